Source: an optimization exercise on an open RTL-to-GDS flow (aim: a short achievable clock period and few clock cycles). Production flows keep margins and buffers that such runs may drop.
Function was checked by simulation only, so behaviour that the tests miss may differ from the original.
The runs stand in the order in which they began. Some may have run side by side, so a run need not build on the results above it, and the first need not be the original design.
The series may have gaps, and a smaller design here may also do less where the tests do not look.

**design/flow/design.v**
```verilog
module engine_multiply
# (
            parameter            WIDTH = 32
)
(
   input    logic                clock,
   input    logic                clock_sreset,
   input    logic [WIDTH-1:0]    dataa,
   input    logic [WIDTH-1:0]    datab,
   input    logic                go,
   output   logic                busy,
   output   logic                result_valid,
   output   logic [WIDTH*2-1:0]  result
);
            localparam           WIDTHD = (WIDTH * 2);
            localparam           WIDTHC = $clog2(WIDTH);
   enum     logic [1:0]          {S1, S2} fsm;
            logic [WIDTH-1:0]    dataa_reg;
            logic [WIDTHD-1:0]   datab_reg;
            logic [WIDTHC-1:0]   count;
   always_ff @ (posedge clock) begin
      if (clock_sreset) begin
         fsm <= S1;
      end
      else begin
         case (fsm)
            S1 : begin
               result_valid <= 1'b0;
               dataa_reg <= dataa;
               datab_reg <= datab;
               result <= {WIDTHD{1'b0}};
               count <= WIDTH[WIDTHC-1:0] - {{WIDTHC-1{1'b0}}, 1'b1};
               busy <= go;
               if (go)
                  fsm <= S2;
            end
            S2 : begin
               if ((~|count) | (~|dataa_reg)) begin
                  busy <= 1'b0;
                  result_valid <= 1'b1;
                  fsm <= S1;
               end
               count <= count - {{WIDTHC-1{1'b0}}, 1'b1};
               if (dataa_reg[0])
                  result <= result + datab_reg;
               dataa_reg <= dataa_reg >> 1;
               datab_reg <= datab_reg << 1;
            end
         endcase
      end
   end
endmodule
module engine_divide # (
            parameter            WIDTH = 32
)
(
   input    logic                clock,
   input    logic                clock_sreset,
   input    logic [WIDTH-1:0]    numerator,
   input    logic [WIDTH-1:0]    denominator,
   input    logic                go,
   output   logic                busy,
   output   logic                result_valid,
   output   logic [WIDTH-1:0]    quotient,
   output   logic [WIDTH-1:0]    remainder
);
            localparam           WIDTHD = (WIDTH * 2);
            localparam           WIDTHC = $clog2(WIDTH + 1);
   enum     logic [2:0]          {S1, S2, S3} fsm;
            logic [WIDTH-1:0]    denominator_reg, numerator_reg;
            logic [WIDTHC-1:0]   count;
            wire  [WIDTH+1:0]    remainder_calc = {1'b0, remainder, numerator_reg[WIDTH-1]} - {2'b00, denominator_reg};
   always_ff @ (posedge clock) begin
      if (clock_sreset) begin
         busy <= 1'b0;
         result_valid <= 1'b0;
         fsm <= S1;
      end
      else begin
         case (fsm)
            S1 : begin
               numerator_reg <= numerator;
               denominator_reg <= denominator;
               remainder <= {WIDTH{1'b0}};
               count <= WIDTH[WIDTHC-1:0] - {{WIDTHC-1{1'b0}}, 1'b1};
               busy <= go;
               result_valid <= 1'b0;
               if (go)
                  fsm <= S2;
            end
            S2 : begin
               result_valid <= ~|count;
               if (~|count) begin
                  busy <= 1'b0;
                  fsm <= S1;
               end
               count <= count - {{WIDTHC-1{1'b0}}, 1'b1};
               numerator_reg <= {numerator_reg[WIDTH-2:0], 1'b0};
               quotient <= {quotient[WIDTH-2:0], ~remainder_calc[WIDTH+1]};
               if (~remainder_calc[WIDTH+1])
                  remainder <= remainder_calc[WIDTH-1:0];
               else
                  remainder <= {remainder[WIDTH-2:0], numerator_reg[WIDTH-1]};
            end            
         endcase
      end
   end
endmodule
module engine # (
            parameter            WIDTHA = 12,
            parameter            WIDTHD = 32,
            parameter            ISA = 6,
            parameter            RESET_ADDR = 'h24,
            parameter            IRQ_ADDR = 'h20,
            parameter            STACK_ADDR = 'h1e0,
            parameter            MULT_SIZE = 32,
            parameter            BARREL_SHIFT = 0
)
(
   input    logic                clock,
   input    logic                clock_sreset,
   output   logic [WIDTHA-1:0]   address,
   output   logic [WIDTHD-1:0]   writedata,
   input    logic [WIDTHD-1:0]   readdata,
   output   logic                read,
   output   logic                write,
   input    logic                waitrequest,
   input    logic [WIDTHD-1:0]   irq
);
            localparam           OP = (WIDTHD / ISA);
            localparam           WIDTHI = (OP * ISA);
            localparam           WIDTHS = $clog2(OP);
            localparam           WIDTHP = (WIDTHA + WIDTHS);
            localparam           WIDTHB = $clog2(WIDTHD);
            localparam           WIDTHM = (MULT_SIZE * 2);
            localparam           ZERO = 128'h0;
            localparam           ONE = 128'h1;
   enum     logic [1:0]          {FETCH, EXECUTE, WRITE} state;
   typedef  logic [ISA-1:0]      itype;
            itype [OP-1:0]       ir;
            itype                instr;
            logic [WIDTHD-1:0]   ra, rb, rc, rx, ry, rk, ri, rt;
            logic [WIDTHD-1:0]   ra_offset, rx_offset, ry_offset;
            logic [WIDTHD-1:0]   prev_ra, next_rc, prev_rc, reg_mux[12:0];
            logic [WIDTHA-1:0]   pc, next_pc;
            logic [WIDTHS-1:0]   slot, next_slot;
            logic [WIDTHD-1:0]   alu[9:0], alu_result, div_rem, div_quot;
            logic [WIDTHD+1:0]   adder;
            logic [WIDTHD*2-1:0] mult_result;
            logic [63:0]         opcode;
            logic [2:0]          opbits;
            logic [3:0]          alu_select, ra_sel, rb_sel, rc_sel;
            logic                pf, ef, ff, irqf, irq_event;
            logic                alu_cout, alu_imm, alu_mem;
            logic                ra_zero, last_slot, mem_op, imm_op, alu_op;
            logic                read_complete, write_complete, mem_complete;
            logic                NOP, JSR, JPZ, JMP, DUP, SWP, POP, PSH;
            logic                EXT, ZEQ, IRQ;
            logic                PUY, STY, LDY, AKX, POX, PUX, STX, LDX;
            logic                MBD, MFD, AKA, STA, LDA, AKY, POY;
            logic                DIV, MLT, XOR, IOR, AND, AGB, SUB, ADD;
            logic                F2I, I2F, FPD, FPM, FPA, SHL, SHR;
            logic                PFX, NUL;
            logic                div_go, div_busy, div_valid;
   engine_divide                 # (
                                    .WIDTH(WIDTHD)
                                 )
                                 divide (
                                    .clock(clock),
                                    .clock_sreset(clock_sreset),
                                    .numerator(ra),
                                    .denominator(rb),
                                    .go(div_go),
                                    .busy(div_busy),
                                    .result_valid(div_valid),
                                    .quotient(div_quot),
                                    .remainder(div_rem)
                                 );
            logic                mult_go, mult_busy, mult_valid;
   engine_multiply               # (
                                    .WIDTH(WIDTHD)
                                 )
                                 multiply (
                                    .clock(clock),
                                    .clock_sreset(clock_sreset),
                                    .dataa(ra),
                                    .datab(rb),
                                    .go(mult_go),
                                    .busy(mult_busy),
                                    .result_valid(mult_valid),
                                    .result(mult_result)
                                 );
   always_comb begin
      ra_offset = ra + rk;
      rx_offset = rx + rk;
      ry_offset = ry + rk;
      writedata = STA ? rb : (MFD | MBD) ? rt : ra;
      read_complete = read & ~waitrequest;
      write_complete = write & ~waitrequest;
      mem_complete = (read_complete | write_complete);
      irq_event = |irq & ~pf & ~ef & ~ff & ~irqf;
      instr = (slot < OP) ? ir[slot] : 6'h17;
      opbits = (ISA == 6) ? instr[5:3] : ef ? {1'b1, instr[4:3]} : {2'b01, instr[3]};
      opcode = 64'h1 << {opbits, instr[2:0]};
      PFX = |opcode[15:0];
      {NOP, JSR, JPZ, JMP, DUP, SWP, POP, PSH} = opcode[23:16];
      {EXT, ZEQ, IRQ} = {opcode[31], opcode[25:24]};
      {PUY, STY, LDY, AKX, POX, PUX, STX, LDX} = opcode[39:32];
      {MBD, MFD, AKA, STA, LDA, AKY, POY} = opcode[46:40];
      {DIV, MLT, XOR, IOR, AND, AGB, SUB, ADD} = opcode[55:48];
      {F2I, I2F, FPD, FPM, FPA, SHL, SHR} = opcode[62:56];
      NUL = |{opcode[63], opcode[47], opcode[30:26]};
      alu_op = ADD | SUB | AGB | AND | IOR | XOR | ZEQ | SHL | SHR | MLT | DIV;
      mem_op = (LDA | STA | LDX | STX | LDY | STY | MFD | MBD);
      imm_op = (~mem_op & ~DIV & ~MLT) | (DIV & div_valid) | (MLT & mult_valid);
      ra_zero = ~|ra;
      adder = {1'b0, rb, 1'b1} + {1'b0, ra ^ {WIDTHD{SUB | AGB}}, (SUB | AGB)};
      alu[0] = adder[WIDTHD:1];
      alu[1] = {WIDTHD{adder[WIDTHD+1]}};
      alu[2] = rb & ra;
      alu[3] = rb | ra;
      alu[4] = rb ^ ra;
      alu[5] = {WIDTHD{ra_zero}};
      alu[6] = ra << ((BARREL_SHIFT != 0) ? rb[WIDTHB-1:0] : 1'b1);
      alu[7] = ra >> ((BARREL_SHIFT != 0) ? rb[WIDTHB-1:0] : 1'b1);
      alu[8] = mult_result[WIDTHD*2-1:WIDTHD];
      alu[9] = div_rem;
      alu_select = AGB ? 4'h1 : AND ? 4'h2 : IOR ? 4'h3 : XOR ? 4'h4 : ZEQ ? 4'h5 :
         SHL ? 4'h6 : SHR ? 4'h7 : MLT ? 4'h8 : DIV ? 4'h9 : 4'h0;
      alu_result = alu[alu_select];
      last_slot = (slot >= (OP - 1));
      next_pc = pc + last_slot;
      next_slot = last_slot ? ZERO[WIDTHS-1:0] : (slot + ONE[WIDTHS-1:0]);
      next_rc = rc + ONE[WIDTHD-1:0];
      prev_rc = rc - ONE[WIDTHD-1:0];
      prev_ra = ra - ONE[WIDTHD-1:0];
   end
   always_comb begin
      reg_mux[0] = ra;
      reg_mux[1] = rb;
      reg_mux[2] = rc;
      reg_mux[3] = rk;
      reg_mux[4] = {next_pc, next_slot};
      reg_mux[5] = rx;
      reg_mux[6] = ry;
      reg_mux[7] = ri;
      reg_mux[8] = alu_result;
      reg_mux[9] = readdata;
      reg_mux[10] = ra_offset;
      reg_mux[11] = mult_result[WIDTHD-1:0];
      reg_mux[12] = div_quot;
      ra_sel = AKA ? 4'ha : PSH ? 4'h3 : POP|STY|SWP|STX ? 4'h1 : JSR ? 4'h4 : IRQ ? 4'h7 :
         alu_op ? 4'h8 : LDX|LDY|LDA ? 4'h9 : PUX ? 4'h5 : PUY ? 4'h6 : STA ? 4'h2 : 4'h0;
      rb_sel = POP|STY|STX|POX|POY ? 4'h2 : PSH|SWP|DUP|IRQ|LDX|LDY|PUX|PUY ? 4'h0 :
         MLT ? 4'hb : DIV ? 4'hc : 4'h1;
      rc_sel = PSH|DUP|IRQ|LDX|LDY|PUX|PUY ? 4'h1 : 4'h2;
      {div_go, mult_go} = 2'b00;
      if (state == EXECUTE)
         {div_go, mult_go} = {DIV & ~div_valid, MLT & ~mult_valid};
   end
   always_ff @ (posedge clock) begin
      if (clock_sreset) begin
         address <= ZERO[WIDTHA-1:0];
         read <= 1'b0;
         write <= 1'b0;
      end
      else
         case (state)
            FETCH : begin
               address <= pc;
               write <= 1'b0;
               if (~irq_event) begin
                  read <= ~read_complete;
               end
            end
            EXECUTE : begin
               address <= (LDX | STX) ? rx_offset[WIDTHA-1:0] :
                  (LDY | STY) ? ry_offset[WIDTHA-1:0] :
                  (LDA | STA) ? ra_offset[WIDTHA-1:0] : rb[WIDTHA-1:0];
               read <= read_complete ? 1'b0 : (LDX | LDY | LDA | MFD | MBD);
               write <= write_complete ? 1'b0 : (STX | STY | STA);
            end
            WRITE : begin
               address <= rc[WIDTHA-1:0];
               write <= ~write_complete;
            end
         endcase
   end
   always_ff @ (posedge clock) begin
      if (clock_sreset) begin
         pc <= RESET_ADDR[WIDTHA-1:0];
         ra <= ZERO[WIDTHD-1:0];
         rb <= ZERO[WIDTHD-1:0];
         rc <= ZERO[WIDTHD-1:0];
         rx <= ZERO[WIDTHD-1:0];
         ry <= ZERO[WIDTHD-1:0];
         rk <= ZERO[WIDTHD-1:0];
         ri <= ZERO[WIDTHD-1:0];
         rt <= ZERO[WIDTHD-1:0];
         ir <= ZERO[OP*ISA-1:0];
         pf <= 1'b0;
         ef <= 1'b0;
         ff <= 1'b0;
         irqf <= 1'b0;
         slot <= ZERO[WIDTHS-1:0];
         state <= FETCH;
      end
      else begin
         case (state)
            FETCH : begin
               ir <= readdata[WIDTHI-1:0];
               if (irq_event) begin
                  irqf <= 1'b1;
                  ri <= {pc, slot};
                  {pc, slot} <= {IRQ_ADDR[WIDTHA-1:0], ZERO[WIDTHS-1:0]};
               end
               else begin
                  ff <= 1'b1;
                  if (read_complete) begin
                     state <= EXECUTE;
                  end
               end
            end
            EXECUTE : begin
               ff <= 1'b0;
               if (NUL | NOP) ;
               if (IRQ) irqf <= 1'b0;
               if (POX) rx <= ra;
               if (AKX) rx <= rx_offset;
               if (AKY) ry <= ry_offset;
               if (MFD | MBD) rt <= readdata;
               if (imm_op | mem_complete) begin
                  pf <= PFX;
                  ef <= EXT;
                  rk <= PFX ? (pf ? {rk[WIDTHD-5:0], instr[3:0]} :
                     {{WIDTHD-4{instr[3]}}, instr[3:0]}) : ZERO[WIDTHD-1:0];
                  ra <= reg_mux[ra_sel];
                  rb <= reg_mux[rb_sel];
                  rc <= reg_mux[rc_sel];
                  if (JSR | JMP | (JPZ & ~ra_zero)) begin
                     {pc, slot} <= JSR ? ra[WIDTHP-1:0] : rk[WIDTHP-1:0];
                     state <= FETCH;
                  end
                  else begin
                     if (MFD | MBD) begin
                        state <= WRITE;
                     end
                     else begin
                        {pc, slot} <= {next_pc, next_slot};
                        if (last_slot)
                           state <= FETCH;
                     end
                  end
               end
            end
            WRITE : begin
               if (write_complete) begin
                  ra <= prev_ra;
                  rc <= MBD ? prev_rc : next_rc;
                  {pc, slot} <= {next_pc, next_slot};
                  if (last_slot)
                     state <= FETCH;
                  else
                     state <= EXECUTE;
               end
            end
         endcase
      end
   end
endmodule
```
**design/flow/run.sh**
```bash
#!/bin/bash
# synth_recipe.tcl (not shown) runs the flow's synth.tcl, then flattens the netlist and writes it again
# the make line also repeats each setting of config.mk as NAME=value (left out here)
make -C /OpenROAD-flow-scripts/flow DESIGN_CONFIG=/design/flow/config.mk WORK_HOME=/design/flow/orfs CLKGATE_MAP_FILE= SYNTH_SCRIPT=/design/flow/synth_recipe.tcl finish
```
**design/flow/config.mk**
```make
export PLATFORM = sky130hd
export DESIGN_NAME = engine
export DESIGN_NICKNAME = engine
export VERILOG_FILES = /design/flow/design.v
export SDC_FILE = /design/flow/constraint.sdc
export NUM_CORES = 4
export LEC_CHECK = 0
export CAP_MARGIN = 20
export CORE_MARGIN = 2
export CORE_UTILIZATION = 40
export SLEW_MARGIN = 20
```
**design/flow/constraint.sdc**
```tcl
create_clock -name core_clock -period 9.0 [get_ports {clock}]
set_input_delay 1.8000 -clock core_clock [delete_from_list [all_inputs] [get_ports {clock}]]
set_output_delay 1.8000 -clock core_clock [all_outputs]
set_load 0.01 [all_outputs]
```
==> results by group, run 1 <==
Cells and area
  – Most common cell after layout, fill and taps aside: nand2_1
  – Layout Utilization: 45.4%
  – Final net count: 5628
  – Most frequent cells in the layout: 644 x nand2_1, 465 x a21oi_1, 442 x o21ai_0
  – Area Overhead vs Synth: 12.4%
  – Layout cell share with drive strength beyond 1: 6.62%

Critical path
  – CP Class: flop to output pin
  – CP Launch Type: flop
  – Setup crit start: slot[0]$_SDFFE_PP0P_
  – Reg-to-Reg End: rc[30]$_SDFFE_PP0P_
  – Worst r2r src: slot[0]$_SDFFE_PP0P_
  – Critical path endpoint: writedata[29]
  – Critical path fanouts, max: 35
  – Reg2reg setup slack: 2.67 ns
  – CP arrival: 4.84 ns
  – Req. time, crit path: 7.20 ns
  – Critical Path Sink Type: output pin
  – Reg2Reg Depth: 19

Flow run
  – Max-cap violations: 0

Timing
  – Fmax: 151 MHz
  – Setup ws final: 2.36 ns
  – Final Critical Period: 6.64 ns
  – Number of setup violations in the final report: 0
  – Crit share post-route: 73.8%
  – RSZ-0062 raised after global routing: false
  – Clock skew: 0.0310 ns
  – Total Neg Setup Slack: 0 ns
  – Slew Viols, Final: 0
  – Worst slew margin: 20.6%
  – Worst-margin pin slew: 1.16 ns
  – Hold Vio Cnt, Final: 0

Routing
  – Vias/cell: 6.55
  – Via Count: 43900
  – Total Wirelength: 200000 um
  – Post-route DRC: 0
  – Drt first pass iters: 9
  – WL/cell: 29.9 um
  – Initial drt markers: 6870
  – Detail Route Antenna Nets: 0

Clock network
  – CTS clk-pin slew, worst paths: 0.06 ns
  – CTS Buffer Depth: 3
  – Post-CTS Setup Repair Bufs: 0
  – CTS Root Cell: clkbuf_16
  – # hold bufs at CTS: 0
  – Cts repair resizes: 0
  – Htree depth: 3
  – Total CTS buffers: 77
  – CTS tree: done
  – Clock Sinks: 607
  – Worst-skew pair later-pin latency: 0.68 ns

Synthesis
  – Synthesized area: 0.0439 mm^2
  – Main flop type after synthesis: dfxtp_1
  – EDFF count, synth: 300
  – Synth area leaders: edfxtp_1 21%, dfxtp_1 14%, ha_1 9.3%, nand2_1 5.5%, a21oi_1 5.3%
  – Post-Synthesis Cells: 5240
  – Most area-hungry cell type in the Yosys netlist: edfxtp_1
  – Mean post-synth cell area: 8.38 um^2
  – Synth warn: 5
  – Syn_nets: 5639
  – Number of synthesized register bits: 607
  – Asr flop ratio synth: 0%
  – Yosys top cell area share: 20.5%
  – Yosys cell types: 99
  – Post-synthesis sequential area ratio: 34.5%

Floorplanning
  – Starting Density: 40.3%
  – Die W: 335 um
  – Full die area: 0.112 mm^2
  – Die span in y: 335 um
  – Ports: 113
  – Row cnt: 121
  – Area of the core: 0.109 mm^2

Place
  – Routability cong.: 1.03
  – Place WS: 2.84 ns
  – DPL Wire Length: 143000 um
  – PortBufs: 112

GRT
  – Largest net degree at the start of global routing: 118
  – Vias in the first global route: 39500
  – First-pass GRT wire length: 285000 um
  – Met2 usage: 49.0%
  – Initial antenna violation count: 15
  – Met1 usage: 46.7%
  – GR Overflow Total: 0
  – Met3 Use GR: 9.53%
  – GRT Overall Usage: 34.5%
  – GR peak layer: met2

Status
  – Status: finished clean

Hold path
  – Hold Path Class: flop to flop
-- Yosys cell counts (all sizes together), types with 60 or more instances --
master	number
a21oi	469
a31oi	87
xnor2	181
xor2	70
nand2	645
dfxtp	307
a22oi	60
o21ai	450
mux2i	105
nor3	100
a222oi	93
inv	184
nand3	121
nor2	373
clkbuf	278
edfxtp	300
ha	326
and2	99
a21o	145
-- area by class of cell --
class                      instances  area, um^2
fill                           10800       59500
multi-input combinational       4111       27000
sequential                       607       15200
clock buffer                     108        2280
timing repair buffer             247        2140
tap                             1414        1770
inverter                         185         702
clock inverter                    33         334
antenna                            7        17.5
-- worst min path at each step --
| stage | from | endpoint | slack (ns) | cells after the start |
|---|---|---|---|---|
| after floorplan | divide.quotient[9]$_DFFE_PP_ | divide.quotient[10]$_DFFE_PP_ | 0.43 | 0 |
| after global placement | divide.quotient[26]$_DFFE_PP_ | divide.quotient[27]$_DFFE_PP_ | 0.43 | 0 |
| after detailed placement | divide.quotient[7]$_DFFE_PP_ | divide.quotient[8]$_DFFE_PP_ | 0.43 | 0 |
| after CTS | divide.quotient[14]$_DFFE_PP_ | divide.quotient[15]$_DFFE_PP_ | 0.45 | 0 |
| after global routing | divide.quotient[21]$_DFFE_PP_ | divide.quotient[22]$_DFFE_PP_ | 0.45 | 0 |
| final | divide.quotient[18]$_DFFE_PP_ | divide.quotient[19]$_DFFE_PP_ | 0.45 | 0 |
-- metrics by stage --
stage               instance area [um^2]  instances  hold WS [ns]
finish                             49400       6712         0.447
global route                       49400       6708         0.453
CTS                                49300       6705         0.449
detailed placement                 46700       6564         0.434
global placement                   46700       6564         0.428
floorplan                          43900       5240         0.427
-- routing by layer --
metal	wire length, um	vias up
li1	-	19500
met1	80200	21100
met2	82000	2825
met3	24700	561
met4	13500	10
met5	65	-
-- worst max-delay path: stages, from the launching register on --
cell	delay [ns]
dfxtp_1	0.91
mux4_2	0.43
a21o_1	0.54
nand3_1	0.40
nor3_4	0.21
buf_4	0.55
mux2i_1	0.17
o21ai_0	0.28
clkdlybuf4s50_1	0.60
-- cells by family after synthesis --
kind of cell | count (synthesis) | synth area share [%]
compound gates | 1803 | 26.8
simple gates | 1610 | 16.8
flops | 607 | 34.5
buf+inv | 522 | 4.59
fa+ha+maj | 332 | 9.56
xor+xnor | 251 | 5.02
mux | 115 | 2.68
Testbench counts, summed over its fixed seeds: cycles 218,161.
Power of run 1 is not shown: the default activity estimate is doubtful for this run.
==> inputs of run 2 (changes only) <==
==> design/flow/design.v (replaced) <==
module engine_multiply
# (
            parameter            WIDTH = 32
)
(
   input    logic                clock,
   input    logic                clock_sreset,
   input    logic                en,
   input    logic                go,
   input    logic                ack,
   input    logic [WIDTH-1:0]    dataa,
   input    logic [WIDTH-1:0]    datab,
   output   logic                busy,
   output   logic                result_valid,
   output   logic [WIDTH*2-1:0]  result
);
            logic [31:0]         mcand, mplier;
            logic [2:0]          count;
            logic [2:0]          na, nb, n;
            logic                swap;
            logic [39:0]         partial;
   function automatic logic [2:0] nbytes(input logic [31:0] x);
      nbytes = (|x[31:24]) ? 3'd4 : (|x[23:16]) ? 3'd3 : (|x[15:8]) ? 3'd2 : (|x[7:0]) ? 3'd1 : 3'd0;
   endfunction
   always_comb begin
      na = nbytes(dataa);
      nb = nbytes(datab);
      swap = (na < nb);
      n = swap ? na : nb;
      partial = mcand * mplier[31:24];
   end
   always_ff @ (posedge clock) begin
      if (clock_sreset) begin
         busy <= 1'b0;
         result_valid <= 1'b0;
         count <= 3'd0;
         mcand <= 32'h0;
         mplier <= 32'h0;
         result <= 64'h0;
      end
      else if (en) begin
         if (ack)
            result_valid <= 1'b0;
         if (go) begin
            mcand <= swap ? datab : dataa;
            case (n)
               3'd1: mplier <= (swap ? dataa : datab) << 24;
               3'd2: mplier <= (swap ? dataa : datab) << 16;
               3'd3: mplier <= (swap ? dataa : datab) << 8;
               default: mplier <= swap ? dataa : datab;
            endcase
            count <= n;
            result <= 64'h0;
            busy <= (n != 3'd0);
            result_valid <= (n == 3'd0);
         end
         else if (busy) begin
            result <= {result[55:0], 8'h00} + {24'h0, partial};
            mplier <= {mplier[23:0], 8'h00};
            count <= count - 3'd1;
            if (count == 3'd1) begin
               busy <= 1'b0;
               result_valid <= 1'b1;
            end
         end
      end
   end
endmodule
module engine_divide # (
            parameter            WIDTH = 32
)
(
   input    logic                clock,
   input    logic                clock_sreset,
   input    logic                en,
   input    logic                go,
   input    logic                ack,
   input    logic [WIDTH-1:0]    numerator,
   input    logic [WIDTH-1:0]    denominator,
   output   logic                busy,
   output   logic                result_valid,
   output   logic [WIDTH-1:0]    quotient,
   output   logic [WIDTH-1:0]    remainder
);
            logic [31:0]         num, den, dsh;
            logic [4:0]          zn, zd, sh, count;
            logic                prep, iter;
            logic [32:0]         diff;
   function automatic logic [4:0] clz(input logic [31:0] x);
      clz = 5'd31;
      for (int i = 0; i < 32; i++)
         if (x[i]) clz = 5'(31 - i);
   endfunction
   always_comb begin
      zn = clz(num);
      zd = clz(den);
      sh = zd - zn;
      diff = {1'b0, remainder} - {1'b0, dsh};
   end
   assign busy = prep | iter;
   always_ff @ (posedge clock) begin
      if (clock_sreset) begin
         prep <= 1'b0;
         iter <= 1'b0;
         result_valid <= 1'b0;
         num <= 32'h0;
         den <= 32'h0;
         dsh <= 32'h0;
         count <= 5'h0;
         quotient <= 32'h0;
         remainder <= 32'h0;
      end
      else if (en) begin
         if (ack)
            result_valid <= 1'b0;
         if (go) begin
            num <= numerator;
            den <= denominator;
            prep <= 1'b1;
         end
         else if (prep) begin
            prep <= 1'b0;
            remainder <= num;
            quotient <= (den == 32'h0) ? 32'hffffffff : 32'h0;
            dsh <= den << sh;
            count <= sh;
            if ((den == 32'h0) || (num < den))
               result_valid <= 1'b1;
            else
               iter <= 1'b1;
         end
         else if (iter) begin
            if (~diff[32])
               remainder <= diff[31:0];
            quotient <= {quotient[30:0], ~diff[32]};
            dsh <= {1'b0, dsh[31:1]};
            count <= count - 5'd1;
            if (count == 5'd0) begin
               iter <= 1'b0;
               result_valid <= 1'b1;
            end
         end
      end
   end
endmodule
module engine_decode (
   input    logic [29:0]         word,
   input    logic [2:0]          s,
   input    logic                pf_in,
   input    logic [31:0]         rk_in,
   output   logic [2:0]          o,
   output   logic [63:0]         dec,
   output   logic                pxo,
   output   logic                wend,
   output   logic [31:0]         keff,
   output   logic                tail_p,
   output   logic [31:0]         rk_trail
);
            logic [5:0]          sop[5];
            logic [3:0]          nib[5];
            logic [4:0]          isp, ge, np;
            logic [2:0]          k;
            logic                hi;
            logic [5:0]          op;
            logic [3:0]          nib_s;
            logic [31:0]         base;
            logic [15:0]         tn;
            logic [19:0]         n20;
   always_comb begin
      for (int i = 0; i < 5; i++) begin
         sop[i] = word[6*i +: 6];
         nib[i] = word[6*i +: 4];
         isp[i] = ~word[6*i + 5] & ~word[6*i + 4];
         ge[i] = (3'(i) >= s);
      end
      hi = (s > 3'd4);
      np = ~isp & ge;
      o = np[0] ? 3'd0 : np[1] ? 3'd1 : np[2] ? 3'd2 : np[3] ? 3'd3 : np[4] ? 3'd4 : 3'd5;
      k = o - s;
      pxo = ~hi & (o == 3'd5);
      case (o)
         3'd0: tail_p = &isp[4:1];
         3'd1: tail_p = &isp[4:2];
         3'd2: tail_p = &isp[4:3];
         3'd3: tail_p = isp[4];
         default: tail_p = 1'b0;
      endcase
      if (hi) tail_p = 1'b0;
      wend = hi | (o >= 3'd4);
      case (s)
         3'd0: nib_s = nib[0];
         3'd1: nib_s = nib[1];
         3'd2: nib_s = nib[2];
         3'd3: nib_s = nib[3];
         default: nib_s = nib[4];
      endcase
      base = pf_in ? rk_in : {32{nib_s[3]}};
      n20 = {nib[0], nib[1], nib[2], nib[3], nib[4]};
      case (o)
         3'd1: tn = {12'h0, nib[0]};
         3'd2: tn = {8'h0, nib[0], nib[1]};
         3'd3: tn = {4'h0, nib[0], nib[1], nib[2]};
         3'd4: tn = {nib[0], nib[1], nib[2], nib[3]};
         default: tn = {nib[1], nib[2], nib[3], nib[4]};
      endcase
      case (k)
         3'd0: keff = rk_in;
         3'd1: keff = {base[27:0], tn[3:0]};
         3'd2: keff = {base[23:0], tn[7:0]};
         3'd3: keff = {base[19:0], tn[11:0]};
         3'd4: keff = {base[15:0], tn[15:0]};
         default: keff = {base[11:0], n20};
      endcase
      if (hi) keff = rk_in;
      case (o)
         3'd0: rk_trail = {{16{nib[1][3]}}, nib[1], nib[2], nib[3], nib[4]};
         3'd1: rk_trail = {{20{nib[2][3]}}, nib[2], nib[3], nib[4]};
         3'd2: rk_trail = {{24{nib[3][3]}}, nib[3], nib[4]};
         default: rk_trail = {{28{nib[4][3]}}, nib[4]};
      endcase
      case (o)
         3'd0: op = sop[0];
         3'd1: op = sop[1];
         3'd2: op = sop[2];
         3'd3: op = sop[3];
         3'd4: op = sop[4];
         default: op = 6'h00;
      endcase
      if (hi) op = 6'h17;
      dec = pxo ? 64'h0 : (64'h1 << op);
   end
endmodule
module engine # (
            parameter            WIDTHA = 12,
            parameter            WIDTHD = 32,
            parameter            ISA = 6,
            parameter            RESET_ADDR = 'h24,
            parameter            IRQ_ADDR = 'h20,
            parameter            STACK_ADDR = 'h1e0,
            parameter            MULT_SIZE = 32,
            parameter            BARREL_SHIFT = 0
)
(
   input    logic                clock,
   input    logic                clock_sreset,
   output   logic [WIDTHA-1:0]   address,
   output   logic [WIDTHD-1:0]   writedata,
   input    logic [WIDTHD-1:0]   readdata,
   output   logic                read,
   output   logic                write,
   input    logic                waitrequest,
   input    logic [WIDTHD-1:0]   irq
);
            logic [11:0]         pc;
            logic [2:0]          slot;
            logic [31:0]         ra, rb, rc, rx, ry, rk, rt;
            logic [14:0]         ri;
            logic                pf, ef, irqf;
            logic [29:0]         ir, nb;
            logic                irv, nbv, boot, mv_ph;
            logic [2:0]          d_o;
            logic [63:0]         d_dec;
            logic                d_pure, d_wend, d_tail_p;
            logic [31:0]         d_keff, d_rk_trail;
            logic                en;
            logic [2:0]          o_inc;
            logic [11:0]         pc_inc;
            logic [14:0]         ret_addr, jtarget;
            logic                NOP, JSR, JPZ, JMP, DUP, SWP, POP, PSH;
            logic                EXT, ZEQ, IRQ;
            logic                PUY, STY, LDY, AKX, POX, PUX, STX, LDX;
            logic                MBD, MFD, AKA, STA, LDA, AKY, POY;
            logic                DIV, MLT, XOR, IOR, AND, AGB, SUB, ADD;
            logic                SHL, SHR, MV, alu_op;
            logic                ra_zero, taken, trail, word_end, ready, exec, gdone;
            logic                data_rd, data_wr, fetch_ir, jfetch, prefetch;
            logic                pf_new, ef_new, irqf_new, irq_take, wr_hit_next;
            logic [31:0]         rk_new;
            logic [11:0]         daddr;
            logic [32:0]         adder;
            logic [31:0]         alu_result;
            logic [2:0]          a_o, b_o, b_s;
            logic [63:0]         a_dec, b_dec;
            logic                a_pure, a_wend, a_tail_p, b_pure, b_wend, b_tail_p, b_pf;
            logic [31:0]         a_keff, a_rk_trail, b_keff, b_rk_trail, b_rk;
            logic [29:0]         b_word;
            logic                mul_go, mul_busy, mul_valid;
            logic [63:0]         mul_result;
            logic                div_go, div_busy, div_valid;
            logic [31:0]         div_quot, div_rem;
   engine_multiply               multiply (
                                    .clock(clock),
                                    .clock_sreset(clock_sreset),
                                    .en(en),
                                    .go(mul_go),
                                    .ack(mul_valid),
                                    .dataa(ra),
                                    .datab(rb),
                                    .busy(mul_busy),
                                    .result_valid(mul_valid),
                                    .result(mul_result)
                                 );
   engine_divide                 divide (
                                    .clock(clock),
                                    .clock_sreset(clock_sreset),
                                    .en(en),
                                    .go(div_go),
                                    .ack(div_valid),
                                    .numerator(ra),
                                    .denominator(rb),
                                    .busy(div_busy),
                                    .result_valid(div_valid),
                                    .quotient(div_quot),
                                    .remainder(div_rem)
                                 );
   engine_decode                 dec_a (
                                    .word(ir),
                                    .s(o_inc),
                                    .pf_in(1'b0),
                                    .rk_in(32'h0),
                                    .o(a_o),
                                    .dec(a_dec),
                                    .pxo(a_pure),
                                    .wend(a_wend),
                                    .keff(a_keff),
                                    .tail_p(a_tail_p),
                                    .rk_trail(a_rk_trail)
                                 );
   engine_decode                 dec_b (
                                    .word(b_word),
                                    .s(b_s),
                                    .pf_in(b_pf),
                                    .rk_in(b_rk),
                                    .o(b_o),
                                    .dec(b_dec),
                                    .pxo(b_pure),
                                    .wend(b_wend),
                                    .keff(b_keff),
                                    .tail_p(b_tail_p),
                                    .rk_trail(b_rk_trail)
                                 );
   always_comb begin
      {NOP, JSR, JPZ, JMP, DUP, SWP, POP, PSH} = d_dec[23:16];
      {EXT, ZEQ, IRQ} = {d_dec[31], d_dec[25:24]};
      {PUY, STY, LDY, AKX, POX, PUX, STX, LDX} = d_dec[39:32];
      {MBD, MFD, AKA, STA, LDA, AKY, POY} = d_dec[46:40];
      {DIV, MLT, XOR, IOR, AND, AGB, SUB, ADD} = d_dec[55:48];
      {SHL, SHR} = d_dec[57:56];
      MV = MFD | MBD;
      alu_op = ADD | SUB | AGB | AND | IOR | XOR | SHL | SHR;
      en = ~waitrequest;
      ra_zero = ~|ra;
      pc_inc = pc + 12'd1;
      o_inc = d_o + 3'd1;
      ret_addr = (d_o == 3'd4) ? {pc_inc, 3'd0} : {pc, o_inc};
      jtarget = JSR ? ra[14:0] : d_keff[14:0];
      taken = JMP | JSR | (JPZ & ~ra_zero);
      trail = d_tail_p & ~taken;
      word_end = d_wend | trail;
      exec = irv & ~boot;
      ready = MV ? mv_ph : MLT ? mul_valid : DIV ? div_valid : 1'b1;
      gdone = exec & ready;
      mul_go = exec & MLT & ~mul_busy & ~mul_valid;
      div_go = exec & DIV & ~div_busy & ~div_valid;
      pf_new = ~taken & (trail | d_pure);
      ef_new = ~taken & ~trail & EXT;
      irqf_new = irqf & ~IRQ;
      irq_take = (|irq) & ~pf_new & ~ef_new & ~irqf_new;
      rk_new = taken ? 32'h0 : trail ? d_rk_trail : d_pure ? d_keff : 32'h0;
      adder = {1'b0, rb} + {1'b0, ra ^ {32{SUB | AGB}}} + {32'h0, SUB | AGB};
      alu_result = AND ? (rb & ra) : IOR ? (rb | ra) : XOR ? (rb ^ ra) :
         AGB ? {32{adder[32]}} : SHL ? {ra[30:0], 1'b0} : SHR ? {1'b0, ra[31:1]} :
         adder[31:0];
      data_rd = exec & (LDX | LDY | LDA | (MV & ~mv_ph));
      data_wr = exec & (STX | STY | STA | (MV & mv_ph));
      fetch_ir = ~boot & ~irv;
      jfetch = exec & taken;
      prefetch = exec & ~nbv & ~data_rd & ~data_wr & ~taken;
      daddr = (LDX | STX) ? rx[11:0] + d_keff[11:0] :
              (LDY | STY) ? ry[11:0] + d_keff[11:0] :
              (LDA | STA) ? ra[11:0] + d_keff[11:0] :
              mv_ph ? rc[11:0] : rb[11:0];
      read = data_rd | fetch_ir | jfetch | prefetch;
      write = data_wr;
      address = (data_rd | data_wr) ? daddr : fetch_ir ? pc : jfetch ? jtarget[14:3] : pc_inc;
      writedata = STA ? rb : MV ? rt : ra;
      wr_hit_next = data_wr & (daddr == pc_inc);
      b_word = (irv & nbv & ~taken) ? nb : readdata[29:0];
      b_s = ~irv ? slot : taken ? jtarget[2:0] : 3'd0;
      b_pf = irv ? pf_new : pf;
      b_rk = irv ? rk_new : rk;
   end
   always_ff @ (posedge clock) begin
      if (clock_sreset) begin
         pc <= RESET_ADDR[11:0];
         slot <= 3'd0;
         ra <= 32'h0;
         rb <= 32'h0;
         rc <= 32'h0;
         rx <= 32'h0;
         ry <= 32'h0;
         rk <= 32'h0;
         rt <= 32'h0;
         ri <= 15'h0;
         pf <= 1'b0;
         ef <= 1'b0;
         irqf <= 1'b0;
         ir <= 30'h0;
         nb <= 30'h0;
         irv <= 1'b0;
         nbv <= 1'b0;
         boot <= 1'b1;
         mv_ph <= 1'b0;
         d_o <= 3'd0;
         d_dec <= 64'h0;
         d_pure <= 1'b0;
         d_wend <= 1'b0;
         d_tail_p <= 1'b0;
         d_keff <= 32'h0;
         d_rk_trail <= 32'h0;
      end
      else if (en) begin
         if (boot) begin
            boot <= 1'b0;
            if (|irq) begin
               irqf <= 1'b1;
               ri <= {pc, slot};
               pc <= IRQ_ADDR[11:0];
               slot <= 3'd0;
            end
         end
         else if (~irv) begin
            ir <= readdata[29:0];
            irv <= 1'b1;
            d_o <= b_o;
            d_dec <= b_dec;
            d_pure <= b_pure;
            d_wend <= b_wend;
            d_tail_p <= b_tail_p;
            d_keff <= b_keff;
            d_rk_trail <= b_rk_trail;
         end
         else begin
            if (exec & MV & ~mv_ph) begin
               rt <= readdata;
               mv_ph <= 1'b1;
            end
            if (prefetch) begin
               nb <= readdata[29:0];
               nbv <= 1'b1;
            end
            if (wr_hit_next)
               nbv <= 1'b0;
            if (gdone) begin
               mv_ph <= 1'b0;
               rk <= rk_new;
               pf <= pf_new;
               ef <= ef_new;
               irqf <= irqf_new;
               if (PSH | IRQ | LDX | LDY | PUX | PUY) begin
                  rc <= rb;
                  rb <= ra;
               end
               if (POP | STX | STY | POX | POY)
                  rb <= rc;
               if (SWP)
                  rb <= ra;
               if (DUP) begin
                  rc <= rb;
                  rb <= ra;
               end
               if (PSH) ra <= d_keff;
               if (IRQ) ra <= {17'h0, ri};
               if (LDX | LDY | LDA) ra <= readdata;
               if (PUX) ra <= rx;
               if (PUY) ra <= ry;
               if (POP | STX | STY | SWP) ra <= rb;
               if (JSR) ra <= {17'h0, ret_addr};
               if (ZEQ) ra <= {32{ra_zero}};
               if (alu_op) ra <= alu_result;
               if (AKA) ra <= ra + d_keff;
               if (STA) ra <= rc;
               if (POX) rx <= ra;
               if (AKX) rx <= rx + d_keff;
               if (AKY) ry <= ry + d_keff;
               if (MV) begin
                  ra <= ra - 32'h1;
                  rc <= MBD ? rc - 32'h1 : rc + 32'h1;
               end
               if (MLT) begin
                  ra <= mul_result[63:32];
                  rb <= mul_result[31:0];
               end
               if (DIV) begin
                  ra <= div_rem;
                  rb <= div_quot;
               end
               if (word_end | taken) begin
                  nbv <= 1'b0;
                  if (irq_take) begin
                     irqf <= 1'b1;
                     ri <= taken ? jtarget : {pc_inc, 3'd0};
                     pc <= IRQ_ADDR[11:0];
                     slot <= 3'd0;
                     irv <= 1'b0;
                  end
                  else begin
                     pc <= taken ? jtarget[14:3] : pc_inc;
                     slot <= taken ? jtarget[2:0] : 3'd0;
                     if (taken | (nbv & ~wr_hit_next) | prefetch) begin
                        ir <= b_word;
                        d_o <= b_o;
                        d_dec <= b_dec;
                        d_pure <= b_pure;
                        d_wend <= b_wend;
                        d_tail_p <= b_tail_p;
                        d_keff <= b_keff;
                        d_rk_trail <= b_rk_trail;
                     end
                     else
                        irv <= 1'b0;
                  end
               end
               else begin
                  slot <= o_inc;
                  d_o <= a_o;
                  d_dec <= a_dec;
                  d_pure <= a_pure;
                  d_wend <= a_wend;
                  d_tail_p <= a_tail_p;
                  d_keff <= a_keff;
                  d_rk_trail <= a_rk_trail;
               end
            end
         end
      end
   end
endmodule
--- a/design/flow/config.mk
+++ b/design/flow/config.mk
@@ -5,7 +5,9 @@
 export SDC_FILE = /design/flow/constraint.sdc
 export NUM_CORES = 4
 export LEC_CHECK = 0
+export ABC_CLOCK_PERIOD_IN_PS = 4000
 export CAP_MARGIN = 20
 export CORE_MARGIN = 2
 export CORE_UTILIZATION = 40
+export SETUP_SLACK_MARGIN = 4
 export SLEW_MARGIN = 20
==> run 2 against run 1 <==
Effect of this change:
- now fails the layout checks on max-capacitance violations, max-slew violations
- global-route usage grew 6.3 points
- cell area grew 58%
- setup slack gained 0.94 ns
- first-iteration DRC count grew 46%
- via count grew 69%
- critical path type is now flop to flop
- worst hold slack gained 0.0047 ns
- sequential share of layout area shrank 12 points
==> results by group, run 2 <==
Status
  – Status: failed layout checks
  – Fail Reasons: max-capacitance violations, max-slew violations

Hold path
  – Hold Path Class: flop to flop
  – WHS Endpoint: multiply.result[62]$_SDFFE_PP0P_
  – Hold Crit Depth: 2 (+2)
  – Hold Startpoint: multiply.result[62]$_SDFFE_PP0P_

Synthesis
  – Synthesized area: 0.0657 mm^2 (+50%)
  – Top-count cell post-synth: nand2_1
  – Main flop type after synthesis: dfxtp_1
  – EDFF count, synth: 0 (-100%)
  – Synth area leaders: dfxtp_1 22%, a21oi_1 7.4%, ha_1 7.0%, fa_1 6.7%, nand2_1 6.7%
  – Top post-synthesis cells by count: 1166 x nand2_1, 965 x a21oi_1, 910 x nor2_1
  – Most area-hungry cell type in the Yosys netlist: dfxtp_1
  – Post-Synthesis Cells: 9031 (+72%)
  – Yosys cell types: 97 (-2.0%)
  – Number of synthesized register bits: 710 (+17%)
  – Asr flop ratio synth: 0% (unchanged)
  – Syn_nets: 9687 (+72%)
  – Post-synthesis sequential area ratio: 21.6% (-13 points)
  – Yosys top cell area share: 21.6% (+1.1 points)
  – Synth warn: 6 (+1)
  – Mean post-synth cell area: 7.27 um^2 (-13%)

Critical path
  – Reg2Reg Depth: 24 (+5)
  – Worst r2r src: multiply.mplier[25]$_SDFFE_PP0P_
  – CP Class: flop to flop
  – Critical path fanouts, max: 6 (-83%)
  – Reg-to-Reg End: multiply.result[44]$_SDFFE_PP0P_
  – Critical Path Sink Type: flop
  – Req. time, crit path: 9.63 ns (+2.43 ns)
  – CP arrival: 6.33 ns (+1.49 ns)
  – CP Launch Type: flop
  – Reg2reg setup slack: 3.29 ns (+0.62 ns)

Timing
  – Hold Vio Cnt, Final: 0 (unchanged)
  – Number of setup violations in the final report: 0 (unchanged)
  – Slew Viols, Final: 4 (+4)
  – Worst slew margin: -21.6% (-42 points)
  – Crit share post-route: 63.4% (-10 points)
  – Worst-margin pin slew: 1.81 ns (+0.647 ns)
  – Fmax: 175 MHz (+16%)
  – RSZ-0062 raised after global routing: true
  – Total Neg Setup Slack: 0 ns (unchanged)
  – Final Critical Period: 5.71 ns (-0.936 ns)
  – Clock skew: 0.0610 ns (+0.0301 ns)

Routing
  – Detail Route met2 WL: 152000 um (+85%)
  – Initial drt markers: 9997 (+46%)
  – Via Count: 74300 (+69%)
  – Total Wirelength: 358000 um (+78%)
  – Drt first pass iters: 9 (unchanged)
  – WL/cell: 31.6 um (+5.7%)
  – Vias/cell: 6.56 (+0.14%)
  – Max Used Layer: met5
  – Met1 Wirelength: 136000 um (+70%)
  – Post-route DRC: 0 (unchanged)
  – Met3 routed wirelength: 34900 um (+42%)
  – Detail Route Antenna Nets: 0 (unchanged)

Cells and area
  – Fill count: 16300 (+51%)
  – Most frequent cells in the layout: 1132 x nand2_1, 912 x a21oi_1, 869 x nor2_1
  – Largest register by flop count: multiply.result
  – Final net count: 9722 (+73%)
  – Finished Cell Area: 0.0779 mm^2 (+58%)
  – Layout cell share with drive strength beyond 1: 14.5% (+7.8 points)
  – Max reg flops: 64
  – Most common cell after layout, fill and taps aside: nand2_1
  – Area Overhead vs Synth: 18.6%

Clock network
  – CTS Root Cell: clkbuf_16
  – Htree depth: 3 (unchanged)
  – Clock Sinks: 710 (+17%)
  – CTS Buffer Depth: 3 (unchanged)
  – Total CTS buffers: 90 (+17%)
  – CTS tree: done
  – Worst-skew pair later-pin latency: 0.79 ns (+0.11 ns)
  – CTS clk-pin slew, worst paths: 0.06 ns (about the same)

Floorplanning
  – Starting Density: 40.3% (-0.049 points)
  – Row cnt: 148 (+22%)
  – Full die area: 0.167 mm^2 (+49%)
  – Ports: 113 (unchanged)
  – Area of the core: 0.163 mm^2 (+50%)
  – Die W: 409 um (+22%)
  – Die span in y: 409 um (+22%)

Place
  – PortBufs: 112 (unchanged)
  – Placement Cell Area: 0.0694 mm^2 (+48%)
  – Routability cong.: 1.06 (+3.5%)
  – DPL Wire Length: 256000 um (+78%)

GRT
  – GRT Overall Usage: 40.8% (+6.3 points)
  – Initial antenna violation count: 21 (+6)
  – GR Overflow Total: 0 (unchanged)
  – Vias in the first global route: 68800 (+74%)
  – Largest net degree at the start of global routing: 173 (+47%)
  – First-pass GRT wire length: 503000 um (+76%)

Flow run
  – Max-cap violations: 1 (+1)
[run 2: final cells by class]
| cell class | instances | area, um^2 | area share (%) |
|---|---|---|---|
| Inverter | 490 | 1850 | 2.38 |
| Multi-Input combinational cell | 7148 | 49800 | 64.0 |
| Tap cell | 2175 | 2720 | 3.49 |
| Sequential cell | 710 | 14300 | 18.4 |
| Antenna cell | 18 | 45.0 | 0.0578 |
| Clock buffer | 123 | 2570 | 3.30 |
| Timing Repair Buffer | 626 | 6040 | 7.76 |
| Clock inverter | 40 | 483 | 0.620 |
[run 2: cells by family (layout without fill, tap and decap cells)]
logic type                 after synthesis  in the layout  share of synthesized area, %
AOI/OAI and AO/OA                     2965           2967                          28.8
xor gates and xnor gates               292            292                          3.89
adders and majority gates              590            590                          13.8
buffers and inverters                 1179           1279                          6.82
DFF                                    710            710                          21.6
muxes                                  248            248                          4.46
other                                    0             18                             0
and+or+nand+nor                       3047           3051                          20.6
[run 2: what timing repair did]
item	CTS	global route
endpoints found under the setup margin	322	251
hold buffers	0	0
gates cloned	10	5
resized for setup	507	309
buffers inserted	150	96
pin swaps	144	196
[run 2: worst max path at each step]
stage,depth (start not counted),to,slack [ns],start
2_1_floorplan,21,multiply.result[44]$_SDFFE_PP0P_,3.84,multiply.mplier[28]$_SDFFE_PP0P_
3_3_place_gp,18,d_keff[27]$_SDFFE_PP0P_,1.91,readdata[22]
3_5_place_dp,19,d_keff[27]$_SDFFE_PP0P_,1.91,ra[5]$_SDFFE_PP0P_
4_1_cts,21,multiply.result[56]$_SDFFE_PP0P_,3.35,multiply.mplier[26]$_SDFFE_PP0P_
5_1_grt,24,multiply.result[57]$_SDFFE_PP0P_,3.15,multiply.mplier[25]$_SDFFE_PP0P_
6_report,24,multiply.result[44]$_SDFFE_PP0P_,3.29,multiply.mplier[25]$_SDFFE_PP0P_
[run 2: critical path, stage by stage, from the launching register on]
cell and delay (ns):
dfxtp_4 0.39, buf_12 0.14, buf_6 0.10, nand2_4 0.04
fa_1 0.50, inv_1 0.05, fa_1 0.50, inv_2 0.04
fa_1 0.49, inv_1 0.05, fa_1 0.55, ha_4 0.22
o21a_4 0.20, o21ai_4 0.23, nor2_4 0.06, a211oi_4 0.24
a21oi_2 0.12, a31o_4 0.26, a221o_1 0.37, buf_4 0.16
a211o_1 0.25, a21o_4 0.23, nand3_2 0.08, xnor2_2 0.09
a22o_1 0.18
[run 2: metal layers]
layer	up-vias	global-route usage, %
li1	32400	-
met5	-	0
met4	12	32.0
met1	35900	50.1
met3	1431	8.92
met2	4576	61.7
[run 2: stage by stage]
stage / hold WS, ns / util [%] / cells / worst slack (ns)
5_1_grt: 0.469 / 47.8 / 11300 / 3.15
2_1_floorplan: 0.418 / - / 9031 / 3.84
6_report: 0.451 / 47.8 / 11300 / 3.29
4_1_cts: 0.452 / 46.4 / 11200 / 3.35
3_3_place_gp: 0.437 / 42.6 / 10900 / 1.91
3_5_place_dp: 0.444 / 42.6 / 10900 / 1.91
Testbench counts for the RTL of run 2, summed over its fixed seeds: cycles 59,289.
Power of run 2 is not shown: the default activity estimate is doubtful for this run.
==> inputs of run 3 (changes only) <==
--- a/design/flow/design.v
+++ b/design/flow/design.v
@@ -7,18 +7,19 @@
    input    logic                clock_sreset,
    input    logic                en,
    input    logic                go,
-   input    logic                ack,
    input    logic [WIDTH-1:0]    dataa,
    input    logic [WIDTH-1:0]    datab,
    output   logic                busy,
-   output   logic                result_valid,
-   output   logic [WIDTH*2-1:0]  result
+   output   logic                done,
+   output   logic [WIDTH*2-1:0]  product
 );
+            logic [63:0]         result;
             logic [31:0]         mcand, mplier;
             logic [2:0]          count;
             logic [2:0]          na, nb, n;
             logic                swap;
-            logic [39:0]         partial;
+            logic [35:0]         pa, pb, pa_r, pb_r;
+            logic                ppv;
    function automatic logic [2:0] nbytes(input logic [31:0] x);
       nbytes = (|x[31:24]) ? 3'd4 : (|x[23:16]) ? 3'd3 : (|x[15:8]) ? 3'd2 : (|x[7:0]) ? 3'd1 : 3'd0;
    endfunction
@@ -27,20 +28,23 @@
       nb = nbytes(datab);
       swap = (na < nb);
       n = swap ? na : nb;
-      partial = mcand * mplier[31:24];
+      pa = mcand * mplier[31:28];
+      pb = mcand * mplier[27:24];
+      product = {result[55:0], 8'h00} + {24'h0, pa_r, 4'h0} + {28'h0, pb_r};
+      done = busy & ppv & (count == 3'd0);
    end
    always_ff @ (posedge clock) begin
       if (clock_sreset) begin
          busy <= 1'b0;
-         result_valid <= 1'b0;
          count <= 3'd0;
          mcand <= 32'h0;
          mplier <= 32'h0;
          result <= 64'h0;
+         pa_r <= 36'h0;
+         pb_r <= 36'h0;
+         ppv <= 1'b0;
       end
       else if (en) begin
-         if (ack)
-            result_valid <= 1'b0;
          if (go) begin
             mcand <= swap ? datab : dataa;
             case (n)
@@ -51,16 +55,22 @@
             endcase
             count <= n;
             result <= 64'h0;
-            busy <= (n != 3'd0);
-            result_valid <= (n == 3'd0);
+            ppv <= 1'b0;
+            busy <= 1'b1;
          end
          else if (busy) begin
-            result <= {result[55:0], 8'h00} + {24'h0, partial};
-            mplier <= {mplier[23:0], 8'h00};
-            count <= count - 3'd1;
-            if (count == 3'd1) begin
+            if (ppv)
+               result <= product;
+            if (count != 3'd0) begin
+               pa_r <= pa;
+               pb_r <= pb;
+               ppv <= 1'b1;
+               mplier <= {mplier[23:0], 8'h00};
+               count <= count - 3'd1;
+            end
+            else begin
+               ppv <= 1'b0;
                busy <= 1'b0;
-               result_valid <= 1'b1;
             end
          end
       end
@@ -74,71 +84,69 @@
    input    logic                clock_sreset,
    input    logic                en,
    input    logic                go,
-   input    logic                ack,
    input    logic [WIDTH-1:0]    numerator,
    input    logic [WIDTH-1:0]    denominator,
    output   logic                busy,
-   output   logic                result_valid,
-   output   logic [WIDTH-1:0]    quotient,
-   output   logic [WIDTH-1:0]    remainder
+   output   logic                done,
+   output   logic [WIDTH-1:0]    quotient_out,
+   output   logic [WIDTH-1:0]    remainder_out
 );
-            logic [31:0]         num, den, dsh;
+            logic [31:0]         quotient, remainder;
+            logic [31:0]         dd;
+            logic [33:0]         dd3;
             logic [4:0]          zn, zd, sh, count;
-            logic                prep, iter;
-            logic [32:0]         diff;
+            logic [31:0]         dsh;
+            logic [33:0]         d3, dsh3;
+            logic [34:0]         c1, c2, c3;
+            logic [1:0]          q;
+            logic [31:0]         r_next;
    function automatic logic [4:0] clz(input logic [31:0] x);
       clz = 5'd31;
       for (int i = 0; i < 32; i++)
          if (x[i]) clz = 5'(31 - i);
    endfunction
    always_comb begin
-      zn = clz(num);
-      zd = clz(den);
+      zn = clz(numerator);
+      zd = clz(denominator);
       sh = zd - zn;
-      diff = {1'b0, remainder} - {1'b0, dsh};
+      dsh = denominator << {sh[4:1], 1'b0};
+      d3 = {2'b00, denominator} + {1'b0, denominator, 1'b0};
+      dsh3 = d3 << {sh[4:1], 1'b0};
+      c1 = {3'b000, remainder} - {3'b000, dd};
+      c2 = {3'b000, remainder} - {2'b00, dd, 1'b0};
+      c3 = {3'b000, remainder} - {1'b0, dd3};
+      q = ~c3[34] ? 2'd3 : ~c2[34] ? 2'd2 : ~c1[34] ? 2'd1 : 2'd0;
+      r_next = ~c3[34] ? c3[31:0] : ~c2[34] ? c2[31:0] : ~c1[34] ? c1[31:0] : remainder;
+      done = busy & (count == 5'd0);
+      quotient_out = {quotient[29:0], q};
+      remainder_out = r_next;
    end
-   assign busy = prep | iter;
    always_ff @ (posedge clock) begin
       if (clock_sreset) begin
-         prep <= 1'b0;
-         iter <= 1'b0;
-         result_valid <= 1'b0;
-         num <= 32'h0;
-         den <= 32'h0;
-         dsh <= 32'h0;
+         busy <= 1'b0;
+         dd <= 32'h0;
+         dd3 <= 34'h0;
          count <= 5'h0;
          quotient <= 32'h0;
          remainder <= 32'h0;
       end
       else if (en) begin
-         if (ack)
-            result_valid <= 1'b0;
          if (go) begin
-            num <= numerator;
-            den <= denominator;
-            prep <= 1'b1;
+            remainder <= numerator;
+            quotient <= 32'h0;
+            dd <= dsh;
+            dd3 <= dsh3;
+            count <= {1'b0, sh[4:1]};
+            busy <= 1'b1;
          end
-         else if (prep) begin
-            prep <= 1'b0;
-            remainder <= num;
-            quotient <= (den == 32'h0) ? 32'hffffffff : 32'h0;
-            dsh <= den << sh;
-            count <= sh;
-            if ((den == 32'h0) || (num < den))
-               result_valid <= 1'b1;
-            else
-               iter <= 1'b1;
-         end
-         else if (iter) begin
-            if (~diff[32])
-               remainder <= diff[31:0];
-            quotient <= {quotient[30:0], ~diff[32]};
-            dsh <= {1'b0, dsh[31:1]};
+         else if (busy) begin
+            remainder <= r_next;
+            quotient <= {quotient[29:0], q};
+            dd <= {2'b00, dd[31:2]};
+            dd3 <= {2'b00, dd3[33:2]};
             count <= count - 5'd1;
-            if (count == 5'd0) begin
-               iter <= 1'b0;
-               result_valid <= 1'b1;
-            end
+            if (count == 5'd0)
+               busy <= 1'b0;
          end
       end
    end
@@ -158,74 +166,59 @@
 );
             logic [5:0]          sop[5];
             logic [3:0]          nib[5];
-            logic [4:0]          isp, ge, np;
-            logic [2:0]          k;
-            logic                hi;
+            logic [4:0]          isp, ge, np, s_oh;
+            logic [5:0]          oh, koh;
+            logic                hi, sign;
             logic [5:0]          op;
-            logic [3:0]          nib_s;
-            logic [31:0]         base;
-            logic [15:0]         tn;
-            logic [19:0]         n20;
+            logic [31:0]         rksh;
+            logic [7:0]          inrun;
+            logic [3:0]          nibsel[8];
    always_comb begin
       for (int i = 0; i < 5; i++) begin
          sop[i] = word[6*i +: 6];
          nib[i] = word[6*i +: 4];
          isp[i] = ~word[6*i + 5] & ~word[6*i + 4];
          ge[i] = (3'(i) >= s);
+         s_oh[i] = (s == 3'(i));
       end
       hi = (s > 3'd4);
       np = ~isp & ge;
-      o = np[0] ? 3'd0 : np[1] ? 3'd1 : np[2] ? 3'd2 : np[3] ? 3'd3 : np[4] ? 3'd4 : 3'd5;
-      k = o - s;
-      pxo = ~hi & (o == 3'd5);
-      case (o)
-         3'd0: tail_p = &isp[4:1];
-         3'd1: tail_p = &isp[4:2];
-         3'd2: tail_p = &isp[4:3];
-         3'd3: tail_p = isp[4];
-         default: tail_p = 1'b0;
-      endcase
-      if (hi) tail_p = 1'b0;
-      wend = hi | (o >= 3'd4);
-      case (s)
-         3'd0: nib_s = nib[0];
-         3'd1: nib_s = nib[1];
-         3'd2: nib_s = nib[2];
-         3'd3: nib_s = nib[3];
-         default: nib_s = nib[4];
-      endcase
-      base = pf_in ? rk_in : {32{nib_s[3]}};
-      n20 = {nib[0], nib[1], nib[2], nib[3], nib[4]};
-      case (o)
-         3'd1: tn = {12'h0, nib[0]};
-         3'd2: tn = {8'h0, nib[0], nib[1]};
-         3'd3: tn = {4'h0, nib[0], nib[1], nib[2]};
-         3'd4: tn = {nib[0], nib[1], nib[2], nib[3]};
-         default: tn = {nib[1], nib[2], nib[3], nib[4]};
-      endcase
-      case (k)
-         3'd0: keff = rk_in;
-         3'd1: keff = {base[27:0], tn[3:0]};
-         3'd2: keff = {base[23:0], tn[7:0]};
-         3'd3: keff = {base[19:0], tn[11:0]};
-         3'd4: keff = {base[15:0], tn[15:0]};
-         default: keff = {base[11:0], n20};
-      endcase
+      oh[0] = np[0];
+      oh[1] = np[1] & ~np[0];
+      oh[2] = np[2] & ~|np[1:0];
+      oh[3] = np[3] & ~|np[2:0];
+      oh[4] = np[4] & ~|np[3:0];
+      oh[5] = ~|np;
+      o = oh[1] ? 3'd1 : oh[2] ? 3'd2 : oh[3] ? 3'd3 : oh[4] ? 3'd4 : oh[5] ? 3'd5 : 3'd0;
+      for (int m = 0; m < 6; m++) begin
+         koh[m] = 1'b0;
+         for (int i = 0; i < 5; i++)
+            if (i + m <= 5) koh[m] = koh[m] | (s_oh[i] & oh[i + m]);
+      end
+      pxo = ~hi & oh[5];
+      tail_p = ~hi & ((oh[0] & &isp[4:1]) | (oh[1] & &isp[4:2]) | (oh[2] & &isp[4:3]) | (oh[3] & isp[4]));
+      wend = hi | oh[4] | oh[5];
+      sign = |(s_oh & {nib[4][3], nib[3][3], nib[2][3], nib[1][3], nib[0][3]});
+      rksh = 32'h0;
+      for (int m = 0; m < 6; m++)
+         rksh = rksh | ({32{koh[m]}} & (rk_in << (4 * m)));
+      for (int j = 0; j < 8; j++) begin
+         inrun[j] = 1'b0;
+         nibsel[j] = 4'h0;
+         for (int i = 0; i < 5; i++)
+            if (i + 1 + j <= 5) begin
+               inrun[j] = inrun[j] | (oh[i + 1 + j] & ge[i]);
+               nibsel[j] = nibsel[j] | ({4{oh[i + 1 + j] & ge[i]}} & nib[i]);
+            end
+         keff[4*j +: 4] = inrun[j] ? nibsel[j] : (pf_in | koh[0]) ? rksh[4*j +: 4] : {4{sign}};
+      end
       if (hi) keff = rk_in;
-      case (o)
-         3'd0: rk_trail = {{16{nib[1][3]}}, nib[1], nib[2], nib[3], nib[4]};
-         3'd1: rk_trail = {{20{nib[2][3]}}, nib[2], nib[3], nib[4]};
-         3'd2: rk_trail = {{24{nib[3][3]}}, nib[3], nib[4]};
-         default: rk_trail = {{28{nib[4][3]}}, nib[4]};
-      endcase
-      case (o)
-         3'd0: op = sop[0];
-         3'd1: op = sop[1];
-         3'd2: op = sop[2];
-         3'd3: op = sop[3];
-         3'd4: op = sop[4];
-         default: op = 6'h00;
-      endcase
+      rk_trail = ({32{oh[0]}} & {{16{nib[1][3]}}, nib[1], nib[2], nib[3], nib[4]}) |
+                 ({32{oh[1]}} & {{20{nib[2][3]}}, nib[2], nib[3], nib[4]}) |
+                 ({32{oh[2]}} & {{24{nib[3][3]}}, nib[3], nib[4]}) |
+                 ({32{oh[3]}} & {{28{nib[4][3]}}, nib[4]});
+      op = ({6{oh[0]}} & sop[0]) | ({6{oh[1]}} & sop[1]) | ({6{oh[2]}} & sop[2]) |
+           ({6{oh[3]}} & sop[3]) | ({6{oh[4]}} & sop[4]);
       if (hi) op = 6'h17;
       dec = pxo ? 64'h0 : (64'h1 << op);
    end
@@ -256,8 +249,8 @@
             logic [31:0]         ra, rb, rc, rx, ry, rk, rt;
             logic [14:0]         ri;
             logic                pf, ef, irqf;
-            logic [29:0]         ir, nb;
-            logic                irv, nbv, boot, mv_ph;
+            logic [29:0]         ir, nb, nb2;
+            logic                irv, nbv, nb2v, boot, mv_ph;
             logic [2:0]          d_o;
             logic [63:0]         d_dec;
             logic                d_pure, d_wend, d_tail_p;
@@ -272,9 +265,18 @@
             logic                MBD, MFD, AKA, STA, LDA, AKY, POY;
             logic                DIV, MLT, XOR, IOR, AND, AGB, SUB, ADD;
             logic                SHL, SHR, MV, alu_op;
+            logic                rb_zero, mul_quick, div_quick;
             logic                ra_zero, taken, trail, word_end, ready, exec, gdone;
             logic                data_rd, data_wr, fetch_ir, jfetch, prefetch;
-            logic                pf_new, ef_new, irqf_new, irq_take, wr_hit_next;
+            logic                pf_new, ef_new, irqf_new, irq_take, wr_hit_next, wr_hit_next2;
+            logic [11:0]         pc_inc2;
+            logic                pf_nt, nb_allp, nb_ok, nb2_ok, fuse;
+            logic [31:0]         rk_nt, base_c, chain_nb;
+            logic [2:0]          c_o;
+            logic [63:0]         c_dec;
+            logic                c_pure, c_wend, c_tail_p;
+            logic [31:0]         c_keff, c_rk_trail;
+            logic [29:0]         c_word;
             logic [31:0]         rk_new;
             logic [11:0]         daddr;
             logic [32:0]         adder;
@@ -293,25 +295,23 @@
                                     .clock_sreset(clock_sreset),
                                     .en(en),
                                     .go(mul_go),
-                                    .ack(mul_valid),
                                     .dataa(ra),
                                     .datab(rb),
                                     .busy(mul_busy),
-                                    .result_valid(mul_valid),
-                                    .result(mul_result)
+                                    .done(mul_valid),
+                                    .product(mul_result)
                                  );
    engine_divide                 divide (
                                     .clock(clock),
                                     .clock_sreset(clock_sreset),
                                     .en(en),
                                     .go(div_go),
-                                    .ack(div_valid),
                                     .numerator(ra),
                                     .denominator(rb),
                                     .busy(div_busy),
-                                    .result_valid(div_valid),
-                                    .quotient(div_quot),
-                                    .remainder(div_rem)
+                                    .done(div_valid),
+                                    .quotient_out(div_quot),
+                                    .remainder_out(div_rem)
                                  );
    engine_decode                 dec_a (
                                     .word(ir),
@@ -339,6 +339,19 @@
                                     .tail_p(b_tail_p),
                                     .rk_trail(b_rk_trail)
                                  );
+   engine_decode                 dec_c (
+                                    .word(c_word),
+                                    .s(3'd0),
+                                    .pf_in(1'b1),
+                                    .rk_in(chain_nb),
+                                    .o(c_o),
+                                    .dec(c_dec),
+                                    .pxo(c_pure),
+                                    .wend(c_wend),
+                                    .keff(c_keff),
+                                    .tail_p(c_tail_p),
+                                    .rk_trail(c_rk_trail)
+                                 );
    always_comb begin
       {NOP, JSR, JPZ, JMP, DUP, SWP, POP, PSH} = d_dec[23:16];
       {EXT, ZEQ, IRQ} = {d_dec[31], d_dec[25:24]};
@@ -358,10 +371,13 @@
       trail = d_tail_p & ~taken;
       word_end = d_wend | trail;
       exec = irv & ~boot;
-      ready = MV ? mv_ph : MLT ? mul_valid : DIV ? div_valid : 1'b1;
+      rb_zero = ~|rb;
+      mul_quick = ra_zero | rb_zero;
+      div_quick = rb_zero | (ra < rb);
+      ready = MV ? mv_ph : MLT ? (mul_valid | mul_quick) : DIV ? (div_valid | div_quick) : 1'b1;
       gdone = exec & ready;
-      mul_go = exec & MLT & ~mul_busy & ~mul_valid;
-      div_go = exec & DIV & ~div_busy & ~div_valid;
+      mul_go = exec & MLT & ~mul_quick & ~mul_busy;
+      div_go = exec & DIV & ~div_quick & ~div_busy;
       pf_new = ~taken & (trail | d_pure);
       ef_new = ~taken & ~trail & EXT;
       irqf_new = irqf & ~IRQ;
@@ -374,17 +390,28 @@
       data_rd = exec & (LDX | LDY | LDA | (MV & ~mv_ph));
       data_wr = exec & (STX | STY | STA | (MV & mv_ph));
       fetch_ir = ~boot & ~irv;
-      jfetch = exec & taken;
-      prefetch = exec & ~nbv & ~data_rd & ~data_wr & ~taken;
+      jfetch = exec & (JMP | JSR | JPZ);
+      prefetch = exec & ~(nbv & nb2v) & ~data_rd & ~data_wr & ~(JMP | JSR | JPZ);
       daddr = (LDX | STX) ? rx[11:0] + d_keff[11:0] :
               (LDY | STY) ? ry[11:0] + d_keff[11:0] :
               (LDA | STA) ? ra[11:0] + d_keff[11:0] :
               mv_ph ? rc[11:0] : rb[11:0];
       read = data_rd | fetch_ir | jfetch | prefetch;
       write = data_wr;
-      address = (data_rd | data_wr) ? daddr : fetch_ir ? pc : jfetch ? jtarget[14:3] : pc_inc;
+      address = (data_rd | data_wr) ? daddr : fetch_ir ? pc : jfetch ? jtarget[14:3] : nbv ? pc_inc2 : pc_inc;
       writedata = STA ? rb : MV ? rt : ra;
       wr_hit_next = data_wr & (daddr == pc_inc);
+      wr_hit_next2 = data_wr & (daddr == pc_inc2);
+      pc_inc2 = pc + 12'd2;
+      pf_nt = d_tail_p | d_pure;
+      rk_nt = d_tail_p ? d_rk_trail : d_pure ? d_keff : 32'h0;
+      base_c = pf_nt ? rk_nt : {32{nb[3]}};
+      chain_nb = {base_c[11:0], nb[3:0], nb[9:6], nb[15:12], nb[21:18], nb[27:24]};
+      nb_allp = ~|{nb[29:28], nb[23:22], nb[17:16], nb[11:10], nb[5:4]};
+      nb_ok = nbv & ~wr_hit_next;
+      nb2_ok = nb_ok & ((nb2v & ~wr_hit_next2) | prefetch);
+      c_word = nb2v ? nb2 : readdata[29:0];
+      fuse = nb2_ok & nb_allp;
       b_word = (irv & nbv & ~taken) ? nb : readdata[29:0];
       b_s = ~irv ? slot : taken ? jtarget[2:0] : 3'd0;
       b_pf = irv ? pf_new : pf;
@@ -407,6 +434,8 @@
          irqf <= 1'b0;
          ir <= 30'h0;
          nb <= 30'h0;
+         nb2 <= 30'h0;
+         nb2v <= 1'b0;
          irv <= 1'b0;
          nbv <= 1'b0;
          boot <= 1'b1;
@@ -446,11 +475,21 @@
                mv_ph <= 1'b1;
             end
             if (prefetch) begin
-               nb <= readdata[29:0];
-               nbv <= 1'b1;
+               if (nbv) begin
+                  nb2 <= readdata[29:0];
+                  nb2v <= 1'b1;
+               end
+               else begin
+                  nb <= readdata[29:0];
+                  nbv <= 1'b1;
+               end
             end
-            if (wr_hit_next)
+            if (wr_hit_next) begin
                nbv <= 1'b0;
+               nb2v <= 1'b0;
+            end
+            if (wr_hit_next2)
+               nb2v <= 1'b0;
             if (gdone) begin
                mv_ph <= 1'b0;
                rk <= rk_new;
@@ -488,15 +527,16 @@
                   rc <= MBD ? rc - 32'h1 : rc + 32'h1;
                end
                if (MLT) begin
-                  ra <= mul_result[63:32];
-                  rb <= mul_result[31:0];
+                  ra <= mul_quick ? 32'h0 : mul_result[63:32];
+                  rb <= mul_quick ? 32'h0 : mul_result[31:0];
                end
                if (DIV) begin
-                  ra <= div_rem;
-                  rb <= div_quot;
+                  ra <= div_quick ? ra : div_rem;
+                  rb <= div_quick ? {32{rb_zero}} : div_quot;
                end
                if (word_end | taken) begin
                   nbv <= 1'b0;
+                  nb2v <= 1'b0;
                   if (irq_take) begin
                      irqf <= 1'b1;
                      ri <= taken ? jtarget : {pc_inc, 3'd0};
@@ -504,10 +544,28 @@
                      slot <= 3'd0;
                      irv <= 1'b0;
                   end
+                  else if (~taken & fuse) begin
+                     pc <= pc_inc2;
+                     slot <= 3'd0;
+                     rk <= chain_nb;
+                     pf <= 1'b1;
+                     ir <= c_word;
+                     d_o <= c_o;
+                     d_dec <= c_dec;
+                     d_pure <= c_pure;
+                     d_wend <= c_wend;
+                     d_tail_p <= c_tail_p;
+                     d_keff <= c_keff;
+                     d_rk_trail <= c_rk_trail;
+                  end
                   else begin
                      pc <= taken ? jtarget[14:3] : pc_inc;
                      slot <= taken ? jtarget[2:0] : 3'd0;
-                     if (taken | (nbv & ~wr_hit_next) | prefetch) begin
+                     if (~taken & nb_ok) begin
+                        nb <= prefetch ? readdata[29:0] : nb2;
+                        nbv <= prefetch | (nb2v & ~wr_hit_next2);
+                     end
+                     if (taken | nb_ok | prefetch) begin
                         ir <= b_word;
                         d_o <= b_o;
                         d_dec <= b_dec;
==> run 3 against run 2 <==
Effect of this change:
- now clean on timing, DRC and antenna
- worst hold slack improved by 0.0017 ns
- routed wire length increased by 41%
- clock skew increased by 0.018 ns
- non-clock buffer count increased by 216
- die area increased by 21%
- flip-flop and latch count increased by 61
==> results by group, run 3 <==
Cells and area
  – Layout Utilization: 49.2% (+1.4 points)
  – Most common cell after layout, fill and taps aside: nand2_1
  – Fill count: 19400 (+19%)
  – Max reg flops: 56 (-13%)
  – Finished Cell Area: 0.0970 mm^2 (+25%)
  – Largest register by flop count: multiply.result
  – Area Overhead vs Synth: 22.2%
  – Final net count: 11800 (+22%)
  – Layout cell share with drive strength beyond 1: 17.1% (+2.6 points)
  – Most frequent cells in the layout: 1311 x nand2_1, 1048 x a21oi_1, 908 x nor2_1

Routing
  – Post-route DRC: 0 (unchanged)
  – Via Count: 97200 (+31%)
  – WL/cell: 36.4 um (+15%)
  – Initial drt markers: 13300 (+33%)
  – Total Wirelength: 504000 um (+41%)
  – Detail Route Antenna Nets: 0 (unchanged)
  – Vias/cell: 7.02 (+7.1%)
  – Drt first pass iters: 9 (unchanged)

Clock network
  – CTS Buffer Depth: 3 (unchanged)
  – Worst-skew pair later-pin latency: 0.81 ns (+0.02 ns)
  – Clock Sinks: 771 (+8.6%)
  – CTS tree: done
  – Total CTS buffers: 102 (+13%)
  – Htree depth: 3 (unchanged)
  – CTS Root Cell: clkbuf_16
  – CTS clk-pin slew, worst paths: 0.06 ns (about the same)

Flow run
  – Max-cap violations: 0 (-1)

Timing
  – Worst slew margin: 11.4% (+33 points)
  – Clock skew: 0.0795 ns (+0.0185 ns)
  – Crit share post-route: 60.2% (-3.3 points)
  – Final Critical Period: 5.41 ns (-0.293 ns)
  – Fmax: 185 MHz (+5.4%)
  – RSZ-0062 raised after global routing: true
  – Worst-margin pin slew: 1.33 ns (-0.479 ns)
  – Hold Slack: 0.453 ns (+0.00170 ns)
  – Number of setup violations in the final report: 0 (unchanged)
  – Slew Viols, Final: 0 (-4)
  – Total Neg Setup Slack: 0 ns (unchanged)
  – Hold Vio Cnt, Final: 0 (unchanged)

Critical path
  – Critical path fanouts, max: 6 (unchanged)
  – Critical Path Sink Type: output pin
  – Reg2reg setup slack: 3.66 ns (+0.37 ns)
  – Bufs and invs on worst path: 2 (-4)
  – Most frequent cell on the critical path: buf_6
  – Worst-path cell chain: ha_4, or4_4, a311o_2, a221oi_4, mux2i_1, nand4_1, buf_6, a21oi_4, buf_6
  – Req. time, crit path: 7.20 ns (-2.43 ns)
  – Delay-heaviest family, CP: compound AO/OA/AOI/OAI gates
  – CP arrival: 3.61 ns (-2.72 ns)
  – CP peak stage delay: 0.49 ns (-0.06 ns)
  – Slowest cell on crit path: or4_4
  – CP Class: flop to output pin
  – CP Launch Type: flop

Synthesis
  – Mean post-synth cell area: 7.22 um^2 (-0.67%)
  – EDFF count, synth: 0 (unchanged)
  – Synthesized area: 0.0794 mm^2 (+21%)
  – Main flop type after synthesis: dfxtp_1
  – Post-synthesis sequential area ratio: 19.5% (-2.2 points)
  – Top post-synthesis cells by count: 1355 x nand2_1, 1122 x a21oi_1, 1009 x nor2_1
  – Post-Synthesis Cells: 11000 (+22%)
  – Synth warn: 7 (+1)
  – Asr flop ratio synth: 0% (unchanged)
  – Syn_nets: 11800 (+21%)
  – Top-count cell post-synth: nand2_1
  – Most area-hungry cell type in the Yosys netlist: dfxtp_1
  – Yosys top cell area share: 19.5% (-2.2 points)
  – Number of synthesized register bits: 771 (+8.6%)
  – Synth area leaders: dfxtp_1 19%, ha_1 8.5%, a21oi_1 7.1%, nand2_1 6.4%, nor2_1 4.8%
  – Yosys cell types: 112 (+15%)

Place
  – PortBufs: 112 (unchanged)
  – DPL Wire Length: 356000 um (+39%)
  – Placement Cell Area: 0.0837 mm^2 (+21%)
  – Routability cong.: 1.09 (+2.3%)

Floorplanning
  – Die span in y: 449 um (+9.8%)
  – Area of the core: 0.197 mm^2 (+21%)
  – Starting Density: 40.2% (-0.058 points)
  – Row cnt: 163 (+10%)
  – Ports: 113 (unchanged)
  – Die W: 449 um (+9.8%)
  – Full die area: 0.202 mm^2 (+21%)

GRT
  – GR Overflow Total: 0 (unchanged)
  – Vias in the first global route: 88900 (+29%)
  – First-pass GRT wire length: 689000 um (+37%)
  – Initial antenna violation count: 33 (+57%)
  – GRT Overall Usage: 47.1% (+6.3 points)
  – Largest net degree at the start of global routing: 157 (-9.2%)

Status
  – Status: finished clean

Hold path
  – Hold Path Class: flop to flop
-- run 3: cell types whose count changed in the layout (fill, tap and decap cells not counted), sizes merged, moves of 72 or more --
cell	change
buf	+194
nand2	+193
ha	+167
a21oi	+158
mux2i	+140
nor2	+106
inv	-98
xnor2	+82
nand3	+75
o21ai	+74
o221ai	+74
a221oi	+72
-- run 3: final cells by class --
type                       instances  area (um^2)  share of cell area (%)
inverter                         411         1630                    1.68
multi-input combinational       8957        64100                    66.1
timing repair buffer             842         8860                    9.14
sequential                       771        15600                    16.1
tap                             2640         3300                    3.41
antenna                           32         80.1                  0.0825
clock inverter                    36          473                   0.488
clock buffer                     144         2970                    3.06
-- run 3: final timing paths --
path | startpoint | end | cells after the start
setup / recovery | d_keff[4]$_SDFFE_PP0P_ | address[11] | 9
hold / removal | d_dec[39]$_SDFFE_PP0P_ | d_dec[39]$_SDFFE_PP0P_ | 1
setup reg to reg | d_keff[0]$_SDFFE_PP0P_ | d_keff[0]$_SDFFE_PP0P_ | 24
hold reg to reg | d_dec[39]$_SDFFE_PP0P_ | d_dec[39]$_SDFFE_PP0P_ | 1
-- run 3: cells by family (layout without fill, tap and decap cells) --
group	after synthesis	in the layout	synth area share, %
compound gates	3754	3755	30.9
simple gates	3700	3706	21.3
buf+inv	1268	1433	6.11
flops	771	771	19.5
fa+ha+maj	695	695	12.5
xor+xnor	425	426	4.73
mux	375	375	5.00
other cells	0	32	0
-- run 3: per-stage QoR --
stage | setup slack [ns] | instances
after floorplan | 4.01 | 11000
after global placement | 1.35 | 13200
after detailed placement | 1.41 | 13300
after CTS | 3.57 | 13600
after global routing | 3.57 | 13800
final | 3.59 | 13800
-- run 3: routing by layer --
metal | GRT usage, % | vias up | wire (um)
met3 | 13.3 | 2412 | 60100
met4 | 43.9 | 20 | 58800
met2 | 69.3 | 7458 | 208000
met5 | 0 | - | 182
met1 | 55.0 | 46700 | 177000
li1 | - | 40500 | -
-- run 3: repair_timing --
item                                    CTS  global route
hold buffers                              0             0
setup buffers                           172           146
endpoints found under the setup margin  572           366
resized for setup                       815           605
pin swaps                               189           272
cloned                                   40            13
Testbench counts for the RTL of run 3, summed over its fixed seeds: cycles 52,488.
Power of run 3 is not shown: the default activity estimate is doubtful for this run.
==> inputs of run 4 (changes only) <==
--- a/design/flow/design.v
+++ b/design/flow/design.v
@@ -18,19 +18,32 @@
             logic [2:0]          count;
             logic [2:0]          na, nb, n;
             logic                swap;
-            logic [35:0]         pa, pb, pa_r, pb_r;
+            logic [39:0]         row[8], s1, c1, s2, c2, s3, c3, s4, c4, s5, c5, s6, c6, ps_r, pc_r;
+            logic [63:0]         acc_s, acc_c, acc_x;
             logic                ppv;
    function automatic logic [2:0] nbytes(input logic [31:0] x);
       nbytes = (|x[31:24]) ? 3'd4 : (|x[23:16]) ? 3'd3 : (|x[15:8]) ? 3'd2 : (|x[7:0]) ? 3'd1 : 3'd0;
    endfunction
+   function automatic logic [79:0] csa(input logic [39:0] a, input logic [39:0] b, input logic [39:0] c);
+      csa = {a ^ b ^ c, ((a & b) | (a & c) | (b & c)) << 1};
+   endfunction
    always_comb begin
       na = nbytes(dataa);
       nb = nbytes(datab);
       swap = (na < nb);
       n = swap ? na : nb;
-      pa = mcand * mplier[31:28];
-      pb = mcand * mplier[27:24];
-      product = {result[55:0], 8'h00} + {24'h0, pa_r, 4'h0} + {28'h0, pb_r};
+      for (int i = 0; i < 8; i++)
+         row[i] = {8'h0, mcand & {32{mplier[24 + i]}}} << i;
+      {s1, c1} = csa(row[0], row[1], row[2]);
+      {s2, c2} = csa(row[3], row[4], row[5]);
+      {s3, c3} = csa(s1, c1, s2);
+      {s4, c4} = csa(c2, row[6], row[7]);
+      {s5, c5} = csa(s3, c3, s4);
+      {s6, c6} = csa(s5, c5, c4);
+      acc_x = {result[55:0], 8'h00};
+      acc_s = acc_x ^ {24'h0, ps_r} ^ {24'h0, pc_r};
+      acc_c = ((acc_x & {24'h0, ps_r}) | (acc_x & {24'h0, pc_r}) | ({24'h0, ps_r} & {24'h0, pc_r})) << 1;
+      product = acc_s + acc_c;
       done = busy & ppv & (count == 3'd0);
    end
    always_ff @ (posedge clock) begin
@@ -40,8 +53,8 @@
          mcand <= 32'h0;
          mplier <= 32'h0;
          result <= 64'h0;
-         pa_r <= 36'h0;
-         pb_r <= 36'h0;
+         ps_r <= 40'h0;
+         pc_r <= 40'h0;
          ppv <= 1'b0;
       end
       else if (en) begin
@@ -62,8 +75,8 @@
             if (ppv)
                result <= product;
             if (count != 3'd0) begin
-               pa_r <= pa;
-               pb_r <= pb;
+               ps_r <= s6;
+               pc_r <= c6;
                ppv <= 1'b1;
                mplier <= {mplier[23:0], 8'h00};
                count <= count - 3'd1;
@@ -94,7 +107,9 @@
             logic [31:0]         quotient, remainder;
             logic [31:0]         dd;
             logic [33:0]         dd3;
-            logic [4:0]          zn, zd, sh, count;
+            logic [4:0]          zn, zd, zn_r, zd_r, sh, count;
+            logic [31:0]         den;
+            logic                prep;
             logic [31:0]         dsh;
             logic [33:0]         d3, dsh3;
             logic [34:0]         c1, c2, c3;
@@ -108,22 +123,26 @@
    always_comb begin
       zn = clz(numerator);
       zd = clz(denominator);
-      sh = zd - zn;
-      dsh = denominator << {sh[4:1], 1'b0};
-      d3 = {2'b00, denominator} + {1'b0, denominator, 1'b0};
+      sh = zd_r - zn_r;
+      dsh = den << {sh[4:1], 1'b0};
+      d3 = {2'b00, den} + {1'b0, den, 1'b0};
       dsh3 = d3 << {sh[4:1], 1'b0};
       c1 = {3'b000, remainder} - {3'b000, dd};
       c2 = {3'b000, remainder} - {2'b00, dd, 1'b0};
       c3 = {3'b000, remainder} - {1'b0, dd3};
       q = ~c3[34] ? 2'd3 : ~c2[34] ? 2'd2 : ~c1[34] ? 2'd1 : 2'd0;
       r_next = ~c3[34] ? c3[31:0] : ~c2[34] ? c2[31:0] : ~c1[34] ? c1[31:0] : remainder;
-      done = busy & (count == 5'd0);
+      done = busy & ~prep & (count == 5'd0);
       quotient_out = {quotient[29:0], q};
       remainder_out = r_next;
    end
    always_ff @ (posedge clock) begin
       if (clock_sreset) begin
          busy <= 1'b0;
+         prep <= 1'b0;
+         den <= 32'h0;
+         zn_r <= 5'h0;
+         zd_r <= 5'h0;
          dd <= 32'h0;
          dd3 <= 34'h0;
          count <= 5'h0;
@@ -134,10 +153,17 @@
          if (go) begin
             remainder <= numerator;
             quotient <= 32'h0;
+            den <= denominator;
+            zn_r <= zn;
+            zd_r <= zd;
+            prep <= 1'b1;
+            busy <= 1'b1;
+         end
+         else if (prep) begin
             dd <= dsh;
             dd3 <= dsh3;
             count <= {1'b0, sh[4:1]};
-            busy <= 1'b1;
+            prep <= 1'b0;
          end
          else if (busy) begin
             remainder <= r_next;
@@ -162,7 +188,8 @@
    output   logic                wend,
    output   logic [31:0]         keff,
    output   logic                tail_p,
-   output   logic [31:0]         rk_trail
+   output   logic [31:0]         rk_trail,
+   output   logic [5:0]          fx
 );
             logic [5:0]          sop[5];
             logic [3:0]          nib[5];
@@ -173,6 +200,9 @@
             logic [31:0]         rksh;
             logic [7:0]          inrun;
             logic [3:0]          nibsel[8];
+            logic [5:0]          ohe;
+            logic [3:0]          pa, pb_pox, pb_jsr, pb_pop, pb_swp, pb_dup, pc_pux;
+            logic                a1, b1, c1, n2;
    always_comb begin
       for (int i = 0; i < 5; i++) begin
          sop[i] = word[6*i +: 6];
@@ -189,15 +219,39 @@
       oh[3] = np[3] & ~|np[2:0];
       oh[4] = np[4] & ~|np[3:0];
       oh[5] = ~|np;
-      o = oh[1] ? 3'd1 : oh[2] ? 3'd2 : oh[3] ? 3'd3 : oh[4] ? 3'd4 : oh[5] ? 3'd5 : 3'd0;
+      op = ({6{oh[0]}} & sop[0]) | ({6{oh[1]}} & sop[1]) | ({6{oh[2]}} & sop[2]) |
+           ({6{oh[3]}} & sop[3]) | ({6{oh[4]}} & sop[4]);
+      if (hi) op = 6'h17;
+      for (int i = 0; i < 4; i++) begin
+         n2 = (sop[i + 1] == 6'h17) || (sop[i + 1] >= 6'h1A && sop[i + 1] <= 6'h1E) ||
+              (sop[i + 1] == 6'h2F) || (sop[i + 1] >= 6'h3A);
+         pa[i] = n2 & ~isp[i] & ~(sop[i] >= 6'h14 && sop[i] <= 6'h16) & (sop[i] != 6'h1F);
+         b1 = (sop[i] == 6'h10);
+         pb_pox[i] = b1 & (sop[i + 1] == 6'h23);
+         pb_jsr[i] = b1 & (sop[i + 1] == 6'h16);
+         pb_pop[i] = b1 & (sop[i + 1] == 6'h11);
+         pb_swp[i] = b1 & (sop[i + 1] == 6'h12);
+         pb_dup[i] = b1 & (sop[i + 1] == 6'h13);
+         pc_pux[i] = (sop[i] == 6'h24) & (sop[i + 1] == 6'h22);
+      end
+      fx = {|(oh[3:0] & pc_pux), |(oh[3:0] & pb_dup), |(oh[3:0] & pb_swp), |(oh[3:0] & pb_pop),
+            |(oh[3:0] & pb_jsr), |(oh[3:0] & pb_pox)};
+      if (hi) fx = 6'h0;
+      ohe = oh;
+      for (int i = 0; i < 4; i++)
+         if (oh[i] & ~hi & (pa[i] | pb_pox[i] | pb_jsr[i] | pb_pop[i] | pb_swp[i] | pb_dup[i] | pc_pux[i])) begin
+            ohe[i] = 1'b0;
+            ohe[i + 1] = 1'b1;
+         end
+      o = ohe[1] ? 3'd1 : ohe[2] ? 3'd2 : ohe[3] ? 3'd3 : ohe[4] ? 3'd4 : ohe[5] ? 3'd5 : 3'd0;
       for (int m = 0; m < 6; m++) begin
          koh[m] = 1'b0;
          for (int i = 0; i < 5; i++)
             if (i + m <= 5) koh[m] = koh[m] | (s_oh[i] & oh[i + m]);
       end
       pxo = ~hi & oh[5];
-      tail_p = ~hi & ((oh[0] & &isp[4:1]) | (oh[1] & &isp[4:2]) | (oh[2] & &isp[4:3]) | (oh[3] & isp[4]));
-      wend = hi | oh[4] | oh[5];
+      tail_p = ~hi & ((ohe[0] & &isp[4:1]) | (ohe[1] & &isp[4:2]) | (ohe[2] & &isp[4:3]) | (ohe[3] & isp[4]));
+      wend = hi | ohe[4] | ohe[5];
       sign = |(s_oh & {nib[4][3], nib[3][3], nib[2][3], nib[1][3], nib[0][3]});
       rksh = 32'h0;
       for (int m = 0; m < 6; m++)
@@ -213,14 +267,11 @@
          keff[4*j +: 4] = inrun[j] ? nibsel[j] : (pf_in | koh[0]) ? rksh[4*j +: 4] : {4{sign}};
       end
       if (hi) keff = rk_in;
-      rk_trail = ({32{oh[0]}} & {{16{nib[1][3]}}, nib[1], nib[2], nib[3], nib[4]}) |
-                 ({32{oh[1]}} & {{20{nib[2][3]}}, nib[2], nib[3], nib[4]}) |
-                 ({32{oh[2]}} & {{24{nib[3][3]}}, nib[3], nib[4]}) |
-                 ({32{oh[3]}} & {{28{nib[4][3]}}, nib[4]});
-      op = ({6{oh[0]}} & sop[0]) | ({6{oh[1]}} & sop[1]) | ({6{oh[2]}} & sop[2]) |
-           ({6{oh[3]}} & sop[3]) | ({6{oh[4]}} & sop[4]);
-      if (hi) op = 6'h17;
-      dec = pxo ? 64'h0 : (64'h1 << op);
+      rk_trail = ({32{ohe[0]}} & {{16{nib[1][3]}}, nib[1], nib[2], nib[3], nib[4]}) |
+                 ({32{ohe[1]}} & {{20{nib[2][3]}}, nib[2], nib[3], nib[4]}) |
+                 ({32{ohe[2]}} & {{24{nib[3][3]}}, nib[3], nib[4]}) |
+                 ({32{ohe[3]}} & {{28{nib[4][3]}}, nib[4]});
+      dec = (pxo | |fx) ? 64'h0 : (64'h1 << op);
    end
 endmodule
 module engine # (
@@ -255,6 +306,10 @@
             logic [63:0]         d_dec;
             logic                d_pure, d_wend, d_tail_p;
             logic [31:0]         d_keff, d_rk_trail;
+            logic [5:0]          d_fx;
+            logic [5:0]          a_fx, b_fx, c_fx;
+            logic                PSHPOX, PSHJSR, PSHPOP, PSHSWP, PSHDUP, AKXPUX;
+            logic [31:0]         rx_k;
             logic                en;
             logic [2:0]          o_inc;
             logic [11:0]         pc_inc;
@@ -324,7 +379,8 @@
                                     .wend(a_wend),
                                     .keff(a_keff),
                                     .tail_p(a_tail_p),
-                                    .rk_trail(a_rk_trail)
+                                    .rk_trail(a_rk_trail),
+                                    .fx(a_fx)
                                  );
    engine_decode                 dec_b (
                                     .word(b_word),
@@ -337,7 +393,8 @@
                                     .wend(b_wend),
                                     .keff(b_keff),
                                     .tail_p(b_tail_p),
-                                    .rk_trail(b_rk_trail)
+                                    .rk_trail(b_rk_trail),
+                                    .fx(b_fx)
                                  );
    engine_decode                 dec_c (
                                     .word(c_word),
@@ -350,7 +407,8 @@
                                     .wend(c_wend),
                                     .keff(c_keff),
                                     .tail_p(c_tail_p),
-                                    .rk_trail(c_rk_trail)
+                                    .rk_trail(c_rk_trail),
+                                    .fx(c_fx)
                                  );
    always_comb begin
       {NOP, JSR, JPZ, JMP, DUP, SWP, POP, PSH} = d_dec[23:16];
@@ -360,6 +418,8 @@
       {DIV, MLT, XOR, IOR, AND, AGB, SUB, ADD} = d_dec[55:48];
       {SHL, SHR} = d_dec[57:56];
       MV = MFD | MBD;
+      {AKXPUX, PSHDUP, PSHSWP, PSHPOP, PSHJSR, PSHPOX} = d_fx;
+      rx_k = rx + d_keff;
       alu_op = ADD | SUB | AGB | AND | IOR | XOR | SHL | SHR;
       en = ~waitrequest;
       ra_zero = ~|ra;
@@ -367,7 +427,7 @@
       o_inc = d_o + 3'd1;
       ret_addr = (d_o == 3'd4) ? {pc_inc, 3'd0} : {pc, o_inc};
       jtarget = JSR ? ra[14:0] : d_keff[14:0];
-      taken = JMP | JSR | (JPZ & ~ra_zero);
+      taken = JMP | JSR | PSHJSR | (JPZ & ~ra_zero);
       trail = d_tail_p & ~taken;
       word_end = d_wend | trail;
       exec = irv & ~boot;
@@ -390,8 +450,8 @@
       data_rd = exec & (LDX | LDY | LDA | (MV & ~mv_ph));
       data_wr = exec & (STX | STY | STA | (MV & mv_ph));
       fetch_ir = ~boot & ~irv;
-      jfetch = exec & (JMP | JSR | JPZ);
-      prefetch = exec & ~(nbv & nb2v) & ~data_rd & ~data_wr & ~(JMP | JSR | JPZ);
+      jfetch = exec & (JMP | JSR | PSHJSR | JPZ);
+      prefetch = exec & ~(nbv & nb2v) & ~data_rd & ~data_wr & ~(JMP | JSR | PSHJSR | JPZ);
       daddr = (LDX | STX) ? rx[11:0] + d_keff[11:0] :
               (LDY | STY) ? ry[11:0] + d_keff[11:0] :
               (LDA | STA) ? ra[11:0] + d_keff[11:0] :
@@ -447,6 +507,7 @@
          d_tail_p <= 1'b0;
          d_keff <= 32'h0;
          d_rk_trail <= 32'h0;
+         d_fx <= 6'h0;
       end
       else if (en) begin
          if (boot) begin
@@ -468,6 +529,7 @@
             d_tail_p <= b_tail_p;
             d_keff <= b_keff;
             d_rk_trail <= b_rk_trail;
+            d_fx <= b_fx;
          end
          else begin
             if (exec & MV & ~mv_ph) begin
@@ -520,7 +582,34 @@
                if (AKA) ra <= ra + d_keff;
                if (STA) ra <= rc;
                if (POX) rx <= ra;
-               if (AKX) rx <= rx + d_keff;
+               if (AKX) rx <= rx_k;
+               if (PSHPOX) begin
+                  ra <= d_keff;
+                  rc <= rb;
+                  rx <= d_keff;
+               end
+               if (PSHJSR) begin
+                  ra <= {17'h0, ret_addr};
+                  rb <= ra;
+                  rc <= rb;
+               end
+               if (PSHPOP)
+                  rc <= rb;
+               if (PSHSWP) begin
+                  rb <= d_keff;
+                  rc <= rb;
+               end
+               if (PSHDUP) begin
+                  ra <= d_keff;
+                  rb <= d_keff;
+                  rc <= ra;
+               end
+               if (AKXPUX) begin
+                  rx <= rx_k;
+                  ra <= rx_k;
+                  rb <= ra;
+                  rc <= rb;
+               end
                if (AKY) ry <= ry + d_keff;
                if (MV) begin
                   ra <= ra - 32'h1;
@@ -557,6 +646,7 @@
                      d_tail_p <= c_tail_p;
                      d_keff <= c_keff;
                      d_rk_trail <= c_rk_trail;
+                     d_fx <= c_fx;
                   end
                   else begin
                      pc <= taken ? jtarget[14:3] : pc_inc;
@@ -574,6 +664,7 @@
                         d_tail_p <= b_tail_p;
                         d_keff <= b_keff;
                         d_rk_trail <= b_rk_trail;
+                        d_fx <= b_fx;
                      end
                      else
                         irv <= 1'b0;
@@ -588,6 +679,7 @@
                   d_tail_p <= a_tail_p;
                   d_keff <= a_keff;
                   d_rk_trail <= a_rk_trail;
+                  d_fx <= a_fx;
                end
             end
          end
--- a/design/flow/config.mk
+++ b/design/flow/config.mk
@@ -6,8 +6,8 @@
 export NUM_CORES = 4
 export LEC_CHECK = 0
 export ABC_CLOCK_PERIOD_IN_PS = 4000
-export CAP_MARGIN = 20
+export CAP_MARGIN = 40
 export CORE_MARGIN = 2
 export CORE_UTILIZATION = 40
 export SETUP_SLACK_MARGIN = 4
-export SLEW_MARGIN = 20
+export SLEW_MARGIN = 40
==> run 4 against run 3 <==
Effect of this change:
- setup slack got worse by 0.14 ns
- worst hold slack better by 0.0021 ns
- sequential share of layout area grew 0.30 points
- global-route usage is 0.24 points higher
- die area rose by 9.0%
- cell area grew 4.7%
- register-to-register slack worse by 0.15 ns
- critical endpoint unchanged
==> results by group, run 4 <==
Status
  – Status: finished clean

Floorplanning
  – Area of the core: 0.215 mm^2 (+8.9%)
  – Full die area: 0.220 mm^2 (+9.0%)
  – Row cnt: 170 (+4.3%)
  – Starting Density: 40.3% (+0.050 points)
  – Die span in y: 469 um (+4.4%)
  – Ports: 113 (unchanged)
  – Die W: 469 um (+4.4%)

GRT
  – Vias in the first global route: 96700 (+8.7%)
  – GR Overflow Total: 0 (unchanged)
  – Largest net degree at the start of global routing: 138 (-12%)
  – GRT Overall Usage: 47.3% (+0.24 points)
  – Initial antenna violation count: 63 (+91%)
  – First-pass GRT wire length: 749000 um (+8.6%)

Routing
  – Post-route DRC: 0 (unchanged)
  – Via Count: 105000 (+7.8%)
  – Vias/cell: 6.96 (-0.93%)
  – Total Wirelength: 546000 um (+8.4%)
  – Drt first pass iters: 9 (unchanged)
  – Initial drt markers: 15500 (+17%)
  – Detail Route Antenna Nets: 0 (unchanged)
  – WL/cell: 36.3 um (-0.47%)

Timing
  – RSZ-0062 raised after global routing: true
  – Worst-margin pin slew: 1.03 ns (-0.299 ns)
  – Worst slew margin: 31.3% (+20 points)
  – Fmax: 180 MHz (-2.6%)
  – Clock skew: 0.0602 ns (-0.0194 ns)
  – Setup ws final: 3.44 ns (-0.142 ns)
  – Hold Vio Cnt, Final: 0 (unchanged)
  – Slew Viols, Final: 0 (unchanged)
  – Final Critical Period: 5.56 ns (+0.142 ns)
  – Crit share post-route: 61.7% (+1.6 points)
  – Number of setup violations in the final report: 0 (unchanged)
  – Total Neg Setup Slack: 0 ns (unchanged)

Cells and area
  – Layout Utilization: 47.3% (-1.9 points)
  – Largest register by flop count: multiply.result
  – Most frequent cells in the layout: 1450 x nand2_1, 1243 x a21oi_1, 961 x nor2_1
  – Most common cell after layout, fill and taps aside: nand2_1
  – Fill count: 21600 (+11%)
  – Max reg flops: 56 (unchanged)
  – Multi-input gate area: 0.0679 mm^2 (+5.9%)
  – Final net count: 12800 (+8.2%)
  – Area Overhead vs Synth: 17.3%
  – Layout cell share with drive strength beyond 1: 14.5% (-2.6 points)
  – Seq. cell area: 0.0166 mm^2 (+6.6%)

Critical path
  – Critical Path Sink Type: output pin
  – CP Launch Type: flop
  – CP Class: flop to output pin
  – CP arrival: 3.76 ns (+0.15 ns)
  – Req. time, crit path: 7.20 ns (about the same)
  – Critical path fanouts, max: 9 (+3)

Place
  – Place WS: 1.89 ns (+0.477 ns)
  – PortBufs: 112 (unchanged)
  – DPL Wire Length: 395000 um (+11%)
  – Routability cong.: 1.10 (+1.4%)

Clock network
  – Total CTS buffers: 108 (+5.9%)
  – CTS Root Cell: clkbuf_16
  – Clock Sinks: 822 (+6.6%)
  – Htree depth: 3 (unchanged)
  – CTS Buffer Depth: 3 (unchanged)
  – Worst-skew pair later-pin latency: 0.82 ns (about the same)
  – CTS tree: done
  – CTS clk-pin slew, worst paths: 0.06 ns (about the same)

Synthesis
  – Mean post-synth cell area: 7.16 um^2 (-0.88%)
  – Yosys cell types: 130 (+16%)
  – Synth warn: 8 (+1)
  – Synth area leaders: dfxtp_1 19%, a21oi_1 7.5%, ha_1 6.5%, nand2_1 6.4%, fa_1 5.2%
  – Top-count cell post-synth: nand2_1
  – Asr flop ratio synth: 0% (unchanged)
  – Most area-hungry cell type in the Yosys netlist: dfxtp_1
  – EDFF count, synth: 0 (unchanged)
  – Synthesized area: 0.0866 mm^2 (+9.1%)
  – Syn_nets: 12800 (+9.2%)
  – Post-synthesis sequential area ratio: 19.0% (-0.44 points)
  – Yosys top cell area share: 19.0% (-0.44 points)
  – Main flop type after synthesis: dfxtp_1
  – Top post-synthesis cells by count: 1480 x nand2_1, 1296 x a21oi_1, 1018 x nor2_1
  – Post-Synthesis Cells: 12100 (+10%)
  – Number of synthesized register bits: 822 (+6.6%)

Hold path
  – Hold Path Class: flop to flop

Flow run
  – Max-cap violations: 0 (unchanged)
-- run 4: final timing paths --
path	from	end	slack (ns)	cells past startpoint
min	rt[5]$_SDFFE_PP0P_	rt[5]$_SDFFE_PP0P_	0.46	2
max reg2reg	d_keff[4]$_SDFFE_PP0P_	ry[11]$_SDFFE_PP0P_	3.51	39
max	d_keff[11]$_SDFFE_PP0P_	address[11]	3.44	10
min reg2reg	rt[5]$_SDFFE_PP0P_	rt[5]$_SDFFE_PP0P_	0.46	2
-- run 4: layout make-up --
type / instances / share of cell area (%)
inverters: 550 / 2.05
diodes: 49 / 0.121
flip-flops and latches: 822 / 16.4
well taps: 2838 / 3.50
repair buffers: 820 / 7.37
clock buffers: 153 / 3.09
clock inverters: 48 / 0.642
multi-input cells: 9779 / 66.9
-- run 4: stage by stage --
stage               hold slack, ns  cells  cell area, um^2
floorplan                    0.416  12100            86600
global placement             0.439  14500            91000
detailed placement           0.442  14500            91300
CTS                          0.450  14900            98800
global route                 0.475  15000           101000
finish                       0.455  15100           102000
-- run 4: routing by layer --
layer / vias up / GRT usage (%) / part of all wire [%]
met1: 50400 / 54.8 / 36
met3: 2495 / 14.2 / 11
met4: 38 / 43.8 / 11
met2: 7769 / 69.7 / 41
met5: - / 0.152 / 0.050
li1: 44100 / - / -
-- run 4: worst max-delay path, cell delays in order, from the launching register on --
cell and delay (ns):
dfxtp_1 0.50, buf_4 0.34, ha_1 0.37, or4_1 0.56, mux2i_1 0.28, a211o_1 0.21
a21oi_2 0.06, nor2_1 0.12, a21oi_1 0.07, a21oi_2 0.26, buf_2 0.19
-- run 4: cell families after synthesis --
kind of cell             count (synthesis)  synth area share [%]
XOR/XNOR                               372                  3.76
buffers and inverters                 1496                  6.75
flip-flops                             822                  19.0
AND/OR/NAND/NOR                       4231                  23.0
adder cells (fa/ha/maj)                673                  11.7
AO/OA/AOI/OAI                         4133                  31.3
multiplexers                           364                  4.43
-- run 4: repair_timing --
action,4_1_cts,5_1_grt
hold endpoints to repair,0,0
hold buffers,0,0
endpoints found under the setup margin,437,327
cloned,10,7
pin swaps,88,115
gates resized for setup,507,337
setup buffers,188,91
Testbench counts for the RTL of run 4, summed over its fixed seeds: cycles 49,085.
Power of run 4 is not shown: the default activity estimate is doubtful for this run.
==> inputs of run 5 (changes only) <==
--- a/design/flow/design.v
+++ b/design/flow/design.v
@@ -15,57 +15,63 @@
 );
             logic [63:0]         result;
             logic [31:0]         mcand, mplier;
-            logic [2:0]          count;
-            logic [2:0]          na, nb, n;
+            logic [1:0]          count;
+            logic [1:0]          na, nb, n;
             logic                swap;
-            logic [39:0]         row[8], s1, c1, s2, c2, s3, c3, s4, c4, s5, c5, s6, c6, ps_r, pc_r;
-            logic [63:0]         acc_s, acc_c, acc_x;
+            logic [47:0]         l0[16], l1[11], l2[8], l3[6], l4[4], l5[3], l6[2];
+            logic [47:0]         ps_r, pc_r;
             logic                ppv;
-   function automatic logic [2:0] nbytes(input logic [31:0] x);
-      nbytes = (|x[31:24]) ? 3'd4 : (|x[23:16]) ? 3'd3 : (|x[15:8]) ? 3'd2 : (|x[7:0]) ? 3'd1 : 3'd0;
+            logic [63:0]         acc_s, acc_c, acc_x;
+   function automatic logic [1:0] nhalves(input logic [31:0] x);
+      nhalves = (|x[31:16]) ? 2'd2 : (|x[15:0]) ? 2'd1 : 2'd0;
    endfunction
-   function automatic logic [79:0] csa(input logic [39:0] a, input logic [39:0] b, input logic [39:0] c);
+   function automatic logic [95:0] csa(input logic [47:0] a, input logic [47:0] b, input logic [47:0] c);
       csa = {a ^ b ^ c, ((a & b) | (a & c) | (b & c)) << 1};
    endfunction
    always_comb begin
-      na = nbytes(dataa);
-      nb = nbytes(datab);
+      na = nhalves(dataa);
+      nb = nhalves(datab);
       swap = (na < nb);
       n = swap ? na : nb;
-      for (int i = 0; i < 8; i++)
-         row[i] = {8'h0, mcand & {32{mplier[24 + i]}}} << i;
-      {s1, c1} = csa(row[0], row[1], row[2]);
-      {s2, c2} = csa(row[3], row[4], row[5]);
-      {s3, c3} = csa(s1, c1, s2);
-      {s4, c4} = csa(c2, row[6], row[7]);
-      {s5, c5} = csa(s3, c3, s4);
-      {s6, c6} = csa(s5, c5, c4);
-      acc_x = {result[55:0], 8'h00};
-      acc_s = acc_x ^ {24'h0, ps_r} ^ {24'h0, pc_r};
-      acc_c = ((acc_x & {24'h0, ps_r}) | (acc_x & {24'h0, pc_r}) | ({24'h0, ps_r} & {24'h0, pc_r})) << 1;
+      for (int i = 0; i < 16; i++)
+         l0[i] = {16'h0, mcand & {32{mplier[16 + i]}}} << i;
+      for (int i = 0; i < 5; i++)
+         {l1[2*i], l1[2*i + 1]} = csa(l0[3*i], l0[3*i + 1], l0[3*i + 2]);
+      l1[10] = l0[15];
+      for (int i = 0; i < 3; i++)
+         {l2[2*i], l2[2*i + 1]} = csa(l1[3*i], l1[3*i + 1], l1[3*i + 2]);
+      l2[6] = l1[9];
+      l2[7] = l1[10];
+      for (int i = 0; i < 2; i++)
+         {l3[2*i], l3[2*i + 1]} = csa(l2[3*i], l2[3*i + 1], l2[3*i + 2]);
+      l3[4] = l2[6];
+      l3[5] = l2[7];
+      for (int i = 0; i < 2; i++)
+         {l4[2*i], l4[2*i + 1]} = csa(l3[3*i], l3[3*i + 1], l3[3*i + 2]);
+      {l5[0], l5[1]} = csa(l4[0], l4[1], l4[2]);
+      l5[2] = l4[3];
+      {l6[0], l6[1]} = csa(l5[0], l5[1], l5[2]);
+      acc_x = {result[47:0], 16'h0000};
+      acc_s = acc_x ^ {16'h0, ps_r} ^ {16'h0, pc_r};
+      acc_c = ((acc_x & {16'h0, ps_r}) | (acc_x & {16'h0, pc_r}) | ({16'h0, ps_r} & {16'h0, pc_r})) << 1;
       product = acc_s + acc_c;
-      done = busy & ppv & (count == 3'd0);
+      done = busy & ppv & (count == 2'd0);
    end
    always_ff @ (posedge clock) begin
       if (clock_sreset) begin
          busy <= 1'b0;
-         count <= 3'd0;
+         count <= 2'd0;
          mcand <= 32'h0;
          mplier <= 32'h0;
          result <= 64'h0;
-         ps_r <= 40'h0;
-         pc_r <= 40'h0;
+         ps_r <= 48'h0;
+         pc_r <= 48'h0;
          ppv <= 1'b0;
       end
       else if (en) begin
          if (go) begin
             mcand <= swap ? datab : dataa;
-            case (n)
-               3'd1: mplier <= (swap ? dataa : datab) << 24;
-               3'd2: mplier <= (swap ? dataa : datab) << 16;
-               3'd3: mplier <= (swap ? dataa : datab) << 8;
-               default: mplier <= swap ? dataa : datab;
-            endcase
+            mplier <= (n == 2'd1) ? (swap ? dataa : datab) << 16 : (swap ? dataa : datab);
             count <= n;
             result <= 64'h0;
             ppv <= 1'b0;
@@ -74,12 +80,12 @@
          else if (busy) begin
             if (ppv)
                result <= product;
-            if (count != 3'd0) begin
-               ps_r <= s6;
-               pc_r <= c6;
+            if (count != 2'd0) begin
+               ps_r <= l6[0];
+               pc_r <= l6[1];
                ppv <= 1'b1;
-               mplier <= {mplier[23:0], 8'h00};
-               count <= count - 3'd1;
+               mplier <= {mplier[15:0], 16'h0000};
+               count <= count - 2'd1;
             end
             else begin
                ppv <= 1'b0;
@@ -107,42 +113,42 @@
             logic [31:0]         quotient, remainder;
             logic [31:0]         dd;
             logic [33:0]         dd3;
-            logic [4:0]          zn, zd, zn_r, zd_r, sh, count;
-            logic [31:0]         den;
-            logic                prep;
+            logic [4:0]          zn, zd, sh, count;
             logic [31:0]         dsh;
             logic [33:0]         d3, dsh3;
             logic [34:0]         c1, c2, c3;
             logic [1:0]          q;
             logic [31:0]         r_next;
+            logic                pow2, pow2_r;
+            logic [31:0]         q_p, r_p;
    function automatic logic [4:0] clz(input logic [31:0] x);
       clz = 5'd31;
       for (int i = 0; i < 32; i++)
          if (x[i]) clz = 5'(31 - i);
    endfunction
    always_comb begin
+      pow2 = ~|(denominator & (denominator - 32'h1));
       zn = clz(numerator);
       zd = clz(denominator);
-      sh = zd_r - zn_r;
-      dsh = den << {sh[4:1], 1'b0};
-      d3 = {2'b00, den} + {1'b0, den, 1'b0};
+      sh = zd - zn;
+      dsh = denominator << {sh[4:1], 1'b0};
+      d3 = {2'b00, denominator} + {1'b0, denominator, 1'b0};
       dsh3 = d3 << {sh[4:1], 1'b0};
       c1 = {3'b000, remainder} - {3'b000, dd};
       c2 = {3'b000, remainder} - {2'b00, dd, 1'b0};
       c3 = {3'b000, remainder} - {1'b0, dd3};
       q = ~c3[34] ? 2'd3 : ~c2[34] ? 2'd2 : ~c1[34] ? 2'd1 : 2'd0;
       r_next = ~c3[34] ? c3[31:0] : ~c2[34] ? c2[31:0] : ~c1[34] ? c1[31:0] : remainder;
-      done = busy & ~prep & (count == 5'd0);
-      quotient_out = {quotient[29:0], q};
-      remainder_out = r_next;
+      done = busy & (count == 5'd0);
+      quotient_out = pow2_r ? q_p : {quotient[29:0], q};
+      remainder_out = pow2_r ? r_p : r_next;
    end
    always_ff @ (posedge clock) begin
       if (clock_sreset) begin
          busy <= 1'b0;
-         prep <= 1'b0;
-         den <= 32'h0;
-         zn_r <= 5'h0;
-         zd_r <= 5'h0;
+         pow2_r <= 1'b0;
+         q_p <= 32'h0;
+         r_p <= 32'h0;
          dd <= 32'h0;
          dd3 <= 34'h0;
          count <= 5'h0;
@@ -153,17 +159,13 @@
          if (go) begin
             remainder <= numerator;
             quotient <= 32'h0;
-            den <= denominator;
-            zn_r <= zn;
-            zd_r <= zd;
-            prep <= 1'b1;
-            busy <= 1'b1;
-         end
-         else if (prep) begin
             dd <= dsh;
             dd3 <= dsh3;
-            count <= {1'b0, sh[4:1]};
-            prep <= 1'b0;
+            count <= pow2 ? 5'd0 : {1'b0, sh[4:1]};
+            busy <= 1'b1;
+            pow2_r <= pow2;
+            q_p <= numerator >> (5'd31 - zd);
+            r_p <= numerator & (denominator - 32'h1);
          end
          else if (busy) begin
             remainder <= r_next;
@@ -189,7 +191,7 @@
    output   logic [31:0]         keff,
    output   logic                tail_p,
    output   logic [31:0]         rk_trail,
-   output   logic [5:0]          fx
+   output   logic [11:0]         fx
 );
             logic [5:0]          sop[5];
             logic [3:0]          nib[5];
@@ -202,6 +204,7 @@
             logic [3:0]          nibsel[8];
             logic [5:0]          ohe;
             logic [3:0]          pa, pb_pox, pb_jsr, pb_pop, pb_swp, pb_dup, pc_pux;
+            logic [3:0]          pb_add, pb_sub, pb_agb, pb_and, pb_ior, pb_xor;
             logic                a1, b1, c1, n2;
    always_comb begin
       for (int i = 0; i < 5; i++) begin
@@ -232,14 +235,22 @@
          pb_pop[i] = b1 & (sop[i + 1] == 6'h11);
          pb_swp[i] = b1 & (sop[i + 1] == 6'h12);
          pb_dup[i] = b1 & (sop[i + 1] == 6'h13);
+         pb_add[i] = b1 & (sop[i + 1] == 6'h30);
+         pb_sub[i] = b1 & (sop[i + 1] == 6'h31);
+         pb_agb[i] = b1 & (sop[i + 1] == 6'h32);
+         pb_and[i] = b1 & (sop[i + 1] == 6'h33);
+         pb_ior[i] = b1 & (sop[i + 1] == 6'h34);
+         pb_xor[i] = b1 & (sop[i + 1] == 6'h35);
          pc_pux[i] = (sop[i] == 6'h24) & (sop[i + 1] == 6'h22);
       end
-      fx = {|(oh[3:0] & pc_pux), |(oh[3:0] & pb_dup), |(oh[3:0] & pb_swp), |(oh[3:0] & pb_pop),
+      fx = {|(oh[3:0] & pb_xor), |(oh[3:0] & pb_ior), |(oh[3:0] & pb_and), |(oh[3:0] & pb_agb),
+            |(oh[3:0] & pb_sub), |(oh[3:0] & pb_add), |(oh[3:0] & pc_pux), |(oh[3:0] & pb_dup), |(oh[3:0] & pb_swp), |(oh[3:0] & pb_pop),
             |(oh[3:0] & pb_jsr), |(oh[3:0] & pb_pox)};
-      if (hi) fx = 6'h0;
+      if (hi) fx = 12'h0;
       ohe = oh;
       for (int i = 0; i < 4; i++)
-         if (oh[i] & ~hi & (pa[i] | pb_pox[i] | pb_jsr[i] | pb_pop[i] | pb_swp[i] | pb_dup[i] | pc_pux[i])) begin
+         if (oh[i] & ~hi & (pa[i] | pb_pox[i] | pb_jsr[i] | pb_pop[i] | pb_swp[i] | pb_dup[i] | pc_pux[i] |
+                            pb_add[i] | pb_sub[i] | pb_agb[i] | pb_and[i] | pb_ior[i] | pb_xor[i])) begin
             ohe[i] = 1'b0;
             ohe[i + 1] = 1'b1;
          end
@@ -271,7 +282,7 @@
                  ({32{ohe[1]}} & {{20{nib[2][3]}}, nib[2], nib[3], nib[4]}) |
                  ({32{ohe[2]}} & {{24{nib[3][3]}}, nib[3], nib[4]}) |
                  ({32{ohe[3]}} & {{28{nib[4][3]}}, nib[4]});
-      dec = (pxo | |fx) ? 64'h0 : (64'h1 << op);
+      dec = pxo ? 64'h0 : (64'h1 << op);
    end
 endmodule
 module engine # (
@@ -303,16 +314,18 @@
             logic [29:0]         ir, nb, nb2;
             logic                irv, nbv, nb2v, boot, mv_ph;
             logic [2:0]          d_o;
-            logic [63:0]         d_dec;
+            logic [63:0]         d_dec, d_op;
             logic                d_pure, d_wend, d_tail_p;
             logic [31:0]         d_keff, d_rk_trail;
-            logic [5:0]          d_fx;
-            logic [5:0]          a_fx, b_fx, c_fx;
+            logic [11:0]         d_fx;
+            logic [11:0]         a_fx, b_fx, c_fx;
             logic                PSHPOX, PSHJSR, PSHPOP, PSHSWP, PSHDUP, AKXPUX;
-            logic [31:0]         rx_k;
+            logic                PSHADD, PSHSUB, PSHAGB, PSHAND, PSHIOR, PSHXOR, PSHALU, kinv;
+            logic [31:0]         rx_k, imm_result;
+            logic [32:0]         ra_k;
             logic                en;
             logic [2:0]          o_inc;
-            logic [11:0]         pc_inc;
+            logic [11:0]         pc_inc;       
             logic [14:0]         ret_addr, jtarget;
             logic                NOP, JSR, JPZ, JMP, DUP, SWP, POP, PSH;
             logic                EXT, ZEQ, IRQ;
@@ -324,7 +337,8 @@
             logic                ra_zero, taken, trail, word_end, ready, exec, gdone;
             logic                data_rd, data_wr, fetch_ir, jfetch, prefetch;
             logic                pf_new, ef_new, irqf_new, irq_take, wr_hit_next, wr_hit_next2;
-            logic [11:0]         pc_inc2;
+            logic [11:0]         pc_inc2;      
+            logic [11:0]         jt_inc, jt_inc2;
             logic                pf_nt, nb_allp, nb_ok, nb2_ok, fuse;
             logic [31:0]         rk_nt, base_c, chain_nb;
             logic [2:0]          c_o;
@@ -410,23 +424,35 @@
                                     .rk_trail(c_rk_trail),
                                     .fx(c_fx)
                                  );
+   function automatic logic sum_eq(input logic [11:0] a, input logic [11:0] b, input logic [11:0] c);
+      logic [11:0] k;
+      k = ((a & b) | ((a | b) & ~c)) << 1;
+      sum_eq = ((a ^ b ^ c) == k);
+   endfunction
    always_comb begin
-      {NOP, JSR, JPZ, JMP, DUP, SWP, POP, PSH} = d_dec[23:16];
-      {EXT, ZEQ, IRQ} = {d_dec[31], d_dec[25:24]};
-      {PUY, STY, LDY, AKX, POX, PUX, STX, LDX} = d_dec[39:32];
-      {MBD, MFD, AKA, STA, LDA, AKY, POY} = d_dec[46:40];
-      {DIV, MLT, XOR, IOR, AND, AGB, SUB, ADD} = d_dec[55:48];
-      {SHL, SHR} = d_dec[57:56];
+      d_op = d_dec;
+      {NOP, JSR, JPZ, JMP, DUP, SWP, POP, PSH} = d_op[23:16];
+      {EXT, ZEQ, IRQ} = {d_op[31], d_op[25:24]};
+      {PUY, STY, LDY, AKX, POX, PUX, STX, LDX} = d_op[39:32];
+      {MBD, MFD, AKA, STA, LDA, AKY, POY} = d_op[46:40];
+      {DIV, MLT, XOR, IOR, AND, AGB, SUB, ADD} = d_op[55:48];
+      {SHL, SHR} = d_op[57:56];
       MV = MFD | MBD;
-      {AKXPUX, PSHDUP, PSHSWP, PSHPOP, PSHJSR, PSHPOX} = d_fx;
+      {PSHXOR, PSHIOR, PSHAND, PSHAGB, PSHSUB, PSHADD, AKXPUX, PSHDUP, PSHSWP, PSHPOP, PSHJSR, PSHPOX} = d_fx;
+      PSHALU = PSHXOR | PSHIOR | PSHAND | PSHAGB | PSHSUB | PSHADD;
       rx_k = rx + d_keff;
+      kinv = PSHSUB | PSHAGB;
+      ra_k = {1'b0, ra} + {1'b0, d_keff ^ {32{kinv}}} + {32'h0, kinv};
+      imm_result = PSHAND ? (ra & d_keff) : PSHIOR ? (ra | d_keff) : PSHXOR ? (ra ^ d_keff) :
+         PSHAGB ? {32{ra_k[32]}} : ra_k[31:0];
       alu_op = ADD | SUB | AGB | AND | IOR | XOR | SHL | SHR;
       en = ~waitrequest;
       ra_zero = ~|ra;
-      pc_inc = pc + 12'd1;
       o_inc = d_o + 3'd1;
       ret_addr = (d_o == 3'd4) ? {pc_inc, 3'd0} : {pc, o_inc};
       jtarget = JSR ? ra[14:0] : d_keff[14:0];
+      jt_inc = jtarget[14:3] + 12'd1;
+      jt_inc2 = jtarget[14:3] + 12'd2;
       taken = JMP | JSR | PSHJSR | (JPZ & ~ra_zero);
       trail = d_tail_p & ~taken;
       word_end = d_wend | trail;
@@ -460,9 +486,14 @@
       write = data_wr;
       address = (data_rd | data_wr) ? daddr : fetch_ir ? pc : jfetch ? jtarget[14:3] : nbv ? pc_inc2 : pc_inc;
       writedata = STA ? rb : MV ? rt : ra;
-      wr_hit_next = data_wr & (daddr == pc_inc);
-      wr_hit_next2 = data_wr & (daddr == pc_inc2);
-      pc_inc2 = pc + 12'd2;
+      wr_hit_next = exec & ((STX & sum_eq(rx[11:0], d_keff[11:0], pc_inc)) |
+                            (STY & sum_eq(ry[11:0], d_keff[11:0], pc_inc)) |
+                            (STA & sum_eq(ra[11:0], d_keff[11:0], pc_inc)) |
+                            (MV & mv_ph & (rc[11:0] == pc_inc)));
+      wr_hit_next2 = exec & ((STX & sum_eq(rx[11:0], d_keff[11:0], pc_inc2)) |
+                             (STY & sum_eq(ry[11:0], d_keff[11:0], pc_inc2)) |
+                             (STA & sum_eq(ra[11:0], d_keff[11:0], pc_inc2)) |
+                             (MV & mv_ph & (rc[11:0] == pc_inc2)));
       pf_nt = d_tail_p | d_pure;
       rk_nt = d_tail_p ? d_rk_trail : d_pure ? d_keff : 32'h0;
       base_c = pf_nt ? rk_nt : {32{nb[3]}};
@@ -480,6 +511,8 @@
    always_ff @ (posedge clock) begin
       if (clock_sreset) begin
          pc <= RESET_ADDR[11:0];
+         pc_inc <= RESET_ADDR[11:0] + 12'd1;
+         pc_inc2 <= RESET_ADDR[11:0] + 12'd2;
          slot <= 3'd0;
          ra <= 32'h0;
          rb <= 32'h0;
@@ -507,7 +540,7 @@
          d_tail_p <= 1'b0;
          d_keff <= 32'h0;
          d_rk_trail <= 32'h0;
-         d_fx <= 6'h0;
+         d_fx <= 12'h0;
       end
       else if (en) begin
          if (boot) begin
@@ -516,6 +549,8 @@
                irqf <= 1'b1;
                ri <= {pc, slot};
                pc <= IRQ_ADDR[11:0];
+               pc_inc <= IRQ_ADDR[11:0] + 12'd1;
+               pc_inc2 <= IRQ_ADDR[11:0] + 12'd2;
                slot <= 3'd0;
             end
          end
@@ -579,37 +614,35 @@
                if (JSR) ra <= {17'h0, ret_addr};
                if (ZEQ) ra <= {32{ra_zero}};
                if (alu_op) ra <= alu_result;
-               if (AKA) ra <= ra + d_keff;
+               if (AKA) ra <= imm_result;
                if (STA) ra <= rc;
                if (POX) rx <= ra;
                if (AKX) rx <= rx_k;
                if (PSHPOX) begin
-                  ra <= d_keff;
-                  rc <= rb;
+                  rb <= rb;
                   rx <= d_keff;
                end
-               if (PSHJSR) begin
+               if (PSHJSR)
                   ra <= {17'h0, ret_addr};
-                  rb <= ra;
-                  rc <= rb;
+               if (PSHPOP) begin
+                  ra <= ra;
+                  rb <= rb;
                end
-               if (PSHPOP)
-                  rc <= rb;
                if (PSHSWP) begin
+                  ra <= ra;
                   rb <= d_keff;
-                  rc <= rb;
                end
                if (PSHDUP) begin
-                  ra <= d_keff;
                   rb <= d_keff;
                   rc <= ra;
                end
                if (AKXPUX) begin
-                  rx <= rx_k;
                   ra <= rx_k;
                   rb <= ra;
                   rc <= rb;
                end
+               if (PSHALU)
+                  ra <= imm_result;
                if (AKY) ry <= ry + d_keff;
                if (MV) begin
                   ra <= ra - 32'h1;
@@ -630,11 +663,15 @@
                      irqf <= 1'b1;
                      ri <= taken ? jtarget : {pc_inc, 3'd0};
                      pc <= IRQ_ADDR[11:0];
+                     pc_inc <= IRQ_ADDR[11:0] + 12'd1;
+                     pc_inc2 <= IRQ_ADDR[11:0] + 12'd2;
                      slot <= 3'd0;
                      irv <= 1'b0;
                   end
                   else if (~taken & fuse) begin
                      pc <= pc_inc2;
+                     pc_inc <= pc_inc2 + 12'd1;
+                     pc_inc2 <= pc_inc2 + 12'd2;
                      slot <= 3'd0;
                      rk <= chain_nb;
                      pf <= 1'b1;
@@ -650,6 +687,8 @@
                   end
                   else begin
                      pc <= taken ? jtarget[14:3] : pc_inc;
+                     pc_inc <= taken ? jt_inc : pc_inc2;
+                     pc_inc2 <= taken ? jt_inc2 : pc_inc2 + 12'd1;
                      slot <= taken ? jtarget[2:0] : 3'd0;
                      if (~taken & nb_ok) begin
                         nb <= prefetch ? readdata[29:0] : nb2;
==> run 5 against run 4 <==
Effect of this change:
- still clean
- critical path depth increased by 3
- clock skew rose by 0.077 ns
- cell area is 21% higher
- cell count increased by 18%
- area after synthesis is 21% higher
- flip-flop and latch count increased by 57
- die area grew 20%
- global-route usage up 0.31 points
- maximum frequency is 6.0% lower
- worst hold slack worse by 0.010 ns
- non-clock buffer count rose by 151
- critical endpoint is now address[10]
==> results by group, run 5 <==
Floorplanning
  – Die W: 515 um (+9.7%)
  – Area of the core: 0.259 mm^2 (+21%)
  – Die span in y: 515 um (+9.7%)
  – Row cnt: 187 (+10%)
  – Full die area: 0.265 mm^2 (+20%)
  – Ports: 113 (unchanged)
  – Starting Density: 40.2% (-0.093 points)

Synthesis
  – Top-count cell post-synth: nand2_1
  – Main flop type after synthesis: dfxtp_1
  – Most area-hungry cell type in the Yosys netlist: dfxtp_1
  – Top post-synthesis cells by count: 1537 x nand2_1, 1393 x a21oi_1, 1237 x nor2_1
  – Asr flop ratio synth: 0% (unchanged)
  – Number of synthesized register bits: 879 (+6.9%)
  – Yosys top cell area share: 16.9% (-2.1 points)
  – Mean post-synth cell area: 7.33 um^2 (+2.4%)
  – EDFF count, synth: 0 (unchanged)
  – Yosys cell types: 107 (-18%)
  – Synth warn: 14 (+6)
  – Synth area leaders: dfxtp_1 17%, fa_1 10%, ha_1 7.8%, a21oi_1 6.7%, nand2_1 5.5%
  – Syn_nets: 15500 (+21%)
  – Post-Synthesis Cells: 14200 (+18%)
  – Post-synthesis sequential area ratio: 16.9% (-2.1 points)
  – Synthesized area: 0.104 mm^2 (+21%)

Timing
  – Hold Slack: 0.445 ns (-0.0102 ns)
  – Final Critical Period: 5.91 ns (+0.355 ns)
  – Fmax: 169 MHz (-6.0%)
  – Worst-margin pin slew: 1.05 ns (+0.0160 ns)
  – Clock skew: 0.137 ns (+0.0771 ns)
  – Total Neg Setup Slack: 0 ns (unchanged)
  – Hold Vio Cnt, Final: 0 (unchanged)
  – Crit share post-route: 65.7% (+3.9 points)
  – Slew Viols, Final: 0 (unchanged)
  – Worst slew margin: 30.3% (-1.0 points)
  – Number of setup violations in the final report: 0 (unchanged)
  – RSZ-0062 raised after global routing: true
  – Setup ws final: 3.09 ns (-0.355 ns)

Clock network
  – CTS tree: done
  – CTS Root Cell: clkbuf_16
  – Clock Sinks: 879 (+6.9%)
  – # hold bufs at CTS: 0 (unchanged)
  – Total CTS buffers: 109 (+0.93%)
  – CTS Buffer Depth: 3 (unchanged)
  – CTS clk-pin slew, worst paths: 0.06 ns (about the same)
  – Htree depth: 3 (unchanged)
  – Worst-skew pair later-pin latency: 0.89 ns (+0.07 ns)

Routing
  – Detail Route Antenna Nets: 0 (unchanged)
  – Vias/cell: 7.00 (+0.67%)
  – Via Count: 124000 (+19%)
  – Drt first pass iters: 8 (-1)
  – Initial drt markers: 20600 (+33%)
  – Post-route DRC: 0 (unchanged)
  – Total Wirelength: 663000 um (+21%)
  – WL/cell: 37.3 um (+2.9%)

Cells and area
  – Most common cell after layout, fill and taps aside: nand2_1
  – Largest register by flop count: multiply.result
  – Max reg flops: 48 (-14%)
  – Most frequent cells in the layout: 1508 x nand2_1, 1306 x a21oi_1, 1170 x nor2_1
  – Area Overhead vs Synth: 17.4%
  – Layout Utilization: 47.2% (-0.059 points)
  – Final net count: 15500 (+21%)
  – Layout cell share with drive strength beyond 1: 14.3% (-0.18 points)
  – Multi-input gate area: 0.0842 mm^2 (+24%)
  – Seq. cell area: 0.0177 mm^2 (+6.8%)
  – Fill count: 26200 (+21%)

GRT
  – GR peak layer: met2
  – First-pass GRT wire length: 901000 um (+20%)
  – Met2 usage: 65.0% (-4.7 points)
  – Met1 usage: 58.2% (+3.4 points)
  – Vias in the first global route: 112000 (+16%)
  – GR Overflow Total: 0 (unchanged)
  – Met3 Use GR: 20.7% (+6.6 points)
  – GRT Overall Usage: 47.6% (+0.31 points)
  – Largest net degree at the start of global routing: 172 (+25%)
  – Initial antenna violation count: 77 (+22%)

Critical path
  – CP arrival: 4.11 ns (+0.35 ns)
  – Reg2reg setup slack: 3.79 ns (+0.28 ns)
  – Reg2Reg Depth: 17 (-56%)
  – CP Launch Type: flop
  – Critical Path Sink Type: output pin
  – Reg-to-Reg End: ra[15]$_SDFFE_PP0P_
  – Critical path fanouts, max: 5 (-4)
  – Worst r2r src: ra[13]$_SDFFE_PP0P_
  – Req. time, crit path: 7.20 ns (about the same)
  – CP Class: flop to output pin

Place
  – Place WS: 1.66 ns (-0.227 ns)
  – PortBufs: 112 (unchanged)
  – DPL Wire Length: 491000 um (+24%)
  – Routability cong.: 1.10 (+0.25%)

Hold path
  – Hold Path Class: flop to flop
  – Hold Crit Depth: 2 (unchanged)
  – Hold Startpoint: d_dec[31]$_SDFFE_PP0P_
  – WHS Endpoint: d_dec[31]$_SDFFE_PP0P_

Flow run
  – Max-cap violations: 0 (unchanged)

Status
  – Status: finished clean
==> run 5: cell type report <==
class	count	share of cell area, %
antenna	47	0.0960
clock buffer	141	2.49
clock inverter	62	0.689
inverter	774	2.47
multi-input combinational	11500	68.8
sequential	879	14.5
tap	3402	3.48
timing repair buffer	971	7.53
==> run 5: repair_timing <==
action	CTS	global route
gates cloned	10	13
gates resized for setup	609	520
setup endpoints to repair	638	496
pin swaps	69	177
buffers inserted	134	157
==> run 5: kinds of logic after synthesis <==
| kind of cell | after synthesis | synth area share (%) |
|---|---|---|
| mux | 335 | 3.41 |
| buf+inv | 1879 | 6.84 |
| flops | 879 | 16.9 |
| compound gates | 4696 | 29.4 |
| fa+ha+maj | 1187 | 18.1 |
| xor+xnor | 483 | 4.06 |
| simple gates | 4769 | 21.4 |
==> run 5: per-stage QoR <==
step / area [um^2] / instances
floorplan: 104000 / 14200
global route: 122000 / 17700
finish: 122000 / 17800
detailed placement: 111000 / 17200
global placement: 110000 / 17200
CTS: 118000 / 17500
==> run 5: how the worst max path moves through the flow <==
stage / from / end / slack (ns) / cells after the start
2_1_floorplan: d_keff[1]$_SDFFE_PP0P_ / address[9] / 4.04 / 15
5_1_grt: d_keff[1]$_SDFFE_PP0P_ / address[9] / 3.10 / 15
3_5_place_dp: rb[3]$_SDFFE_PP0P_ / divide.dd3[19]$_SDFFE_PP0P_ / 1.66 / 21
6_report: d_keff[1]$_SDFFE_PP0P_ / address[10] / 3.09 / 13
3_3_place_gp: rb[3]$_SDFFE_PP0P_ / divide.dd3[19]$_SDFFE_PP0P_ / 1.75 / 21
4_1_cts: ra[1]$_SDFFE_PP0P_ / address[9] / 3.27 / 16
==> run 5: routing by layer <==
metal	vias to the layer above	share of wire (%)	wire length, um
met1	59800	37	243000
li1	51400	-	-
met4	67	9.9	65600
met3	2948	15	98600
met5	-	0.16	1090
met2	10100	38	254000
==> run 5: worst max-delay path, stage by stage (launching register included) <==
cell and delay [ns]:
dfxtp_4 0.41, clkinvlp_4 0.18, buf_4 0.17, buf_4 0.14
fa_2 0.41, nor2b_4 0.16, o31ai_4 0.09, a211oi_4 0.50
nor2b_4 0.11, nand2b_1 0.14, xor2_2 0.30, o22ai_2 0.14
a41oi_4 0.36, buf_6 0.16
Testbench counts for the RTL of run 5, summed over its fixed seeds: cycles 46,502.
Power of run 5 is not shown: the default activity estimate is doubtful for this run.

## separate check: timing with driven ports
In the flow no input, the clock included, has a driving cell. The finished layouts below were timed again as built, in two steps. Step 1 sets driving cells, clkbuf_16 on the clock port and buf_2 on the other inputs (assumed; they add their load-dependent delay and slew). Step 2, shift: input delay + t, output delay - t, t = (earliest + latest rising clock arrival at the registers) / 2. This alone moves slack from input paths to output paths. Slacks: ideal / step 1 / step 2; pairs: ideal / step 1.
run | t (ns) | setup slack, ns | slew at the worst register clock pin (ns)
run 1 | 0.736 | 2.357 / 2.284 / 2.669 | 0.07 / 0.07
run 2 | 0.851 | 3.293 / 3.293 / 2.825 | 0.07 / 0.07
run 3 | 0.871 | 3.586 / 3.484 / 3.021 | 0.07 / 0.07
run 4 | 0.896 | 3.444 / 3.341 / 3.056 | 0.07 / 0.07
run 5 | 0.915 | 3.089 / 2.992 / 3.178 | 0.08 / 0.08
The setup slack of run 3, which loses most, moves by -0.102 ns with the drivers and by -0.565 ns with both steps.
